Background: an optimization exercise with open tools, aiming at small area. Do not read the settings as production practice.
At most, simulation tests tie the RTL to the original design; equivalence was not proved.
The runs stand in the order in which they began. Some may have run side by side, so a run need not build on the results above it, and the first need not be the original design.
Some runs may be left out. An edit can pass the tests and still lose a function that they never use.
No functional check of the RTL was part of runs 2 to 5.
In runs 8 to 16 the design's own scripts or RTL, not TritonCTS, make the clock network.
No driver is modelled on the clock port, so clock power and skew are understated where the tree is cut down; a real chip needs a root buffer or a tree.
Power is estimated from default activity; no workload was simulated.

==> design/flow/config.mk <==
export PLATFORM = sky130hd
export DESIGN_NAME = knightrider
export DESIGN_NICKNAME = knightrider
export VERILOG_FILES = /design/flow/design.v
export SDC_FILE = /design/flow/constraint.sdc
export NUM_CORES = 4
export LEC_CHECK = 0
export CAP_MARGIN = 20
export CORE_MARGIN = 2
export CORE_UTILIZATION = 40
export SLEW_MARGIN = 20
==> design/flow/constraint.sdc <==
create_clock -name core_clock -period 10.0 [get_ports {clk}]
set_input_delay 2.0000 -clock core_clock [delete_from_list [all_inputs] [get_ports {clk}]]
set_output_delay 2.0000 -clock core_clock [all_outputs]
set_load 0.01 [all_outputs]
==> design/flow/design.v <==
`timescale 1ns / 1ps
module pwm( input clk,
            input rst,
            input [7:0] duty,
            output reg led
    );
    reg [16:0] count;
    localparam [16:0] period = 17'd99999;
    always @(posedge clk or posedge rst)
        if (rst == 1)
            count <= 0;
        else if (count < period)
            count <= count + 1;
        else
            count <= 0;
    always @(*)
        if (count[16:9] < duty)
            led <= 1;
        else
            led <= 0;
endmodule
`timescale 1ns / 1ps
module knightrider(
    input clk,
	input rst,
    input [1:0]mode,
    output [7:0] led
    );
parameter [20:0] speed=21'd2_097_100;
parameter [14:0] delay1=15'd19_512;
parameter [14:0] delay2=15'd15_512;
parameter [7:0] limit=8'd128;
wire inc,dec;
assign inc=1'b0;
assign dec=1'b0;
reg[7:0]data0;
reg[7:0]data1;
reg[7:0]data2;
reg[7:0]data3;
reg[7:0]data4;
reg[7:0]data5;
reg[7:0]data6;
reg[7:0]data7;
reg[20:0] krt_cnt;
reg [14:0] del_cnt;
reg [7:0] active;
reg direction; 
reg direction_block;
reg [7:0] slow;
wire kr_tick=(speed==krt_cnt);
wire del_tick=mode[1]?(delay1==del_cnt):(delay2==del_cnt);
wire [15:0] disp_data;
pwm pwm_0 (.clk(clk),.rst(rst),.duty(data0),.led(led[0]));
pwm pwm_1 (.clk(clk),.rst(rst),.duty(data1),.led(led[1]));
pwm pwm_2 (.clk(clk),.rst(rst),.duty(data2),.led(led[2]));
pwm pwm_3 (.clk(clk),.rst(rst),.duty(data3),.led(led[3]));
pwm pwm_4 (.clk(clk),.rst(rst),.duty(data4),.led(led[4]));
pwm pwm_5 (.clk(clk),.rst(rst),.duty(data5),.led(led[5]));
pwm pwm_6 (.clk(clk),.rst(rst),.duty(data6),.led(led[6]));
pwm pwm_7 (.clk(clk),.rst(rst),.duty(data7),.led(led[7]));
always@(posedge clk)
	begin
		if(rst|kr_tick)
			krt_cnt<=krt_cnt^krt_cnt;
		else
			krt_cnt<=krt_cnt+1;
	end
always @(posedge clk)
	begin
		if(rst)
			begin
				data0<=data0^data0;
				data1<=data1^data1;
				data2<=data2^data2;
				data3<=data3^data3;
				data4<=data4^data4;
				data5<=data5^data5;
				data6<=data6^data6;
				data7<=data7^data7;
				active<=8'd1;
				direction<=1;
				direction_block<=1;
				del_cnt<=del_cnt^del_cnt;
				slow<=slow^slow;
			end
		else if(mode[0])
			begin
				if(inc)
					begin
						data0<=data0+1;
						data1<=data1+1;
						data2<=data2+1;
						data3<=data3+1;
						data4<=data4+1;
						data5<=data5+1;
						data6<=data6+1;
						data7<=data7+1;
					end
				else if(dec)
					begin
						data0<=data0-1;
						data1<=data1-1;
						data2<=data2-1;
						data3<=data3-1;
						data4<=data4-1;
						data5<=data5-1;
						data6<=data6-1;
						data7<=data7-1;
					end
			end
		else
			begin
				if(kr_tick)
					begin
						if(direction)
							active<=active<<1;
						else
							active<=active>>1;
						if(((active==8'b0000_0010)|(active==8'b0100_0000))&~direction_block)
							begin
								direction_block<=~direction_block;
								direction<=~direction;
							end
						else if(active==8'b0001_0000)
							direction_block<=~direction_block;
						case(active)
							8'd1:	data0<=8'hFF;
							8'd2:	data1<=8'hFF;
							8'd4:	data2<=8'hFF;
							8'd8:	data3<=8'hFF;
							8'd16:	data4<=8'hFF;
							8'd32:	data5<=8'hFF;
							8'd64:	data6<=8'hFF;
							8'd128:	data7<=8'hFF;
						endcase
					end
				else
					begin
						if(del_tick)
							begin
								del_cnt<=del_cnt^del_cnt;
								if(|data0)
									begin
										if(data0>=limit | (slow[0]|mode[1]))
											data0<=data0-1;
										if(data0<limit)
											slow[0]<=~slow[0];
									end
								if(|data1)
									begin
										if(data1>=limit | (slow[1]|mode[1]))
											data1<=data1-1;
										if(data1<limit)
											slow[1]<=~slow[1];
									end
								if(|data2)
									begin
										if(data2>=limit | (slow[2]|mode[1]))
											data2<=data2-1;
										if(data2<limit)
											slow[2]<=~slow[2];
									end
								if(|data3)
									begin
										if(data3>=limit | (slow[3]|mode[1]))
											data3<=data3-1;
										if(data3<limit)
											slow[3]<=~slow[3];
									end
								if(|data4)
									begin
										if(data4>=limit | (slow[4]|mode[1]))
											data4<=data4-1;
										if(data4<limit)
											slow[4]<=~slow[4];
									end
								if(|data5)
									begin
										if(data5>=limit | (slow[5]|mode[1]))
											data5<=data5-1;
										if(data5<limit)
											slow[5]<=~slow[5];
									end
								if(|data6)
									begin
										if(data6>=limit | (slow[6]|mode[1]))
											data6<=data6-1;
										if(data6<limit)
											slow[6]<=~slow[6];
									end
								if(|data7)
									begin
										if(data7>=limit | (slow[7]|mode[1]))
											data7<=data7-1;
										if(data7<limit)
											slow[7]<=~slow[7];
									end
							end
						else
							del_cnt<=del_cnt+1;
					end
			end
	end
endmodule
==> design/flow/run.sh <==
#!/bin/bash
# synth_recipe.tcl (not shown) runs the flow's synth.tcl, then flattens the netlist and writes it again
# the make line also repeats each setting of config.mk as NAME=value (left out here)
make -C /OpenROAD-flow-scripts/flow DESIGN_CONFIG=/design/flow/config.mk WORK_HOME=/design/flow/orfs CLKGATE_MAP_FILE= SYNTH_SCRIPT=/design/flow/synth_recipe.tcl finish
==> metrics.md, run 1 <==
| Metric | Value |
|---|---|
| Hold_buf cts | 0 |
| Syn_nets | 1,615 |
| PwrDens | 149 mW/mm² |
| CP required | 8.00 ns |
| Crit path launch type | register |
| FP Rows | 69 |
| Mapped cell area | 0.0146 mm² |
| CP max-delay cell | clkdlybuf4s50_1 |
| Max Cap Viol | 0 |
| Tot Pwr | 2.40 mW |
| Synth Register Bits | 254 |
| WHS | 0.470 ns |
| Share of flip-flops with an asynchronous set or reset | 53.5% |
| Maximum VDD drop | 122 µV |
| CTS sink count | 254 |
| Total CTS buffers | 30 |
| Worst Path Max Fanout | 3 |
| Worst Tran Pin Value | 1.04 ns |
| H-Tree Depth | 1 |
| Pin count of the biggest net entering global routing | 96 |
| Power Internal | 1.84 mW |
| Commonest cells after routing, fill and taps aside | nor2_1, dfrtp_1, a21oi_1 |
| RD Place Congestion | 0.789 |
| Final ANT Viol Nets | 0 |
| TritonCTS clock tree | done |
| TritonRoute pass-1 iters | 7 |
| Most common cell after layout, fill and taps aside | nor2_1 |
| Sequential Power Share | 47.5% |
| Synth cell types | 67 |
| Vias in the first global route | 10.6k |
| Starting DRC count in detailed routing | 615 |
| Vias per Instance | 5.43 |
| P_sw | 558 µW |
| Fin nets | 1,612 |
| Seq. cell area | 0.00664 mm² |
| Tmin final | 4.59 ns |
| Initial antenna violation count | 0 |
| Synth area leader | dfrtp_1 |
| Post_cts resized | 0 |
| Post-Syn Instances | 1,527 |
| Setup TNS | 0 ns |
| Final slew viol count | 0 |
| Synth top area share | 23.3% |
| CP bufs+invs | 2 |
| Routed WL | 29,200 µm |
| Multi-input logic area | 0.00731 mm² |
| EDFF count, synth | 87 |
| Max-slew headroom | 30.2% |
| Setup Buffers After CTS | 0 |
| Fin cells | 2,009 |
| Ys flop type | dfrtp_1 |
| Die area | 0.0380 mm² |
| Most used cell, CP | a21o_1 |
| Type of the most critical hold path | register to register |
| Clock share of power | 46.2% |
| Core ar. | 0.0357 mm² |
| Net Sw Frac | 23.3% |
| Worst-Skew Late Latency | 0.55 ns |
| Syn avg cell area | 9.56 µm² |
| Status | timing/DRC/antenna clean |
| Crit path arrival time | 2.59 ns |
| Number of port buffers | 11 |
| Final HPWL DP | 19,700 µm |
| Fmax | 218 MHz |
| Effective utilization at floorplan | 40.8% |
| Sequential area share after synthesis | 45.5% |
| GRT Total Usage | 15.4% |
| Global route total overflow | 0 |
| Leakage | 6.58 nW |
| Yosys warnings | 2 |
| Fillers | 3,417 |
| Clock Path Buffers | 3 |
| Final clock skew | 0.0159 ns |
| CP top delay family | compound AO/OA/AOI/OAI gates |
| Clock root buffer | clkbuf_16 |
| Combinational share of power | 6.3% |
| Worst path cell trace | inv_1 > ha_1 > a21o_1 > a21o_1 > a21oi_1 > o31a_1 > clkdlybuf4s50_1 |
| Critical path class | register to primary output |
| IO Pins | 12 |
| Final Setup Violations | 0 |
| Area delta synth->final | 10.6% |
| DIE WIDTH | 195 µm |
| First-pass GRT wire length | 50,800 µm |
| Via count | 10.9k |
| Die height | 195 µm |
| Placed insts | 1,953 |
| CTS clock-pin slew for the worst setup and hold paths | 0.06 ns |
| CP max stage delay | 0.55 ns |
| Top cells by area, synth | dfrtp_1, edfxtp_1, ha_1, xnor2_1, nor2_1 |
| Layout cells sized above 1 | 6.01% |
| # DRC | 0 |
| RSZ-0062 raised after global routing | false |
| Fin crit share | 45.9% |
| Wire length per cell | 14.6 µm |
| Crit. End Element | primary output |
| Diodes inserted | 0 |
| Final Hold Viols | 0 |
-- final cells by class --
class	instances	share of cell area, %
multi-input combinational	1110	45.3
clock buffer	40	5.46
sequential	254	41.1
clock inverter	16	0.829
inverter	103	2.43
tap	461	3.57
timing repair buffer	25	1.32
-- worst register-to-register path: cells and delay by family (launching register included) --
family / cells / cell delay, ns
AOI/OAI and AO/OA: 1 / 0.97
adders and majority gates: 1 / 0.13
buffers and inverters: 1 / 0.09
DFF: 1 / 0.45
and+or+nand+nor: 3 / 0.98
-- power by group through the flow --
stage | clock [mW] | combinational [mW] | sequential, mW
final | 1.11 | 0.151 | 1.14
after global routing | 1.19 | 0.174 | 1.14
after CTS | 1.14 | 0.155 | 1.14
after detailed placement | 0 | 0.153 | 1.16
after global placement | 0 | 0.148 | 1.16
after floorplan | 0 | 0.121 | 1.15
-- cells by family after synthesis --
family	after synthesis	synth area share, %
and+or+nand+nor	579	20.8
AOI/OAI and AO/OA	289	12.4
DFF	254	45.5
buffers and inverters	163	4.54
xor gates and xnor gates	150	9.00
adders and majority gates	84	7.20
muxes	8	0.549
-- worst paths after layout --
| kind | start | endpoint | slack (ns) | depth (start not counted) |
|---|---|---|---|---|
| min in group asynchronous | rst | pwm_0.count[13]$_DFF_PP0_ | 1.67 | 2 |
| worst max-delay path | data3[5]$_SDFFCE_PP0P_ | led[3] | 5.41 | 7 |
| max in group asynchronous | rst | pwm_4.count[14]$_DFF_PP0_ | 7.09 | 3 |
| worst max register to register | del_cnt[0]$_SDFFCE_PP0P_ | data4[4]$_SDFFCE_PP0P_ | 6.99 | 6 |
| worst min-delay path | krt_cnt[0]$_SDFF_PN0_ | krt_cnt[0]$_SDFF_PN0_ | 0.47 | 1 |
| worst min register to register | krt_cnt[0]$_SDFF_PN0_ | krt_cnt[0]$_SDFF_PN0_ | 0.47 | 1 |
-- synthesized netlist by cell type (18+ instances only) --
cell type,n
nor2_1,174
dfrtp_1,136
a21oi_1,115
inv_1,103
xnor2_1,101
edfxtp_1,87
ha_1,84
nand3_1,76
nand2_1,68
nand4_1,50
xor2_1,49
clkbuf_1,41
o21ai_0,40
nor3_1,36
nor4_1,32
or3_1,32
dfxtp_1,31
a21o_1,27
or4_1,18
-- state kept, by name (all words and copies together) (netlist names), 17 cells and up --
register     count
pwm_7.count     17
pwm_0.count     17
pwm_1.count     17
pwm_3.count     17
pwm_4.count     17
krt_cnt         21
pwm_5.count     17
pwm_2.count     17
pwm_6.count     17
-- per-layer routing --
layer / share of wire (%) / vias up / track usage, %
met5: 0 / - / 0
met3: 3.2 / 28 / 2.14
met2: 46 / 119 / 25.8
met4: 1.4 / 0 / 3.19
li1: - / 5500 / -
met1: 49 / 5268 / 21.4
-- metrics by stage --
stage / cell area, µm² / worst slack [ns] / util [%]
3_5_place_dp: 15100 / 4.73 / 42.3
3_3_place_gp: 15100 / 4.87 / 42.3
5_1_grt: 16100 / 5.26 / 45.2
2_1_floorplan: 14600 / 2.46 / -
6_report: 16100 / 5.41 / 45.2
4_1_cts: 16100 / 5.32 / 45.2
==> inputs of run 2 (changes only) <==
==> design/flow/design.v (replaced) <==
`timescale 1ns / 1ps
module pwm( input clk,
            input rst,
            output reg [7:0] hi
    );
    reg [8:0] lo;
    wire wrap = (&{hi[7:6], hi[1:0]}) & (&{lo[7], lo[4:0]});
    always @(posedge clk or posedge rst)
        if (rst)
            {hi, lo} <= 17'd0;
        else if (wrap)
            {hi, lo} <= 17'd0;
        else
            {hi, lo} <= {hi, lo} + 17'd1;
endmodule
`timescale 1ns / 1ps
module knightrider(
    input clk,
    input rst,
    input [1:0] mode,
    output [7:0] led
    );
parameter [20:0] speed=21'd2_097_100;
parameter [14:0] delay1=15'd19_512;
parameter [14:0] delay2=15'd15_512;
localparam [20:0] KRT0 = 21'h1FFFFF - speed;
localparam [14:0] DEL0 = 15'h7FFF - delay1;
localparam [14:0] DEL2 = delay2 + DEL0;
reg [20:0] krt_cnt;
reg [14:0] del_cnt;
reg [2:0] pos;
reg direction;
reg [63:0] data;
reg [7:0] slow;
wire kr_tick = &krt_cnt;
wire del_tick = mode[1] ? (&del_cnt) : (del_cnt == DEL2);
wire kt = kr_tick & ~mode[0];
wire dt = del_tick & ~kr_tick & ~mode[0];
wire del_run = ~kr_tick & ~mode[0];
wire [7:0] phi;
pwm pwm_0 (.clk(clk), .rst(rst), .hi(phi));
always @(posedge clk)
    if (rst | kr_tick)
        krt_cnt <= KRT0;
    else
        krt_cnt <= krt_cnt + 21'd1;
always @(posedge clk)
    if (rst | dt)
        del_cnt <= DEL0;
    else if (del_run)
        del_cnt <= del_cnt + 15'd1;
always @(posedge clk)
    if (rst) begin
        pos <= 3'd0;
        direction <= 1'b1;
    end else if (kt) begin
        pos <= direction ? pos + 3'd1 : pos - 3'd1;
        direction <= direction ? (pos != 3'd6) : (pos == 3'd1);
    end
genvar i;
generate for (i = 0; i < 8; i = i + 1) begin : ch
    wire [7:0] d = data[8*i +: 8];
    wire nz = |d;
    wire dec = dt & (d[7] | (nz & (slow[i] | mode[1])));
    wire tog = dt & nz & ~d[7];
    always @(posedge clk) begin
        if (rst)
            data[8*i +: 8] <= 8'd0;
        else if (kt & (pos == i))
            data[8*i +: 8] <= 8'hFF;
        else if (dec)
            data[8*i +: 8] <= d - 8'd1;
        if (rst)
            slow[i] <= 1'b0;
        else if (tog)
            slow[i] <= ~slow[i];
    end
    assign led[i] = phi < d;
end endgenerate
endmodule
==> metrics.md, run 2 <==
| Metric | Value |
|---|---|
| Fin crit share | 49.1% |
| Final ANT Viol Nets | 0 |
| Die area | 0.0218 mm² |
| Count leader, synth | nor2_1 |
| Synth Register Bits | 129 |
| TritonRoute pass-1 iters | 4 |
| Max Cap Viol | 0 |
| WHS | 0.409 ns |
| Crit path launch type | register |
| Setup Buffers After CTS | 0 |
| Mapped cell area | 0.00825 mm² |
| R2R Path End | del_cnt[9]$_SDFFE_PP1P_ |
| Clock Path Buffers | 2 |
| Leakage | 3.31 nW |
| Sequential Power Share | 44.8% |
| Final instance area | 0.00911 mm² |
| Post-place setup slack | 4.84 ns |
| Min-Delay Endpoint | krt_cnt[0]$_SDFF_PP1_ |
| Setup TNS | 0 ns |
| Via count | 6,911 |
| Area delta synth->final | 10.4% |
| Status | timing/DRC/antenna clean |
| Die height | 148 µm |
| Multi-input logic area | 0.00508 mm² |
| GRT Total Usage | 18.9% |
| P_sw | 294 µW |
| Most common cell after layout, fill and taps aside | nor2_1 |
| RD Place Congestion | 0.854 |
| IO Pins | 12 |
| Final Setup Violations | 0 |
| Vias in the first global route | 6,478 |
| Vias per Instance | 5.51 |
| Hold_buf cts | 0 |
| FP Rows | 52 |
| Fillers | 1,993 |
| Combinational share of power | 3.2% |
| Max-slew headroom | 43.8% |
| Global route total overflow | 0 |
| Pin count of the biggest net entering global routing | 43 |
| Fmax | 204 MHz |
| Sequential area share after synthesis | 32.3% |
| Diodes inserted | 0 |
| Final clock skew | 0.0130 ns |
| Critical path class | register to primary output |
| Hold Crit Depth | 1 |
| Fin cells | 1,254 |
| Max reg flops | 64 |
| Grt met1 use | 25.3% |
| Power Internal | 881 µW |
| EDFF count, synth | 0 |
| Core ar. | 0.0202 mm² |
| Yosys warnings | 2 |
| Commonest cells after routing, fill and taps aside | nor2_1, dfxtp_1, ha_1 |
| Busiest grt layer | met2 |
| Cell Area, Placed | 0.00853 mm² |
| Net Sw Frac | 25.0% |
| Ys flop type | dfxtp_1 |
| Maximum VDD drop | 118 µV |
| Starting DRC count in detailed routing | 451 |
| Final HPWL DP | 14,100 µm |
| Global-route track usage on met3 | 3.55% |
| Total CTS buffers | 17 |
| Number of port buffers | 11 |
| Crit path arrival time | 2.91 ns |
| DIE WIDTH | 148 µm |
| Clock share of power | 52.0% |
| H-Tree Depth | 4 |
| Routed WL | 20,300 µm |
| PwrDens | 129 mW/mm² |
| RSZ-0062 raised after global routing | false |
| Fin nets | 1,057 |
| Top cells by area, synth | dfxtp_1, ha_1, nor2_1, dfrtp_1, xnor2_1 |
| Seq. cell area | 0.00267 mm² |
| Type of the most critical hold path | register to register |
| TritonCTS clock tree | done |
| CTS sink count | 129 |
| Synth area leader | dfxtp_1 |
| Final core occ | 45.0% |
| Syn_nets | 1,051 |
| Wire length per cell | 16.2 µm |
| Worst-Skew Late Latency | 0.43 ns |
| Worst setup margin | 5.09 ns |
| Final Hold Viols | 0 |
| Clock root buffer | clkbuf_16 |
| Reg-to-reg slack, setup | 7.09 ns |
| HP Start | krt_cnt[0]$_SDFF_PP1_ |
| Largest registers | data: 64 flops, krt_cnt: 21 flops, del_cnt: 15 flops |
| CTS clock-pin slew for the worst setup and hold paths | 0.07 ns |
| # DRC | 0 |
| Synth top area share | 27.2% |
| Final slew viol count | 0 |
| Tot Pwr | 1.17 mW |
| CP required | 8.00 ns |
| Synth cell types | 76 |
| R2r startpoint | krt_cnt[0]$_SDFF_PP1_ |
| Worst Path Max Fanout | 14 |
| Synth top cells by count | nor2_1, dfxtp_1, ha_1 |
| Share of flip-flops with an asynchronous set or reset | 13.2% |
| Effective utilization at floorplan | 40.8% |
| Crit. End Element | primary output |
| Layout cells sized above 1 | 8.43% |
| Worst Tran Pin Value | 0.842 ns |
| Placed insts | 1,222 |
| Tmin final | 4.91 ns |
| Met2 usage in global routing | 30.9% |
| Most flops, register | data |
| Worst-case reg-to-reg path depth | 7 |
| First-pass GRT wire length | 32,900 µm |
| Initial antenna violation count | 0 |
| Post-Syn Instances | 965 |
| Post_cts resized | 0 |
| Syn avg cell area | 8.55 µm² |
==> run 2: cell types whose count changed after synthesis, moves of 21 or more <==
cell and delta:
xnor2_1 -57, nor2_1 -55, dfxtp_1 +81, nand4_1 -25, edfxtp_1 -87, clkbuf_1 -27, xor2_1 -21, nand2_1 -29
dfrtp_1 -119, a21oi_1 -76, inv_1 -23, nand3_1 -32, a21o_1 -25, or3_1 -25
==> run 2: area by class of cell <==
cell class / instances / area share (%)
inverters: 81 / 3.34
repair buffers: 16 / 1.57
flip-flops and latches: 129 / 29.3
clock inverters: 15 / 1.64
well taps: 270 / 3.71
clock buffers: 17 / 4.67
multi-input cells: 726 / 55.8
==> run 2: kinds of logic after synthesis <==
family                     after synthesis  synth area share (%)
AOI/OAI and AO/OA                      179                  14.9
xor gates and xnor gates                72                  7.65
buffers and inverters                  110                  6.10
and+or+nand+nor                        382                  25.1
DFF                                    129                  32.3
muxes                                   11                  1.41
adders and majority gates               82                  12.4
==> run 2: critical path: stages, from the launching register on <==
cell             delay [ns]
dfrtp_1                0.79
ha_1                   0.35
o21ai_0                0.07
a21boi_0               0.11
o21ai_0                0.16
a21oi_1                0.08
o41ai_1                0.31
clkdlybuf4s50_1        0.62
==> run 2: routing by layer <==
| metal | routed length [µm] | share of wire (%) | up-vias |
|---|---|---|---|
| met2 | 9380 | 46 | 115 |
| met3 | 664 | 3.3 | 27 |
| met5 | 0 | 0 | - |
| met4 | 343 | 1.7 | 0 |
| met1 | 9890 | 49 | 3258 |
| li1 | - | - | 3511 |
==> run 2: how the worst max path moves through the flow <==
stage,startpoint,to,cells after the start
global route,pwm_0.hi[1]$_DFF_PP0_,led[2],7
global placement,mode[1],data[4]$_SDFFE_PP0P_,7
CTS,pwm_0.hi[1]$_DFF_PP0_,led[1],7
detailed placement,mode[1],data[4]$_SDFFE_PP0P_,7
finish,pwm_0.hi[1]$_DFF_PP0_,led[1],7
floorplan,mode[1],data[4]$_SDFFE_PP0P_,7
==> run 2: power by group through the flow <==
stage | Clock, mW | Combinational, mW | Sequential (mW)
floorplan | 0 | 0.0314 | 0.534
global placement | 0 | 0.0375 | 0.537
detailed placement | 0 | 0.0381 | 0.537
CTS | 0.622 | 0.0382 | 0.526
global route | 0.645 | 0.0417 | 0.527
finish | 0.611 | 0.0379 | 0.526
==> inputs of run 3 (changes only) <==
==> design/flow/design.v (replaced) <==
`timescale 1ns / 1ps
module pwm( input clk,
            input rst,
            output reg [7:0] hi
    );
    reg [8:0] lo;
    wire wrap = (&{hi[7:6], hi[1:0]}) & (&{lo[7], lo[4:0]});
    always @(posedge clk or posedge rst)
        if (rst)
            {hi, lo} <= 17'd0;
        else if (wrap)
            {hi, lo} <= 17'd0;
        else
            {hi, lo} <= {hi, lo} + 17'd1;
endmodule
`timescale 1ns / 1ps
module knightrider(
    input clk,
    input rst,
    input [1:0] mode,
    output [7:0] led
    );
parameter [20:0] speed=21'd2_097_100;
parameter [14:0] delay1=15'd19_512;
parameter [14:0] delay2=15'd15_512;
parameter [20:0] KRT0 = 21'h001100;
localparam [14:0] DEL0 = 15'h7FFF - delay1;
localparam [14:0] DEL2 = delay2 + DEL0;
reg [20:0] krt_cnt;
reg [14:0] del_cnt;
reg [2:0] pos;
reg direction;
reg [63:0] data;
reg [7:0] slow;
wire kr_tick = ~|krt_cnt[19:0];
wire run = ~kr_tick & ~mode[0];
wire kt = kr_tick & ~mode[0];
wire [15:0] dc;
assign dc[0] = run;
genvar k;
generate for (k = 0; k < 15; k = k + 1) begin : dch
    assign dc[k+1] = dc[k] & del_cnt[k];
end endgenerate
wire dt = mode[1] ? dc[15] : (run & (del_cnt == DEL2));
wire [7:0] phi;
pwm pwm_0 (.clk(clk), .rst(rst), .hi(phi));
always @(posedge clk)
    if (rst | kr_tick)
        krt_cnt <= KRT0;
    else
        krt_cnt <= {krt_cnt[19:0], krt_cnt[20] ^ krt_cnt[18]};
always @(posedge clk)
    if (rst | dt)
        del_cnt <= DEL0;
    else
        del_cnt <= del_cnt ^ dc[14:0];
always @(posedge clk)
    if (rst) begin
        pos <= 3'd0;
        direction <= 1'b1;
    end else if (kt) begin
        pos <= direction ? pos + 3'd1 : pos - 3'd1;
        direction <= direction ? (pos != 3'd6) : (pos == 3'd1);
    end
genvar i;
generate for (i = 0; i < 8; i = i + 1) begin : ch
    wire [7:0] d = data[8*i +: 8];
    wire [8:0] z;
    assign z[0] = 1'b1;
    for (k = 0; k < 8; k = k + 1) begin : zc
        assign z[k+1] = z[k] & ~d[k];
    end
    wire nz = ~z[8];
    wire dec = dt & (d[7] | (nz & (slow[i] | mode[1])));
    wire set = kt & (pos == i);
    always @(posedge clk) begin
        data[8*i +: 8] <= {8{~rst}} & ({8{set}} | (d ^ ({8{dec}} & z[7:0])));
        slow[i] <= ~rst & (slow[i] ^ (dt & nz & ~d[7]));
    end
    wire [8:0] c;
    assign c[0] = 1'b0;
    for (k = 0; k < 8; k = k + 1) begin : cmp
        assign c[k+1] = (d[k] & ~phi[k]) | ((d[k] | ~phi[k]) & c[k]);
    end
    assign led[i] = c[8];
end endgenerate
endmodule
--- a/design/flow/config.mk
+++ b/design/flow/config.mk
@@ -7,5 +7,7 @@
 export LEC_CHECK = 0
 export CAP_MARGIN = 20
 export CORE_MARGIN = 2
-export CORE_UTILIZATION = 40
+export CORE_UTILIZATION = 60
+export CTS_BUF_LIST = sky130_fd_sc_hd__clkbuf_4
+export CTS_CLUSTER_SIZE = 30
 export SLEW_MARGIN = 20
==> metrics.md, run 3 <==
| Metric | Value |
|---|---|
| Status | timing/DRC/antenna clean |
| Compound-Gate Fraction of Synth Area | 18.8% |
| Worst-Skew Late Latency | 0.55 ns |
| Syn avg cell area | 8.67 µm² |
| Placed insts | 885 |
| Final clock skew | 0.0159 ns |
| Most flops, register | data |
| Max Cap Viol | 0 |
| Initial antenna violation count | 0 |
| DIE WIDTH | 109 µm |
| Syn_nets | 803 |
| Max-slew headroom | 42.8% |
| Die height | 109 µm |
| FP Rows | 38 |
| CP startpoint | mode[0] |
| Yosys warnings | 2 |
| Setup Buffers After CTS | 0 |
| Type of the most critical hold path | register to register |
| Clock Path Buffers | 2 |
| WHS | 0.469 ns |
| CTS sink count | 129 |
| RD Place Congestion | 0.833 |
| First-pass GRT wire length | 25,700 µm |
| Commonest cells after routing, fill and taps aside | dfxtp_1, nor2_1, o21ai_0 |
| Final Hold Viols | 0 |
| Synth area leader | dfxtp_1 |
| Share of flip-flops with an asynchronous set or reset | 13.2% |
| Mux cell area share after synthesis | 0.301% |
| CTS clock-pin slew for the worst setup and hold paths | 0.11 ns |
| Post-Synth XOR/XNOR Area | 6.97% |
| Post-Synth Simple-Gate Area | 19.2% |
| Synth top area share | 33.7% |
| Core ar. | 0.0108 mm² |
| Synth top cells by count | dfxtp_1, nor2_1, o21ai_0 |
| Synthesized-area fraction occupied by adder cells | 9.81% |
| RSZ-0062 raised after global routing | false |
| Top cells by area, synth | dfxtp_1, dfrtp_1, ha_1, o21ai_0, nor2_1 |
| Pin count of the biggest net entering global routing | 57 |
| Worst Path Max Fanout | 48 |
| CP required | 10.40 ns |
| Post-Syn Instances | 768 |
| H-Tree Depth | 4 |
| Vias in the first global route | 5,308 |
| Largest registers | data: 64 flops, krt_cnt: 21 flops, del_cnt: 15 flops |
| IO Pins | 12 |
| Final HPWL DP | 10,300 µm |
| Final Setup Violations | 0 |
| Starting DRC count in detailed routing | 527 |
| Clock root buffer | clkbuf_4 |
| Synth Register Bits | 129 |
| Number of port buffers | 11 |
| Maximum VDD drop | 139 µV |
| Fmax | 157 MHz |
| Post_cts resized | 0 |
| Hold_buf cts | 0 |
| Count leader, synth | dfxtp_1 |
| Largest family of logic cells by synthesized area | simple AND/OR/NAND/NOR gates |
| Final slew viol count | 0 |
| Diodes inserted | 0 |
| Layout cells sized above 1 | 6.31% |
| EDFF count, synth | 0 |
| HP Start | krt_cnt[0]$_SDFF_PP0_ |
| Die area | 0.0120 mm² |
| TritonRoute pass-1 iters | 5 |
| PwrDens | 134 mW/mm² |
| Synth cell types | 58 |
| Worst Tran Pin Value | 0.858 ns |
| Crit path arrival time | 6.75 ns |
| Area delta synth->final | 6.82% |
| Crit. End Element | register |
| Routed WL | 15,800 µm |
| Tmin final | 6.35 ns |
| Ys flop type | dfxtp_1 |
| R2r startpoint | krt_cnt[14]$_SDFF_PP0_ |
| Wire length per cell | 17.3 µm |
| Via count | 5,654 |
| Vias per Instance | 6.17 |
| Sequential area share after synthesis | 40.1% |
| Fin cells | 916 |
| Final ANT Viol Nets | 0 |
| Crit path launch type | input port |
| Leakage | 2.71 nW |
| Critical path class | input port to register |
| # DRC | 0 |
| Fin crit share | 63.5% |
| TritonCTS clock tree | done |
| Fin nets | 799 |
| Mapped cell area | 0.00666 mm² |
| Max reg flops | 64 |
| Effective utilization at floorplan | 61.4% |
| Most common cell after layout, fill and taps aside | dfxtp_1 |
| Setup TNS | 0 ns |
| Total CTS buffers | 17 |
| GRT Total Usage | 27.9% |
| Global route total overflow | 0 |
-- run 3: changes by cell type after synthesis, sizes merged, moves of 25 or more --
cell / delta
ha: -51
inv: -45
maj3: +26
nand3: -27
nand4: -25
nor2: -55
nor3: -44
-- run 3: per-layer routing --
metal	track usage, %	vias up	wire length, µm
met1	37.1	2673	7190
li1	-	2745	-
met3	6.05	36	1040
met4	11.7	0	373
met2	43.9	200	7210
met5	0	-	0
-- run 3: critical path, stage by stage --
cell and delay, ns:
clkdlybuf4s50_1 0.52, nor2_1 0.07, ha_1 0.19, ha_1 0.18, ha_1 0.18, ha_1 0.18, ha_1 0.18, ha_1 0.18
ha_1 0.18, ha_1 0.18, ha_1 0.18, ha_1 0.18, ha_1 0.18, ha_1 0.18, ha_1 0.18, ha_1 0.18
ha_1 0.16, and2_1 0.13, buf_4 0.28, nor2_1 0.27, buf_4 0.29, nor2_1 0.08, ha_1 0.22, xnor2_1 0.13
a21oi_1 0.07
-- run 3: stage by stage --
step	power [mW]	instance area, µm²	setup WS [ns]	util, %
floorplan	0.572	6660	4.04	-
global placement	0.585	6810	3.15	62.8
detailed placement	0.587	6810	3.07	62.8
CTS	0.963	7110	3.67	65.6
global route	0.989	7110	3.35	65.6
finish	0.955	7110	3.65	65.6
-- run 3: report_power, final --
group	leakage [nW]	switching (mW)	internal, mW
Sequential	1.13	0.00693	0.522
Clock	0.161	0.188	0.192
Combinational	1.42	0.0260	0.0195
Total	2.71	0.221	0.734
-- run 3: cell type report --
cell class,count,area [µm²]
Fill cell,937,3730
Multi-Input combinational cell,560,3670
Clock inverter,14,171
Sequential cell,129,2670
Timing Repair Buffer,18,158
Tap cell,140,175
Clock buffer,17,128
Inverter,38,143
-- run 3: logic make-up (layout without fill, tap and decap cells) --
| kind of cell | count (synthesis) | count (layout) |
|---|---|---|
| AO/OA/AOI/OAI | 198 | 198 |
| XOR/XNOR | 53 | 53 |
| adder cells (fa/ha/maj) | 57 | 57 |
| buffers and inverters | 79 | 87 |
| flip-flops | 129 | 129 |
| multiplexers | 2 | 2 |
| AND/OR/NAND/NOR | 250 | 250 |
-- run 3: path summary, 6_finish.rpt --
kind,endpoint,cells after the start,slack [ns]
max,data[57]$_DFF_P_,25,3.65
min,krt_cnt[1]$_SDFF_PP0_,1,0.47
max reg2reg,data[57]$_DFF_P_,27,4.34
min reg2reg,krt_cnt[1]$_SDFF_PP0_,1,0.47
max in group asynchronous,pwm_0.lo[1]$_DFF_PP0_,3,7.43
min in group asynchronous,pwm_0.hi[1]$_DFF_PP0_,2,1.95
==> inputs of run 4 (changes only) <==
--- a/design/flow/config.mk
+++ b/design/flow/config.mk
@@ -8,6 +8,7 @@
 export CAP_MARGIN = 20
 export CORE_MARGIN = 2
 export CORE_UTILIZATION = 60
-export CTS_BUF_LIST = sky130_fd_sc_hd__clkbuf_4
-export CTS_CLUSTER_SIZE = 30
+export CTS_BUF_LIST = sky130_fd_sc_hd__clkbuf_8
+export CTS_CLUSTER_DIAMETER = 200
+export CTS_CLUSTER_SIZE = 60
 export SLEW_MARGIN = 20
==> metrics.md, run 4 <==
| Metric | Value |
|---|---|
| Post-Syn Instances | 768 |
| Count leader, synth | dfxtp_1 |
| Clock share of power | 46.5% |
| Max reg flops | 64 |
| Via count | 5,638 |
| FP Rows | 38 |
| Routed WL | 16,000 µm |
| TritonRoute pass-1 iters | 4 |
| EDFF count, synth | 0 |
| Area delta synth->final | 9.02% |
| Post_cts resized | 0 |
| Vias per Instance | 6.16 |
| Core ar. | 0.0108 mm² |
| CP required | 10.30 ns |
| Effective utilization at floorplan | 61.4% |
| RSZ-0062 raised after global routing | false |
| Type of the most critical hold path | register to register |
| Net Sw Frac | 22.0% |
| Busiest grt layer | met2 |
| GRT Total Usage | 28.4% |
| Reg-to-reg slack, setup | 4.31 ns |
| TritonCTS clock tree | done |
| RD Place Congestion | 0.833 |
| PwrDens | 148 mW/mm² |
| Worst-Skew Late Latency | 0.46 ns |
| HP Start | krt_cnt[19]$_SDFF_PP0_ |
| Grt met1 use | 36.9% |
| Setup Buffers After CTS | 0 |
| Pin count of the biggest net entering global routing | 57 |
| Hold_buf cts | 0 |
| IO Pins | 12 |
| P_sw | 237 µW |
| Commonest cells after routing, fill and taps aside | dfxtp_1, nor2_1, o21ai_0 |
| Fillers | 917 |
| Clock root buffer | clkbuf_8 |
| Max Cap Viol | 0 |
| Largest registers | data: 64 flops, krt_cnt: 21 flops, del_cnt: 15 flops |
| Fin nets | 799 |
| Total CTS buffers | 17 |
| Fmax | 155 MHz |
| Global-route track usage on met3 | 7.17% |
| Sequential Power Share | 49.3% |
| Crit. End Element | register |
| Seq. cell area | 0.00267 mm² |
| Worst-case reg-to-reg path depth | 27 |
| Maximum VDD drop | 152 µV |
| Final Setup Violations | 0 |
| Status | timing/DRC/antenna clean |
| Clock Path Buffers | 2 |
| Critical path class | input port to register |
| Worst Tran Pin Value | 0.917 ns |
| Die height | 109 µm |
| Synth cell types | 58 |
| Fin crit share | 64.7% |
| First-pass GRT wire length | 26,000 µm |
| Most common cell after layout, fill and taps aside | dfxtp_1 |
| Multi-input logic area | 0.00367 mm² |
| Synth area leader | dfxtp_1 |
| Vias in the first global route | 5,327 |
| Setup TNS | 0 ns |
| Number of port buffers | 11 |
| Hold Crit Depth | 1 |
| CTS sink count | 129 |
| Die area | 0.0120 mm² |
| Cell Area, Placed | 0.00681 mm² |
| WHS | 0.464 ns |
| Ys flop type | dfxtp_1 |
| Worst Path Max Fanout | 48 |
| Most flops, register | data |
| Syn_nets | 803 |
| Leakage | 2.78 nW |
| Power Internal | 837 µW |
| Yosys warnings | 2 |
| Final ANT Viol Nets | 0 |
| Min-Delay Endpoint | krt_cnt[20]$_SDFF_PP0_ |
| Initial antenna violation count | 0 |
| Share of flip-flops with an asynchronous set or reset | 13.2% |
| CTS clock-pin slew for the worst setup and hold paths | 0.07 ns |
| R2R Path End | data[57]$_DFF_P_ |
| R2r startpoint | krt_cnt[14]$_SDFF_PP0_ |
| Combinational share of power | 4.2% |
| Syn avg cell area | 8.67 µm² |
| Final clock skew | 0.0118 ns |
| DIE WIDTH | 109 µm |
| Wire length per cell | 17.4 µm |
| Synth top cells by count | dfxtp_1, nor2_1, o21ai_0 |
| Layout cells sized above 1 | 6.83% |
| Global route total overflow | 0 |
| Sequential area share after synthesis | 40.1% |
| Final instance area | 0.00726 mm² |
| H-Tree Depth | 4 |
| Diodes inserted | 0 |
| Tmin final | 6.47 ns |
| Crit path launch type | input port |
| Crit path arrival time | 6.78 ns |
| Met2 usage in global routing | 44.8% |
| Max-slew headroom | 38.7% |
| Top cells by area, synth | dfxtp_1, dfrtp_1, ha_1, o21ai_0, nor2_1 |
| # DRC | 0 |
| Final Hold Viols | 0 |
| Mapped cell area | 0.00666 mm² |
| Synth top area share | 33.7% |
| Final HPWL DP | 10,300 µm |
| Starting DRC count in detailed routing | 494 |
| Synth Register Bits | 129 |
| Final slew viol count | 0 |
-- run 4: power by group through the flow --
| stage | sequential (mW) | clock, mW | combinational (mW) |
|---|---|---|---|
| 2_1_floorplan | 0.538 | 0 | 0.0333 |
| 3_3_place_gp | 0.540 | 0 | 0.0448 |
| 3_5_place_dp | 0.541 | 0 | 0.0458 |
| 4_1_cts | 0.529 | 0.505 | 0.0461 |
| 5_1_grt | 0.530 | 0.524 | 0.0526 |
| 6_report | 0.529 | 0.499 | 0.0455 |
-- run 4: worst max-delay path by stage --
stage | from | to | slack, ns | depth (start not counted)
floorplan | mode[0] | data[41]$_DFF_P_ | 4.04 | 24
global placement | mode[0] | data[57]$_DFF_P_ | 3.15 | 25
detailed placement | mode[0] | data[57]$_DFF_P_ | 3.07 | 25
CTS | mode[0] | data[57]$_DFF_P_ | 3.53 | 25
global route | mode[0] | data[41]$_DFF_P_ | 3.22 | 25
finish | mode[0] | data[57]$_DFF_P_ | 3.53 | 25
-- run 4: layout make-up --
class | count | share of cell area, %
Clock buffer | 21 | 3.98
Clock inverter | 10 | 2.16
Inverter | 38 | 1.97
Multi-Input combinational cell | 560 | 50.5
Sequential cell | 129 | 36.8
Tap cell | 140 | 2.41
Timing Repair Buffer | 18 | 2.17
-- run 4: kinds of logic (layout without fill, tap and decap cells) --
group                    Yosys count  count (layout)  share of synthesized area [%]
AO/OA/AOI/OAI                    198             198                           18.8
AND/OR/NAND/NOR                  250             250                           19.2
flip-flops                       129             129                           40.1
adder cells (fa/ha/maj)           57              57                           9.81
multiplexers                       2               2                          0.301
buffers and inverters             79              87                           4.81
XOR/XNOR                          53              53                           6.98
-- run 4: worst max-delay path, cell delays in order --
cell and delay [ns]:
clkdlybuf4s50_1 0.52, nor2_1 0.07, ha_1 0.19, ha_1 0.18, ha_1 0.18, ha_1 0.18, ha_1 0.18, ha_1 0.18
ha_1 0.18, ha_1 0.18, ha_1 0.18, ha_1 0.18, ha_1 0.18, ha_1 0.18, ha_1 0.18, ha_1 0.19
ha_1 0.18, and2_1 0.13, buf_4 0.28, nor2_1 0.27, buf_4 0.29, nor2_1 0.08, ha_1 0.22, xnor2_1 0.13
a21oi_1 0.07
-- run 4: metrics by stage --
stage | instances | setup WS, ns | total power [mW] | util, %
after floorplan | 768 | 4.04 | 0.572 | -
after global placement | 885 | 3.15 | 0.585 | 62.8
after detailed placement | 885 | 3.07 | 0.587 | 62.8
after CTS | 916 | 3.53 | 1.08 | 66.9
after global routing | 916 | 3.22 | 1.11 | 66.9
final | 916 | 3.53 | 1.07 | 66.9
-- run 4: per-layer routing --
layer | vias to the layer above | wire (µm)
li1 | 2735 | -
met1 | 2663 | 7210
met2 | 200 | 7340
met3 | 40 | 993
met4 | 0 | 431
met5 | - | 0
==> inputs of run 5 (changes only) <==
==> design/flow/flow/run.sh (new file) <==
#!/bin/bash
# Standard layout, with the clock tree built without dummy loads.
export CTS_ARGS="-sink_clustering_enable -repair_clock_nets -dont_use_dummy_load -buf_list sky130_fd_sc_hd__clkbuf_4 -sink_clustering_size 30"
bash standard.sh > standard.log 2>&1
==> design/flow/standard.sh (new file) <==
#!/bin/bash
# synth_recipe.tcl (not shown) runs the flow's synth.tcl, then flattens the netlist and writes it again
# the make line also repeats each setting of config.mk as NAME=value (left out here)
make -C /OpenROAD-flow-scripts/flow DESIGN_CONFIG=/design/flow/config.mk WORK_HOME=/design/flow/orfs CLKGATE_MAP_FILE= SYNTH_SCRIPT=/design/flow/synth_recipe.tcl "${@:-finish}"
--- a/design/flow/config.mk
+++ b/design/flow/config.mk
@@ -8,7 +8,4 @@
 export CAP_MARGIN = 20
 export CORE_MARGIN = 2
 export CORE_UTILIZATION = 60
-export CTS_BUF_LIST = sky130_fd_sc_hd__clkbuf_8
-export CTS_CLUSTER_DIAMETER = 200
-export CTS_CLUSTER_SIZE = 60
 export SLEW_MARGIN = 20
removed: design/flow/run.sh
==> metrics.md, run 5 <==
| Metric | Value |
|---|---|
| Starting DRC count in detailed routing | 475 |
| Initial antenna violation count | 0 |
| Max Cap Viol | 0 |
| Final slew viol count | 0 |
| GRT Total Usage | 27.7% |
| Clock root buffer | clkbuf_4 |
| PwrDens | 117 mW/mm² |
| Die area | 0.0120 mm² |
| Core ar. | 0.0108 mm² |
| Worst-Skew Late Latency | 0.54 ns |
| Worst setup margin | 3.61 ns |
| Fillers | 960 |
| Synth Register Bits | 129 |
| Yosys warnings | 2 |
| H-Tree Depth | 4 |
| Post-place setup slack | 3.07 ns |
| Largest registers | data: 64 flops, krt_cnt: 21 flops, del_cnt: 15 flops |
| Most used cell, CP | ha_1 |
| Fmax | 157 MHz |
| Status | timing/DRC/antenna clean |
| CP max stage delay | 0.52 ns |
| Fin crit share | 63.9% |
| Die height | 109 µm |
| Final clock skew | 0.0279 ns |
| Commonest cells after routing, fill and taps aside | dfxtp_1, nor2_1, o21ai_0 |
| CP max-delay cell | clkdlybuf4s50_1 |
| RSZ-0062 raised after global routing | false |
| Via count | 5,575 |
| Diodes inserted | 0 |
| Final ANT Viol Nets | 0 |
| CP top delay family | adder cells |
| Crit path launch type | input port |
| Synth area leader | dfxtp_1 |
| Leakage | 2.63 nW |
| Synth top cells by count | dfxtp_1, nor2_1, o21ai_0 |
| TritonRoute pass-1 iters | 5 |
| Fin nets | 799 |
| CP bufs+invs | 3 |
| Sequential area share after synthesis | 40.1% |
| First-pass GRT wire length | 25,500 µm |
| Setup TNS | 0 ns |
| Vias in the first global route | 5,271 |
| Synth top area share | 33.7% |
| Wire length per cell | 17.4 µm |
| Post-Syn Instances | 768 |
| Final Hold Viols | 0 |
| TritonCTS clock tree | done |
| Max-slew headroom | 43.2% |
| RD Place Congestion | 0.833 |
| Number of port buffers | 11 |
| CTS sink count | 129 |
| Total CTS buffers | 17 |
| FP Rows | 38 |
| Most flops, register | data |
| Tmin final | 6.39 ns |
| Effective utilization at floorplan | 61.4% |
| Area delta synth->final | 4.25% |
| Global route total overflow | 0 |
| IO Pins | 12 |
| Count leader, synth | dfxtp_1 |
| DIE WIDTH | 109 µm |
| Pin count of the biggest net entering global routing | 57 |
| Hold_buf cts | 0 |
| Final Setup Violations | 0 |
| EDFF count, synth | 0 |
| Most common cell after layout, fill and taps aside | dfxtp_1 |
| Type of the most critical hold path | register to register |
| Vias per Instance | 6.18 |
| Mapped cell area | 0.00666 mm² |
| Top cells by area, synth | dfxtp_1, dfrtp_1, ha_1, o21ai_0, nor2_1 |
| Worst Path Max Fanout | 48 |
| Routed WL | 15,700 µm |
| Worst Tran Pin Value | 0.852 ns |
| Layout cells sized above 1 | 5.12% |
| Syn avg cell area | 8.67 µm² |
| Clock Path Buffers | 2 |
| Setup Buffers After CTS | 0 |
| Ys flop type | dfxtp_1 |
| CTS clock-pin slew for the worst setup and hold paths | 0.11 ns |
| Share of flip-flops with an asynchronous set or reset | 13.2% |
| Syn_nets | 803 |
| Crit path arrival time | 6.75 ns |
| Critical path class | input port to register |
| # DRC | 0 |
| Final HPWL DP | 10,300 µm |
| Maximum VDD drop | 126 µV |
| Max reg flops | 64 |
| Crit. End Element | register |
| Post_cts resized | 0 |
| Synth cell types | 58 |
| WHS | 0.471 ns |
| CP required | 10.37 ns |
-- run 5: cell counts after synthesis --
Identical to the previous run, type by type.
-- run 5: path summary, 6_finish.rpt --
kind	slack, ns	endpoint	startpoint	cells past startpoint
worst max-delay path	3.61	data[57]$_DFF_P_	mode[0]	25
worst min-delay path	0.47	krt_cnt[1]$_SDFF_PP0_	krt_cnt[0]$_SDFF_PP0_	1
worst max register to register	4.31	data[57]$_DFF_P_	krt_cnt[14]$_SDFF_PP0_	27
worst min register to register	0.47	krt_cnt[1]$_SDFF_PP0_	krt_cnt[0]$_SDFF_PP0_	1
max in group asynchronous	7.43	pwm_0.hi[6]$_DFF_PP0_	rst	3
min in group asynchronous	1.95	pwm_0.hi[1]$_DFF_PP0_	rst	2
-- run 5: cell type report --
type | instances | area [µm²] | share of cell area (%)
clock buffers | 17 | 128 | 1.84
repair buffers | 18 | 158 | 2.27
multi-input cells | 560 | 3670 | 52.9
inverters | 38 | 143 | 2.06
flip-flops and latches | 129 | 2670 | 38.4
well taps | 140 | 175 | 2.52
-- run 5: layer usage --
metal / global-route usage (%) / wire (µm) / share of wire (%) / vias to the layer above
li1: - / - / - / 2719
met1: 36.4 / 7210 / 46 / 2647
met2: 43.5 / 7190 / 46 / 171
met3: 6.34 / 892 / 5.7 / 38
met4: 12.3 / 444 / 2.8 / 0
met5: 0 / 0 / 0 / -
-- run 5: where the power goes --
| group | switching (mW) | internal (mW) |
|---|---|---|
| Clock | 0.160 | 0.0775 |
| Sequential | 0.00693 | 0.522 |
| Combinational | 0.0261 | 0.0195 |
| Total | 0.193 | 0.619 |
-- run 5: cell families (layout without fill, tap and decap cells) --
kind of cell	after synthesis	count (layout)	share of synthesized area [%]
adder cells (fa/ha/maj)	57	57	9.81
AO/OA/AOI/OAI	198	198	18.8
multiplexers	2	2	0.301
XOR/XNOR	53	53	6.98
AND/OR/NAND/NOR	250	250	19.2
buffers and inverters	79	73	4.81
flip-flops	129	129	40.1
-- run 5: per-stage QoR --
step | std cells | total power [mW] | instance area (µm²) | utilization, %
floorplan | 768 | 0.572 | 6660 | -
global placement | 885 | 0.585 | 6810 | 62.8
detailed placement | 885 | 0.587 | 6810 | 62.8
CTS | 902 | 0.818 | 6940 | 64.0
global route | 902 | 0.843 | 6940 | 64.0
finish | 902 | 0.812 | 6940 | 64.0
==> inputs of run 6 (changes only) <==
--- a/design/flow/design.v
+++ b/design/flow/design.v
@@ -4,14 +4,20 @@
             output reg [7:0] hi
     );
     reg [8:0] lo;
-    wire wrap = (&{hi[7:6], hi[1:0]}) & (&{lo[7], lo[4:0]});
+    wire lz = ~|lo[7:0];
+    wire carry = lo[8] & lz;                   
+    wire fb = lo[8] ^ lo[4] ^ lz;
+    wire h194 = hi[7] & hi[6] & hi[1] & ~hi[0];
+    wire h195 = hi[7] & hi[6] & hi[1] & hi[0];
     always @(posedge clk or posedge rst)
-        if (rst)
-            {hi, lo} <= 17'd0;
-        else if (wrap)
-            {hi, lo} <= 17'd0;
-        else
-            {hi, lo} <= {hi, lo} + 17'd1;
+        if (rst) begin
+            lo <= 9'd0;
+            hi <= 8'd0;
+        end else begin
+            lo <= {lo[7:0], fb} | ((carry & h194) ? 9'b110110110 : 9'b0);
+            if (carry)
+                hi <= (hi + 8'd1) & ~(h195 ? 8'b11000100 : 8'b0);
+        end
 endmodule
 `timescale 1ns / 1ps
 module knightrider(
==> design/flow/flow/run.sh (replaced) <==
#!/bin/bash
# The standard layout (standard.sh) with these changes:
#  - synthesis maps with an area-oriented abc script and no adder cells
#  - port buffers are buf_1
#  - the clock tree is built without dummy loads
set -euo pipefail
here=$(pwd)
export AREA_ABC_SCRIPT=$here/flow/area.abc
export ADDER_MAP_FILE=
export BUFFER_PORTS_ARGS="-buffer_cell sky130_fd_sc_hd__buf_1"
export CTS_ARGS="-sink_clustering_enable -repair_clock_nets -dont_use_dummy_load -buf_list {sky130_fd_sc_hd__clkbuf_4 sky130_fd_sc_hd__clkbuf_8} -sink_clustering_size 20"
sed "s#SYNTH_SCRIPT=[^ ]*#SYNTH_SCRIPT=$here/flow/synth.tcl#" standard.sh > flow_standard.sh
bash flow_standard.sh > flow.log 2>&1
==> design/flow/flow/area.abc (new file) <==
strash
&get -n
&st
&dch -f
&nf -a -R 1000
&st
&syn2
&dch -f
&nf -a -R 1000
&st
&dch -f
&nf -a -R 1000
&put
==> design/flow/flow/synth.tcl (new file) <==
# The standard flow's synthesis script (synth_recipe.tcl), with abc's mapping script
# replaced by an area-oriented one (flow/area.abc).
proc synth {args} { yosys synth -nofsm -noshare {*}$args }
proc abc {args} {
  set i [lsearch -exact $args -script]
  if { $i >= 0 } { lset args [expr { $i + 1 }] $::env(AREA_ABC_SCRIPT) }
  yosys abc {*}$args
}
source $::env(SCRIPTS_DIR)/synth.tcl
# left out here: clear keep_hierarchy, flatten, clean up, hide names made inside functions, write 1_2_yosys.v
==> metrics.md, run 6 <==
| Metric | Value |
|---|---|
| Clock root buffer | clkbuf_8 |
| Setup Buffers After CTS | 0 |
| Total CTS buffers | 17 |
| Combinational share of power | 3.8% |
| Final HPWL DP | 7400 µm |
| Max Cap Viol | 0 |
| Net Sw Frac | 21.8% |
| Post_cts resized | 0 |
| Worst Tran Pin Value | 0.778 ns |
| Type of the most critical hold path | register to register |
| Syn_nets | 605 |
| Wire length per cell | 15.8 µm |
| Sequential area share after synthesis | 49.2% |
| Mapped cell area | 0.00543 mm² |
| CP required | 8.00 ns |
| Syn avg cell area | 9.03 µm² |
| Worst-Skew Late Latency | 0.43 ns |
| Status | timing/DRC/antenna clean |
| Vias in the first global route | 4,175 |
| Synth top cells by count | dfxtp_1, o21ai_0, nand2_1 |
| RD Place Congestion | 0.812 |
| First-pass GRT wire length | 19,800 µm |
| PwrDens | 149 mW/mm² |
| Synth cell types | 32 |
| Most flops, register | data |
| CP top delay family | adder cells |
| Commonest cells after routing, fill and taps aside | dfxtp_1, o21ai_0, nand2_1 |
| Vias per Instance | 6.15 |
| Leakage | 2.07 nW |
| GRT Total Usage | 24.9% |
| Share of flip-flops with an asynchronous set or reset | 13.2% |
| TritonRoute pass-1 iters | 5 |
| Hold_buf cts | 0 |
| CTS clock-pin slew for the worst setup and hold paths | 0.09 ns |
| Sequential Power Share | 60.3% |
| Clock Path Buffers | 2 |
| Fin crit share | 55.4% |
| Power Internal | 683 µW |
| Tmin final | 5.54 ns |
| IO Pins | 12 |
| Top cells by area, synth | dfxtp_1, dfrtp_1, maj3_1, o21ai_0, a31oi_1 |
| Area delta synth->final | 8.14% |
| Pin count of the biggest net entering global routing | 75 |
| Worst setup margin | 4.46 ns |
| Final Setup Violations | 0 |
| Maximum VDD drop | 139 µV |
| DIE WIDTH | 99.1 µm |
| P_sw | 191 µW |
| Most common cell after layout, fill and taps aside | dfxtp_1 |
| Synth Register Bits | 129 |
| Ys flop type | dfxtp_1 |
| Effective utilization at floorplan | 61.9% |
| Layout cells sized above 1 | 3.48% |
| Crit. End Element | primary output |
| CP max-delay cell | maj3_1 |
| Synth area leader | dfxtp_1 |
| Worst path cell trace | clkinv_1 > maj3_1 > maj3_1 > maj3_1 > maj3_1 > maj3_1 > a21oi_1 > o2bb2ai_1 > buf_1 |
| CTS sink count | 129 |
| Die area | 0.00982 mm² |
| Initial antenna violation count | 0 |
| Final ANT Viol Nets | 0 |
| Global route total overflow | 0 |
| Final Hold Viols | 0 |
| Max-slew headroom | 48.1% |
| Diodes inserted | 0 |
| CP max stage delay | 0.50 ns |
| Max reg flops | 64 |
| Largest registers | data: 64 flops, krt_cnt: 21 flops, del_cnt: 15 flops |
| Fin nets | 639 |
| # DRC | 0 |
| Crit path launch type | register |
| Worst Path Max Fanout | 9 |
| Setup TNS | 0 ns |
| Fmax | 181 MHz |
| Crit path arrival time | 3.54 ns |
| FP Rows | 34 |
| Count leader, synth | dfxtp_1 |
| Starting DRC count in detailed routing | 231 |
| Die height | 99.1 µm |
| Synth top area share | 41.3% |
| Final slew viol count | 0 |
| RSZ-0062 raised after global routing | false |
| CP bufs+invs | 2 |
| EDFF count, synth | 0 |
| TritonCTS clock tree | done |
| Post-Syn Instances | 601 |
| Clock share of power | 35.9% |
| Yosys warnings | 2 |
| Final clock skew | 0.0360 ns |
| Core ar. | 0.00876 mm² |
| Routed WL | 11,700 µm |
| Post-place setup slack | 4.64 ns |
| Via count | 4,560 |
| H-Tree Depth | 4 |
| Critical path class | register to primary output |
| Most used cell, CP | maj3_1 |
| Final core occ | 66.9% |
| Number of port buffers | 11 |
## run 6: changes by cell type after synthesis, sizes merged, moves of 9 or more
| cell | delta |
|---|---|
| or2 | +19 |
| clkbuf | -27 |
| nor2 | -17 |
| maj3 | +10 |
| buf | -14 |
| xnor2 | -15 |
| a31oi | +24 |
| ha | -31 |
| nor2b | -16 |
| o211ai | -9 |
| xor2 | -23 |
| inv | -35 |
## run 6: stage by stage
step / cells / instance area, µm² / power (mW) / hold WS (ns)
CTS: 741 / 5870 / 0.883 / 0.397
global route: 741 / 5870 / 0.908 / 0.405
floorplan: 601 / 5430 / 0.558 / 0.347
global placement: 724 / 5630 / 0.570 / 0.350
detailed placement: 724 / 5630 / 0.571 / 0.358
finish: 741 / 5870 / 0.874 / 0.392
## run 6: power groups by stage
stage	clock (mW)	combinational, mW	sequential (mW)
final	0.314	0.0330	0.527
after global routing	0.343	0.0370	0.528
after CTS	0.323	0.0332	0.527
after detailed placement	0	0.0331	0.538
after global placement	0	0.0324	0.537
after floorplan	0	0.0211	0.536
## run 6: per-layer routing
metal | GRT usage [%] | part of all wire, %
met4 | 7.27 | 0.99
met5 | 0 | 0
met1 | 33.7 | 46
met2 | 40.5 | 48
met3 | 5.34 | 4.9
## run 6: final timing paths
path	slack, ns	cells after the start	start	to
max	4.46	9	pwm_0.hi[1]$_DFFE_PP0P_	led[5]
min	0.39	0	pwm_0.lo[2]$_DFF_PP0_	pwm_0.lo[3]$_DFF_PP0_
max reg2reg	6.06	19	krt_cnt[14]$_SDFF_PP0_	data[54]$_DFF_P_
min reg2reg	0.39	0	pwm_0.lo[2]$_DFF_PP0_	pwm_0.lo[3]$_DFF_PP0_
max in group asynchronous	7.68	4	rst	pwm_0.hi[6]$_DFFE_PP0P_
min in group asynchronous	2.03	4	rst	pwm_0.lo[2]$_DFF_PP0_
## run 6: cell families (layout without fill, tap and decap cells)
| logic type | Yosys count | count (layout) | synth area share, % |
|---|---|---|---|
| DFF | 129 | 129 | 49.2 |
| AOI/OAI and AO/OA | 177 | 177 | 18.6 |
| adders and majority gates | 36 | 36 | 6.64 |
| xor gates and xnor gates | 15 | 15 | 2.42 |
| and+or+nand+nor | 235 | 235 | 22.6 |
| buffers and inverters | 9 | 41 | 0.623 |
## run 6: final cells by class
class | count | area (µm²)
fillers | 734 | 2900
inverters | 9 | 33.8
well taps | 108 | 135
flip-flops and latches | 129 | 2670
clock buffers | 17 | 234
repair buffers | 15 | 72.6
multi-input cells | 463 | 2720
## run 6: worst register-to-register path, delay by kind of cell, from the launching register on
| kind | cells | cell delay (ns) |
|---|---|---|
| flip-flops | 1 | 0.35 |
| AND/OR/NAND/NOR | 13 | 2.62 |
| AO/OA/AOI/OAI | 3 | 0.33 |
| buffers and inverters | 3 | 0.50 |
==> inputs of run 7 (changes only) <==
==> design/flow/flow/run.sh (replaced) <==
#!/bin/bash
# The standard layout (standard.sh) with these changes:
#  - synthesis maps with an area-oriented abc script and no adder cells
#  - port buffers are buf_1
#  - the clock tree is built without dummy loads
set -euo pipefail
here=$(pwd)
export AREA_ABC_SCRIPT=$here/flow/area.abc
export ADDER_MAP_FILE=
export BUFFER_PORTS_ARGS="-buffer_cell sky130_fd_sc_hd__buf_1"
export CTS_ARGS="-sink_clustering_enable -repair_clock_nets -dont_use_dummy_load -buf_list sky130_fd_sc_hd__clkbuf_8"
sed "s#SYNTH_SCRIPT=[^ ]*#SYNTH_SCRIPT=$here/flow/synth.tcl#" standard.sh > flow_standard.sh
bash flow_standard.sh > flow.log 2>&1
==> metrics.md, run 7 <==
| Metric | Value |
|---|---|
| Final clock skew | 0.0360 ns |
| Initial antenna violation count | 0 |
| Final ANT Viol Nets | 0 |
| R2r startpoint | krt_cnt[14]$_SDFF_PP0_ |
| Worst Tran Pin Value | 0.778 ns |
| Count leader, synth | dfxtp_1 |
| Via count | 4,560 |
| Fmax | 181 MHz |
| Worst path cell trace | clkinv_1 > maj3_1 > maj3_1 > maj3_1 > maj3_1 > maj3_1 > a21oi_1 > o2bb2ai_1 > buf_1 |
| Sequential area share after synthesis | 49.2% |
| CP required | 8.00 ns |
| Reg-to-reg slack, setup | 6.06 ns |
| Final instance area | 0.00587 mm² |
| Hold_buf cts | 0 |
| P_sw | 191 µW |
| Effective utilization at floorplan | 61.9% |
| Mapped cell area | 0.00543 mm² |
| Crit path launch type | register |
| Worst setup margin | 4.46 ns |
| TritonCTS clock tree | done |
| Top cells by area, synth | dfxtp_1, dfrtp_1, maj3_1, o21ai_0, a31oi_1 |
| Fin crit share | 55.4% |
| Status | timing/DRC/antenna clean |
| Synth top cells by count | dfxtp_1, o21ai_0, nand2_1 |
| Global route total overflow | 0 |
| PwrDens | 149 mW/mm² |
| Worst path depth | 9 |
| Clock Path Buffers | 2 |
| Ys flop type | dfxtp_1 |
| Share of flip-flops with an asynchronous set or reset | 13.2% |
| Die area | 0.00982 mm² |
| CTS clock-pin slew for the worst setup and hold paths | 0.09 ns |
| R2R Path End | data[54]$_DFF_P_ |
| Fin nets | 639 |
| Most used cell, CP | maj3_1 |
| Final Hold Viols | 0 |
| Final HPWL DP | 7400 µm |
| EDFF count, synth | 0 |
| Power Internal | 683 µW |
| CP bufs+invs | 2 |
| Synth top area share | 41.3% |
| Clock share of power | 35.9% |
| CP startpoint | pwm_0.hi[1]$_DFFE_PP0P_ |
| Pin count of the biggest net entering global routing | 75 |
| Worst-Skew Late Latency | 0.43 ns |
| Tmin final | 5.54 ns |
| Post-place setup slack | 4.64 ns |
| Max-slew headroom | 48.1% |
| Leakage | 2.07 nW |
| Routed WL | 11,700 µm |
| Wire length per cell | 15.8 µm |
| Worst Path Max Fanout | 9 |
| First-pass GRT wire length | 19,800 µm |
| Core ar. | 0.00876 mm² |
| Vias in the first global route | 4,175 |
| Commonest cells after routing, fill and taps aside | dfxtp_1, o21ai_0, nand2_1 |
| Synth cell types | 32 |
| Largest registers | data: 64 flops, krt_cnt: 21 flops, del_cnt: 15 flops |
| CTS sink count | 129 |
| Final slew viol count | 0 |
| TritonRoute pass-1 iters | 5 |
| Net Sw Frac | 21.8% |
| Crit. End Element | primary output |
| H-Tree Depth | 4 |
| RSZ-0062 raised after global routing | false |
| CP max stage delay | 0.50 ns |
| Crit path arrival time | 3.54 ns |
| Die height | 99.1 µm |
| Sequential Power Share | 60.3% |
| Post-Syn Instances | 601 |
| Diodes inserted | 0 |
| Starting DRC count in detailed routing | 231 |
| Worst-case reg-to-reg path depth | 19 |
| GRT Total Usage | 24.9% |
| RD Place Congestion | 0.812 |
| Yosys warnings | 2 |
| Setup TNS | 0 ns |
| Critical path endpoint | led[5] |
| DIE WIDTH | 99.1 µm |
| Layout cells sized above 1 | 3.48% |
| Area delta synth->final | 8.14% |
| Max reg flops | 64 |
| Cell Area, Placed | 0.00563 mm² |
| Maximum VDD drop | 139 µV |
| Most flops, register | data |
| Vias per Instance | 6.15 |
| Final Setup Violations | 0 |
| # DRC | 0 |
| CP top delay family | adder cells |
| Post_cts resized | 0 |
| Syn avg cell area | 9.03 µm² |
| CP max-delay cell | maj3_1 |
| Number of port buffers | 11 |
| Setup Buffers After CTS | 0 |
| Syn_nets | 605 |
| Critical path class | register to primary output |
| Combinational share of power | 3.8% |
| Synth area leader | dfxtp_1 |
| Most common cell after layout, fill and taps aside | dfxtp_1 |
| FP Rows | 34 |
| IO Pins | 12 |
| Total CTS buffers | 17 |
| Max Cap Viol | 0 |
| Clock root buffer | clkbuf_8 |
| Type of the most critical hold path | register to register |
| Synth Register Bits | 129 |
-- run 7: cell counts after synthesis --
No cell type changed its count.
-- run 7: worst min-delay path by stage --
stage	start	endpoint	slack [ns]	cells past startpoint
final	pwm_0.lo[2]$_DFF_PP0_	pwm_0.lo[3]$_DFF_PP0_	0.39	0
after CTS	pwm_0.lo[5]$_DFF_PP0_	pwm_0.lo[6]$_DFF_PP0_	0.40	0
after floorplan	pwm_0.lo[2]$_DFF_PP0_	pwm_0.lo[3]$_DFF_PP0_	0.35	0
after detailed placement	pwm_0.lo[2]$_DFF_PP0_	pwm_0.lo[3]$_DFF_PP0_	0.36	0
after global placement	pwm_0.lo[2]$_DFF_PP0_	pwm_0.lo[3]$_DFF_PP0_	0.35	0
after global routing	pwm_0.lo[2]$_DFF_PP0_	pwm_0.lo[3]$_DFF_PP0_	0.40	0
-- run 7: power by group through the flow --
stage	clock [mW]	sequential [mW]	combinational, mW
global route	0.343	0.528	0.0370
finish	0.314	0.527	0.0330
detailed placement	0	0.538	0.0331
CTS	0.323	0.527	0.0332
global placement	0	0.537	0.0324
floorplan	0	0.536	0.0211
-- run 7: per-layer routing --
layer	up-vias	wire length, µm	global-route usage (%)
li1	2297	-	-
met1	2128	5440	33.7
met2	122	5580	40.5
met3	13	576	5.34
met4	0	116	7.27
met5	-	0	0
-- run 7: through the flow --
step | cells | util [%] | hold WS, ns | total power [mW]
6_report | 741 | 66.9 | 0.392 | 0.874
3_5_place_dp | 724 | 64.3 | 0.358 | 0.571
3_3_place_gp | 724 | 64.3 | 0.350 | 0.570
5_1_grt | 741 | 66.9 | 0.405 | 0.908
2_1_floorplan | 601 | - | 0.347 | 0.558
4_1_cts | 741 | 66.9 | 0.397 | 0.883
-- run 7: area by class of cell --
type | count | area (µm²)
fillers | 734 | 2900
multi-input cells | 463 | 2720
flip-flops and latches | 129 | 2670
repair buffers | 15 | 72.6
clock buffers | 17 | 234
well taps | 108 | 135
inverters | 9 | 33.8
-- run 7: worst register-to-register path, cell delays in order, from the launching register on --
cell	delay [ns]
dfxtp_1	0.35
nor4_1	0.06
nand4_1	0.08
nor4_1	0.05
buf_4	0.15
nor2_1	0.25
and3_1	0.39
nand4_1	0.13
clkinv_1	0.11
nand2_1	0.09
nor2_1	0.24
nand4_1	0.15
o21ai_1	0.11
buf_4	0.24
o21ai_0	0.16
or4_1	0.49
or3_1	0.37
or2_0	0.24
nand2_1	0.08
a31oi_1	0.06
-- run 7: logic make-up (layout without fill, tap and decap cells) --
logic type / Yosys count / in the layout / share of synthesized area (%)
adder cells (fa/ha/maj): 36 / 36 / 6.64
buffers and inverters: 9 / 41 / 0.623
AND/OR/NAND/NOR: 235 / 235 / 22.6
XOR/XNOR: 15 / 15 / 2.42
AO/OA/AOI/OAI: 177 / 177 / 18.6
flip-flops: 129 / 129 / 49.2
==> inputs of run 8 (changes only) <==
==> design/flow/flow/run.sh (replaced) <==
#!/bin/bash
# The standard layout (standard.sh) with these changes:
#  - synthesis maps with an area-oriented abc script and no adder cells
#  - port buffers are buf_1
#  - the clock tree is rebuilt after CTS as a root buffer and eight leaf
#    buffers, one per cluster of flip-flops (flow/mytree.tcl)
set -euo pipefail
here=$(pwd)
export AREA_ABC_SCRIPT=$here/flow/area.abc
export ADDER_MAP_FILE=
export BUFFER_PORTS_ARGS="-buffer_cell sky130_fd_sc_hd__buf_1"
export CTS_ARGS="-sink_clustering_enable -repair_clock_nets -dont_use_dummy_load -buf_list sky130_fd_sc_hd__clkbuf_8"
export MYTREE_TCL=$here/flow/mytree.tcl
export POST_CTS_TCL=$here/flow/post_cts.tcl
sed "s#SYNTH_SCRIPT=[^ ]*#SYNTH_SCRIPT=$here/flow/synth.tcl#" standard.sh > flow_standard.sh
bash flow_standard.sh > flow.log 2>&1
==> design/flow/flow/mytree.tcl (new file) <==
# Replace the clock tree that CTS built with a two-level tree: one root
# buffer driving one leaf buffer per cluster of flip-flops.
proc mytree_build { nleaf leaf_cell root_cell } {
  set block [ord::get_db_block]
  set db [ord::get_db]
  set leaf_master [$db findMaster $leaf_cell]
  set root_master [$db findMaster $root_cell]
  set clk_port_net [$block findNet clk]
  # flip-flop clock pins
  set sinks {}
  foreach inst [$block getInsts] {
    set m [[$inst getMaster] getName]
    if { [string match "sky130_fd_sc_hd__df*" $m] } {
      set it [$inst findITerm CLK]
      lappend sinks $it
    }
  }
  # remove CTS buffers and their nets
  set old_nets {}
  foreach inst [$block getInsts] {
    set n [$inst getName]
    if { [string match "clkbuf_*" $n] || [string match "clkload*" $n] } {
      foreach it [$inst getITerms] {
        set net [$it getNet]
        if { $net != "NULL" && [$net getName] != "clk" } { lappend old_nets $net }
        $it disconnect
      }
      odb::dbInst_destroy $inst
    }
  }
  foreach it $sinks { $it disconnect }
  foreach net [lsort -unique $old_nets] {
    if { [llength [$net getITerms]] == 0 } { odb::dbNet_destroy $net }
  }
  # k-means on sink locations
  set pts {}
  foreach it $sinks {
    set b [[$it getInst] getBBox]
    lappend pts [list [expr {([$b xMin] + [$b xMax]) / 2}] [expr {([$b yMin] + [$b yMax]) / 2}]]
  }
  set n [llength $pts]
  set sorted [lsort -integer -index 0 $pts]
  set cents {}
  for {set k 0} {$k < $nleaf} {incr k} {
    lappend cents [lindex $sorted [expr {int(($k + 0.5) * $n / $nleaf)}]]
  }
  for {set iter 0} {$iter < 50} {incr iter} {
    set assign {}
    foreach p $pts {
      set best 0; set bd 1e30
      for {set k 0} {$k < $nleaf} {incr k} {
        set c [lindex $cents $k]
        set d [expr {abs([lindex $p 0] - [lindex $c 0]) + abs([lindex $p 1] - [lindex $c 1])}]
        if { $d < $bd } { set bd $d; set best $k }
      }
      lappend assign $best
    }
    set newc {}
    for {set k 0} {$k < $nleaf} {incr k} {
      set sx 0; set sy 0; set cnt 0
      foreach p $pts a $assign { if { $a == $k } { incr cnt; set sx [expr {$sx + [lindex $p 0]}]; set sy [expr {$sy + [lindex $p 1]}] } }
      if { $cnt > 0 } { lappend newc [list [expr {$sx / $cnt}] [expr {$sy / $cnt}]] } else { lappend newc [lindex $cents $k] }
    }
    set cents $newc
  }
  # root buffer at the centroid of the leaves
  set rx 0; set ry 0
  foreach c $cents { set rx [expr {$rx + [lindex $c 0]}]; set ry [expr {$ry + [lindex $c 1]}] }
  set rx [expr {$rx / $nleaf}]; set ry [expr {$ry / $nleaf}]
  set root [odb::dbInst_create $block $root_master clkbuf_root]
  $root setLocation $rx $ry
  $root setPlacementStatus PLACED
  [$root findITerm A] connect $clk_port_net
  set rootnet [odb::dbNet_create $block clknet_root]
  $rootnet setSigType CLOCK
  [$root findITerm X] connect $rootnet
  for {set k 0} {$k < $nleaf} {incr k} {
    set c [lindex $cents $k]
    set leaf [odb::dbInst_create $block $leaf_master clkbuf_leaf_$k]
    $leaf setLocation [lindex $c 0] [lindex $c 1]
    $leaf setPlacementStatus PLACED
    [$leaf findITerm A] connect $rootnet
    set lnet [odb::dbNet_create $block clknet_leaf_$k]
    $lnet setSigType CLOCK
    [$leaf findITerm X] connect $lnet
    set cnt 0
    foreach it $sinks a $assign { if { $a == $k } { $it connect $lnet; incr cnt } }
    puts "mytree: leaf $k at $c drives $cnt flip-flops"
  }
  $clk_port_net setSigType CLOCK
}
==> design/flow/flow/post_cts.tcl (new file) <==
# Runs at the end of ORFS's CTS step (POST_CTS_TCL): rebuild the clock tree
# as a root buffer driving eight leaf buffers, one per cluster of flip-flops.
source $::env(MYTREE_TCL)
mytree_build 8 sky130_fd_sc_hd__clkbuf_8 sky130_fd_sc_hd__clkbuf_4
detailed_placement
check_placement -verbose
estimate_parasitics -placement
report_clock_skew
==> metrics.md, run 8 <==
| Metric | Value |
|---|---|
| WHS | 0.372 ns |
| Syn_nets | 605 |
| Critical path class | register to primary output |
| Share of flip-flops with an asynchronous set or reset | 13.2% |
| FP Rows | 34 |
| Yosys warnings | 2 |
| Final Setup Violations | 0 |
| Number of port buffers | 11 |
| Post-Syn Instances | 601 |
| Max reg flops | 64 |
| Compound-Gate Fraction of Synth Area | 18.6% |
| Wire length per cell | 15.6 µm |
| Synth cell types | 32 |
| Vias per Instance | 6.16 |
| Worst setup margin | 4.41 ns |
| GRT Total Usage | 23.7% |
| Met2 routed WL | 5540 µm |
| Worst-Skew Late Latency | 0.50 ns |
| Crit. End Element | primary output |
| Met1 WL | 5300 µm |
| # DRC | 0 |
| Starting DRC count in detailed routing | 224 |
| Crit path arrival time | 3.59 ns |
| Core ar. | 0.00876 mm² |
| Diodes inserted | 0 |
| Final clock skew | 0.0398 ns |
| Max Cap Viol | 0 |
| Final slew viol count | 0 |
| Final ANT Viol Nets | 0 |
| Mux cell area share after synthesis | 0% |
| Pin count of the biggest net entering global routing | 75 |
| Vias in the first global route | 4,100 |
| Ys flop type | dfxtp_1 |
| Top cells by area, synth | dfxtp_1, dfrtp_1, maj3_1, o21ai_0, a31oi_1 |
| CP startpoint | pwm_0.hi[1]$_DFFE_PP0P_ |
| Routed WL | 11,500 µm |
| CTS sink count | 129 |
| Fin nets | 631 |
| Most flops, register | data |
| Final Hold Viols | 0 |
| Top Layer Used | met4 |
| PwrDens | 136 mW/mm² |
| Commonest cells after routing, fill and taps aside | dfxtp_1, o21ai_0, nand2_1 |
| IO Pins | 12 |
| Setup TNS | 0 ns |
| Largest family of logic cells by synthesized area | simple AND/OR/NAND/NOR gates |
| Die height | 99.1 µm |
| Tot Pwr | 781 µW |
| Most common cell after layout, fill and taps aside | dfxtp_1 |
| Critical path endpoint | led[5] |
| Maximum VDD drop | 123 µV |
| Tmin final | 5.59 ns |
| DIE WIDTH | 99.1 µm |
| Global route total overflow | 0 |
| Initial antenna violation count | 0 |
| Synth top cells by count | dfxtp_1, o21ai_0, nand2_1 |
| Sequential area share after synthesis | 49.2% |
| EDFF count, synth | 0 |
| Synth Register Bits | 129 |
| TritonRoute pass-1 iters | 5 |
| Leakage | 2.01 nW |
| Fmax | 179 MHz |
| Syn avg cell area | 9.03 µm² |
| CTS clock-pin slew for the worst setup and hold paths | 0.08 ns |
| Placed insts | 724 |
| Fin cells | 733 |
| Die area | 0.00982 mm² |
| Metal3 WL | 479 µm |
| Count leader, synth | dfxtp_1 |
| CP required | 8.00 ns |
| Area delta synth->final | 6.00% |
| Reg-to-reg slack, setup | 6.07 ns |
| Max-slew headroom | 48.6% |
| R2r startpoint | krt_cnt[18]$_SDFF_PP0_ |
| Worst Tran Pin Value | 0.768 ns |
| Synth area leader | dfxtp_1 |
| First-pass GRT wire length | 19,500 µm |
| Effective utilization at floorplan | 61.9% |
| Worst Path Max Fanout | 9 |
| Post-Synth XOR/XNOR Area | 2.42% |
| Status | timing/DRC/antenna clean |
| Via count | 4,516 |
| R2R Path End | data[22]$_DFF_P_ |
| Synth top area share | 41.3% |
| Worst-case reg-to-reg path depth | 18 |
| Fin crit share | 55.9% |
| RSZ-0062 raised after global routing | false |
| Type of the most critical hold path | register to register |
| RD Place Congestion | 0.812 |
| Crit path launch type | register |
| Largest registers | data: 64 flops, krt_cnt: 21 flops, del_cnt: 15 flops |
| Layout cells sized above 1 | 2.24% |
| Synthesized-area fraction occupied by adder cells | 6.64% |
| Final HPWL DP | 7400 µm |
| Mapped cell area | 0.00543 mm² |
| Post-place setup slack | 4.64 ns |
| Post-Synth Simple-Gate Area | 22.6% |
-- run 8: cell types whose count changed in the layout (fill, tap and decap cells not counted), sizes merged --
| cell | delta |
|---|---|
| clkbuf | -8 |
-- run 8: how the worst min path moves through the flow --
stage | from | endpoint | slack, ns | cells past startpoint
5_1_grt | pwm_0.lo[2]$_DFF_PP0_ | pwm_0.lo[3]$_DFF_PP0_ | 0.38 | 0
6_report | pwm_0.lo[2]$_DFF_PP0_ | pwm_0.lo[3]$_DFF_PP0_ | 0.37 | 0
3_3_place_gp | pwm_0.lo[2]$_DFF_PP0_ | pwm_0.lo[3]$_DFF_PP0_ | 0.35 | 0
3_5_place_dp | pwm_0.lo[2]$_DFF_PP0_ | pwm_0.lo[3]$_DFF_PP0_ | 0.36 | 0
2_1_floorplan | pwm_0.lo[2]$_DFF_PP0_ | pwm_0.lo[3]$_DFF_PP0_ | 0.35 | 0
-- run 8: final cells by class --
cell class / instances / area (µm²)
sequential: 129 / 2670
inverter: 9 / 33.8
multi-input combinational: 463 / 2720
tap: 108 / 135
buffer: 9 / 118
timing repair buffer: 15 / 72.6
fill: 741 / 3010
-- run 8: cells by family (layout without fill, tap and decap cells) --
logic type               Yosys count  in the layout
flip-flops                       129            129
AND/OR/NAND/NOR                  235            235
AO/OA/AOI/OAI                    177            177
adder cells (fa/ha/maj)           36             36
buffers and inverters              9             33
XOR/XNOR                          15             15
-- run 8: report_power, final --
group | switching [mW] | internal, mW
combinational | 0.0202 | 0.0126
sequential | 0.00520 | 0.521
clock | 0.146 | 0.0759
total | 0.172 | 0.610
-- run 8: metrics by stage --
step	utilization, %	cell area (µm²)
floorplan	-	5430
global placement	64.3	5630
detailed placement	64.3	5630
global route	65.6	5750
finish	65.6	5750
-- run 8: metal layers --
metal  vias to the layer above  track usage (%)
met5                         -                0
met4                         0             5.37
met3                        17             2.95
met2                       103             39.8
met1                      2118             33.0
li1                       2278                -
-- run 8: worst max-delay path, cell delays in order, from the launching register on --
cell,delay [ns]
dfrtp_1,0.40
clkinv_1,0.37
maj3_1,0.49
maj3_1,0.36
maj3_1,0.37
maj3_1,0.37
maj3_1,0.37
a21oi_1,0.15
o2bb2ai_1,0.11
buf_1,0.13
==> inputs of run 9 (changes only) <==
--- a/design/flow/flow/run.sh
+++ b/design/flow/flow/run.sh
@@ -2,8 +2,8 @@
 # The standard layout (standard.sh) with these changes:
 #  - synthesis maps with an area-oriented abc script and no adder cells
 #  - port buffers are buf_1
-#  - the clock tree is rebuilt after CTS as a root buffer and eight leaf
-#    buffers, one per cluster of flip-flops (flow/mytree.tcl)
+#  - the clock tree is rebuilt after CTS as a root inverter and eight leaf
+#    inverters, one per cluster of flip-flops (flow/mytree.tcl)
 set -euo pipefail
 here=$(pwd)
 export AREA_ABC_SCRIPT=$here/flow/area.abc
--- a/design/flow/flow/mytree.tcl
+++ b/design/flow/flow/mytree.tcl
@@ -1,5 +1,12 @@
 # Replace the clock tree that CTS built with a two-level tree: one root
-# buffer driving one leaf buffer per cluster of flip-flops.
+# cell driving one leaf cell per cluster of flip-flops (k-means on their
+# locations). With inverters for both levels the clock keeps its polarity.
+proc mytree_out { inst } {
+  foreach it [$inst getITerms] {
+    if { [$it isOutputSignal] } { return $it }
+  }
+  error "mytree: no output on [$inst getName]"
+}
 proc mytree_build { nleaf leaf_cell root_cell } {
   set block [ord::get_db_block]
   set db [ord::get_db]
@@ -73,7 +80,7 @@
   [$root findITerm A] connect $clk_port_net
   set rootnet [odb::dbNet_create $block clknet_root]
   $rootnet setSigType CLOCK
-  [$root findITerm X] connect $rootnet
+  [mytree_out $root] connect $rootnet
   for {set k 0} {$k < $nleaf} {incr k} {
     set c [lindex $cents $k]
     set leaf [odb::dbInst_create $block $leaf_master clkbuf_leaf_$k]
@@ -82,7 +89,7 @@
     [$leaf findITerm A] connect $rootnet
     set lnet [odb::dbNet_create $block clknet_leaf_$k]
     $lnet setSigType CLOCK
-    [$leaf findITerm X] connect $lnet
+    [mytree_out $leaf] connect $lnet
     set cnt 0
     foreach it $sinks a $assign { if { $a == $k } { $it connect $lnet; incr cnt } }
     puts "mytree: leaf $k at $c drives $cnt flip-flops"
==> design/flow/flow/post_cts.tcl (replaced) <==
# Runs at the end of ORFS's CTS step (POST_CTS_TCL): rebuild the clock tree
# as a root inverter driving eight leaf inverters, one per cluster of
# flip-flops; the two inversions cancel.
source $::env(MYTREE_TCL)
mytree_build 8 sky130_fd_sc_hd__inv_8 sky130_fd_sc_hd__inv_6
detailed_placement
check_placement -verbose
estimate_parasitics -placement
report_clock_skew
==> metrics.md, run 9 <==
| Metric | Value |
|---|---|
| Synth top area share | 41.3% |
| Most flops, register | data |
| CTS clock-pin slew for the worst setup and hold paths | 0.07 ns |
| Ys flop type | dfxtp_1 |
| Setup TNS | 0 ns |
| Global route total overflow | 0 |
| Post-Syn Instances | 601 |
| Wire length per cell | 15.6 µm |
| Most common cell after layout, fill and taps aside | dfxtp_1 |
| Number of port buffers | 11 |
| Yosys warnings | 2 |
| Syn avg cell area | 9.03 µm² |
| Synth top cells by count | dfxtp_1, o21ai_0, nand2_1 |
| Worst path cell trace | clkinv_1 > maj3_1 > maj3_1 > maj3_1 > maj3_1 > maj3_1 > a21oi_1 > o2bb2ai_1 > buf_1 |
| CP max stage delay | 0.49 ns |
| Mapped cell area | 0.00543 mm² |
| Final slew viol count | 0 |
| Layout cells sized above 1 | 2.24% |
| WHS | 0.371 ns |
| Initial antenna violation count | 0 |
| Fin crit share | 53.4% |
| Final core occ | 65.4% |
| Die height | 99.1 µm |
| CTS sink count | 129 |
| Largest registers | data: 64 flops, krt_cnt: 21 flops, del_cnt: 15 flops |
| Sequential area share after synthesis | 49.2% |
| Vias in the first global route | 4,100 |
| GRT Total Usage | 23.6% |
| Most used cell, CP | maj3_1 |
| Max Cap Viol | 0 |
| Routed WL | 11,400 µm |
| Max reg flops | 64 |
| Critical path class | register to primary output |
| Count leader, synth | dfxtp_1 |
| EDFF count, synth | 0 |
| Worst-Skew Late Latency | 0.25 ns |
| Final clock skew | 0.0342 ns |
| Worst Tran Pin Value | 0.782 ns |
| Crit. End Element | primary output |
| CP max-delay cell | maj3_1 |
| RD Place Congestion | 0.812 |
| Area delta synth->final | 5.65% |
| Core ar. | 0.00876 mm² |
| Via count | 4,506 |
| Final HPWL DP | 7400 µm |
| Crit path arrival time | 3.34 ns |
| DIE WIDTH | 99.1 µm |
| Final Hold Viols | 0 |
| Max-slew headroom | 47.9% |
| Fin cells | 733 |
| Effective utilization at floorplan | 61.9% |
| Maximum VDD drop | 105 µV |
| Placed insts | 724 |
| TritonRoute pass-1 iters | 4 |
| Fillers | 738 |
| Share of flip-flops with an asynchronous set or reset | 13.2% |
| Starting DRC count in detailed routing | 238 |
| Die area | 0.00982 mm² |
| IO Pins | 12 |
| Syn_nets | 605 |
| RSZ-0062 raised after global routing | false |
| Top cells by area, synth | dfxtp_1, dfrtp_1, maj3_1, o21ai_0, a31oi_1 |
| CP required | 8.00 ns |
| Tmin final | 5.34 ns |
| PwrDens | 134 mW/mm² |
| # DRC | 0 |
| Commonest cells after routing, fill and taps aside | dfxtp_1, o21ai_0, nand2_1 |
| Synth cell types | 32 |
| Final Setup Violations | 0 |
| First-pass GRT wire length | 19,400 µm |
| Vias per Instance | 6.15 |
| Diodes inserted | 0 |
| Final ANT Viol Nets | 0 |
| Pin count of the biggest net entering global routing | 75 |
| Fmax | 187 MHz |
| Worst Path Max Fanout | 9 |
| Status | timing/DRC/antenna clean |
| Type of the most critical hold path | register to register |
| Crit path launch type | register |
| Synth area leader | dfxtp_1 |
| FP Rows | 34 |
| Leakage | 2.01 nW |
| Synth Register Bits | 129 |
| Fin nets | 631 |
-- run 9: final cells by class --
type	count	area [µm²]	share of cell area, %
inverters	18	133	2.31
multi-input cells	463	2720	47.5
flip-flops and latches	129	2670	46.5
well taps	108	135	2.36
repair buffers	15	72.6	1.27
-- run 9: cell families (layout without fill, tap and decap cells) --
kind of cell | after synthesis | in the layout | share of synthesized area, %
fa+ha+maj | 36 | 36 | 6.64
simple gates | 235 | 235 | 22.6
xor+xnor | 15 | 15 | 2.42
buf+inv | 9 | 33 | 0.623
flops | 129 | 129 | 49.2
compound gates | 177 | 177 | 18.6
-- run 9: per-layer routing --
| layer | vias to the layer above | wire length (µm) | track usage [%] |
|---|---|---|---|
| met5 | - | 0 | 0 |
| met4 | 0 | 148 | 5.06 |
| met3 | 14 | 440 | 2.81 |
| met2 | 97 | 5470 | 39.6 |
| met1 | 2112 | 5380 | 33.1 |
| li1 | 2283 | - | - |
-- run 9: critical path: cells and delay by family, from the launching register on --
family	cells	cell delay (ns)
adders and majority gates	5	1.96
buffers and inverters	2	0.50
DFF	1	0.39
AOI/OAI and AO/OA	2	0.26
-- run 9: where the power goes --
part / internal (mW) / switching [mW] / leakage, nW
sequential: 0.521 / 0.00515 / 1.12
clock: 0.0304 / 0.181 / 0.0529
combinational: 0.0126 / 0.0204 / 0.832
total: 0.564 / 0.206 / 2.01
-- run 9: stage by stage --
step / area [µm²] / power [mW] / setup slack (ns)
global route: 5730 / 0.804 / 4.47
global placement: 5630 / 0.570 / 4.75
finish: 5730 / 0.771 / 4.66
floorplan: 5430 / 0.558 / 4.80
detailed placement: 5630 / 0.571 / 4.64
-- run 9: path summary, 6_finish.rpt --
check	depth (start not counted)	startpoint	slack, ns	end
max reg2reg	19	krt_cnt[15]$_SDFF_PP0_	6.08	data[46]$_DFF_P_
min	0	pwm_0.lo[2]$_DFF_PP0_	0.37	pwm_0.lo[3]$_DFF_PP0_
max in group asynchronous	4	rst	7.52	pwm_0.lo[4]$_DFF_PP0_
min reg2reg	0	pwm_0.lo[2]$_DFF_PP0_	0.37	pwm_0.lo[3]$_DFF_PP0_
min in group asynchronous	4	rst	2.22	pwm_0.hi[4]$_DFFE_PP0P_
max	9	pwm_0.hi[1]$_DFFE_PP0P_	4.66	led[5]
==> inputs of run 10 (changes only) <==
==> design/flow/config.mk (replaced) <==
export PLATFORM = sky130hd
export DESIGN_NAME = knightrider
export DESIGN_NICKNAME = knightrider
export VERILOG_FILES = /design/flow/design.v
export SDC_FILE = /design/flow/constraint.sdc
export NUM_CORES = 4
export LEC_CHECK = 0
export CAP_MARGIN = 10
export CORE_MARGIN = 2
export CORE_UTILIZATION = 75
export SLEW_MARGIN = 10
==> metrics.md, run 10 <==
| Metric | Value |
|---|---|
| Most flops, register | data |
| Fin nets | 630 |
| RSZ-0062 raised after global routing | false |
| Synth top cells by count | dfxtp_1, o21ai_0, nand2_1 |
| Final Setup Violations | 0 |
| Effective utilization at floorplan | 76.0% |
| PwrDens | 135 mW/mm² |
| Synth area leader | dfxtp_1 |
| TritonRoute pass-1 iters | 5 |
| Worst-case reg-to-reg path depth | 18 |
| Most common cell after layout, fill and taps aside | dfxtp_1 |
| Final ANT Viol Nets | 0 |
| Initial antenna violation count | 0 |
| Max-slew headroom | 40.0% |
| Area delta synth->final | 5.30% |
| Crit path launch type | register |
| Worst Path Max Fanout | 9 |
| Worst-Skew Late Latency | 0.25 ns |
| CTS clock-pin slew for the worst setup and hold paths | 0.10 ns |
| Number of port buffers | 11 |
| DIE WIDTH | 89.1 µm |
| Pin count of the biggest net entering global routing | 75 |
| Final clock skew | 0.0247 ns |
| Vias in the first global route | 4,202 |
| Mapped cell area | 0.00543 mm² |
| Die height | 89.1 µm |
| Setup TNS | 0 ns |
| Via count | 4,615 |
| CTS sink count | 129 |
| Ys flop type | dfxtp_1 |
| Wire length per cell | 16.2 µm |
| Core ar. | 0.00714 mm² |
| Largest registers | data: 64 flops, krt_cnt: 21 flops, del_cnt: 15 flops |
| Tmin final | 5.39 ns |
| Sequential area share after synthesis | 49.2% |
| Crit. End Element | primary output |
| Syn avg cell area | 9.03 µm² |
| Count leader, synth | dfxtp_1 |
| Synth cell types | 32 |
| Max Cap Viol | 0 |
| Multi-input logic area | 0.00272 mm² |
| Synth top area share | 41.3% |
| Diodes inserted | 0 |
| Hold Crit Depth | 0 |
| Yosys warnings | 2 |
| Post-Syn Instances | 601 |
| Commonest cells after routing, fill and taps aside | dfxtp_1, o21ai_0, nand2_1 |
| Reg-to-reg slack, setup | 5.95 ns |
| Layout cells sized above 1 | 2.08% |
| EDFF count, synth | 0 |
| Maximum VDD drop | 125 µV |
| Fmax | 186 MHz |
| Max reg flops | 64 |
| IO Pins | 12 |
| Routed WL | 11,700 µm |
| Share of flip-flops with an asynchronous set or reset | 13.2% |
| Fin crit share | 53.9% |
| Syn_nets | 605 |
| WHS | 0.389 ns |
| Leakage | 2.00 nW |
| Top cells by area, synth | dfxtp_1, dfrtp_1, maj3_1, o21ai_0, a31oi_1 |
| Die area | 0.00793 mm² |
| Fillers | 503 |
| # DRC | 0 |
| First-pass GRT wire length | 18,700 µm |
| Type of the most critical hold path | register to register |
| Global route total overflow | 0 |
| Critical path class | register to primary output |
| FP Rows | 31 |
| Worst Tran Pin Value | 0.895 ns |
| Status | timing/DRC/antenna clean |
| Synth Register Bits | 129 |
| Seq. cell area | 0.00267 mm² |
| Starting DRC count in detailed routing | 206 |
| GRT Total Usage | 29.5% |
| Vias per Instance | 6.38 |
| CP required | 8.00 ns |
| Final Hold Viols | 0 |
| RD Place Congestion | 0.814 |
| Crit path arrival time | 3.39 ns |
| Final HPWL DP | 7690 µm |
| Final slew viol count | 0 |
[run 10: cell counts after synthesis]
No cell type changed its count.
[run 10: path summary, 6_finish.rpt]
kind,startpoint,to
hold / removal,pwm_0.lo[2]$_DFF_PP0_,pwm_0.lo[3]$_DFF_PP0_
max in group asynchronous,rst,pwm_0.lo[4]$_DFF_PP0_
min in group asynchronous,rst,pwm_0.lo[6]$_DFF_PP0_
setup / recovery,pwm_0.hi[1]$_DFFE_PP0P_,led[1]
setup reg to reg,krt_cnt[18]$_SDFF_PP0_,data[22]$_DFF_P_
hold reg to reg,pwm_0.lo[2]$_DFF_PP0_,pwm_0.lo[3]$_DFF_PP0_
[run 10: cell type report]
class                      instances  area share (%)
timing repair buffer              14            1.14
sequential                       129            46.7
inverter                          18            2.32
tap                               99            2.17
multi-input combinational        463            47.7
[run 10: power by group]
group	leakage [nW]	internal (mW)	switching (mW)
combinational	0.827	0.0123	0.0202
clock	0.0529	0.0304	0.183
sequential	1.12	0.521	0.00526
[run 10: cells by family (layout without fill, tap and decap cells)]
logic type	Yosys count	count (layout)	share of synthesized area [%]
adder cells (fa/ha/maj)	36	36	6.64
flip-flops	129	129	49.2
AND/OR/NAND/NOR	235	235	22.6
XOR/XNOR	15	15	2.42
AO/OA/AOI/OAI	177	177	18.6
buffers and inverters	9	32	0.623
[run 10: metal layers]
metal	vias to the layer above	GRT usage, %	wire [µm]
li1	2284	-	-
met1	2194	37.2	5170
met2	105	52.0	5720
met3	32	4.06	545
met4	0	10.3	309
met5	-	0	0
[run 10: critical path, cell delays in order (launching register included)]
cell,delay (ns)
dfrtp_1,0.40
clkinv_1,0.38
maj3_1,0.50
maj3_1,0.36
maj3_1,0.36
maj3_1,0.37
maj3_1,0.36
a21oi_1,0.14
o2bb2ai_1,0.13
buf_1,0.14
[run 10: through the flow]
step                std cells  setup slack (ns)  area [µm²]  util, %  power [mW]
global placement          714              4.79        5610     78.7       0.569
global route              723              4.50        5710     80.0       0.798
floorplan                 601              4.80        5430        -       0.558
detailed placement        714              4.59        5610     78.7       0.570
finish                    723              4.61        5710     80.0       0.773
==> inputs of run 11 (changes only) <==
--- a/design/flow/flow/run.sh
+++ b/design/flow/flow/run.sh
@@ -2,7 +2,7 @@
 # The standard layout (standard.sh) with these changes:
 #  - synthesis maps with an area-oriented abc script and no adder cells
 #  - port buffers are buf_1
-#  - the clock tree is rebuilt after CTS as a root inverter and eight leaf
+#  - the clock tree is rebuilt after CTS as a root inverter and seven leaf
 #    inverters, one per cluster of flip-flops (flow/mytree.tcl)
 set -euo pipefail
 here=$(pwd)
==> design/flow/flow/post_cts.tcl (replaced) <==
# Runs at the end of ORFS's CTS step (POST_CTS_TCL): rebuild the clock tree
# as a root inverter driving seven leaf inverters, one per cluster of
# flip-flops; the two inversions cancel.
source $::env(MYTREE_TCL)
mytree_build 7 sky130_fd_sc_hd__inv_8 sky130_fd_sc_hd__inv_6
detailed_placement
check_placement -verbose
estimate_parasitics -placement
report_clock_skew
==> metrics.md, run 11 <==
| Metric | Value |
|---|---|
| Status | timing/DRC/antenna clean |
| CTS clock-pin slew for the worst setup and hold paths | 0.10 ns |
| Syn_nets | 605 |
| Cell Area, Placed | 0.00561 mm² |
| First-pass GRT wire length | 18,700 µm |
| R2r startpoint | krt_cnt[18]$_SDFF_PP0_ |
| Sequential area share after synthesis | 49.2% |
| Fin nets | 629 |
| Min-Delay Endpoint | pwm_0.lo[3]$_DFF_PP0_ |
| CP max stage delay | 0.49 ns |
| Worst path cell trace | clkinv_1 > maj3_1 > maj3_1 > maj3_1 > maj3_1 > maj3_1 > a21oi_1 > o2bb2ai_1 > buf_1 |
| Worst-Skew Late Latency | 0.24 ns |
| Final Setup Violations | 0 |
| Maximum VDD drop | 148 µV |
| Worst Tran Pin Value | 0.906 ns |
| Crit path launch type | register |
| Crit path arrival time | 3.37 ns |
| Yosys warnings | 2 |
| Worst setup margin | 4.63 ns |
| Type of the most critical hold path | register to register |
| Synth top cells by count | dfxtp_1, o21ai_0, nand2_1 |
| Count leader, synth | dfxtp_1 |
| Global-route track usage on met3 | 3.97% |
| Starting DRC count in detailed routing | 284 |
| Post-place setup slack | 4.59 ns |
| Initial antenna violation count | 0 |
| Effective utilization at floorplan | 76.0% |
| Diodes inserted | 0 |
| GRT Total Usage | 29.4% |
| Max Cap Viol | 0 |
| Max-slew headroom | 39.2% |
| Ys flop type | dfxtp_1 |
| Busiest grt layer | met2 |
| Most common cell after layout, fill and taps aside | dfxtp_1 |
| Final clock skew | 0.0170 ns |
| RSZ-0062 raised after global routing | false |
| Setup TNS | 0 ns |
| Vias in the first global route | 4,189 |
| Worst-case reg-to-reg path depth | 18 |
| Fin crit share | 53.7% |
| Vias per Instance | 6.33 |
| # DRC | 0 |
| Top cells by area, synth | dfxtp_1, dfrtp_1, maj3_1, o21ai_0, a31oi_1 |
| Worst Path Max Fanout | 9 |
| Crit. End Element | primary output |
| Die height | 89.1 µm |
| Fillers | 505 |
| FP Rows | 31 |
| HP Start | pwm_0.lo[2]$_DFF_PP0_ |
| Tmin final | 5.37 ns |
| CP bufs+invs | 2 |
| Commonest cells after routing, fill and taps aside | dfxtp_1, o21ai_0, nand2_1 |
| Synth Register Bits | 129 |
| Syn avg cell area | 9.03 µm² |
| Final instance area | 0.00570 mm² |
| DIE WIDTH | 89.1 µm |
| TritonRoute pass-1 iters | 5 |
| R2R Path End | data[22]$_DFF_P_ |
| RD Place Congestion | 0.814 |
| Layout cells sized above 1 | 1.93% |
| Routed WL | 11,700 µm |
| Area delta synth->final | 5.10% |
| Fmax | 186 MHz |
| Largest registers | data: 64 flops, krt_cnt: 21 flops, del_cnt: 15 flops |
| Synth area leader | dfxtp_1 |
| Final ANT Viol Nets | 0 |
| Grt met1 use | 37.1% |
| Most flops, register | data |
| Leakage | 1.99 nW |
| Hold Crit Depth | 0 |
| Final HPWL DP | 7690 µm |
| PwrDens | 134 mW/mm² |
| Seq. cell area | 0.00267 mm² |
| Met2 usage in global routing | 52.2% |
| Max reg flops | 64 |
| Pin count of the biggest net entering global routing | 75 |
| Synth cell types | 32 |
| Number of port buffers | 11 |
| Share of flip-flops with an asynchronous set or reset | 13.2% |
| Core ar. | 0.00714 mm² |
| CP max-delay cell | maj3_1 |
| Final slew viol count | 0 |
| Critical path class | register to primary output |
| Die area | 0.00793 mm² |
| IO Pins | 12 |
| CP top delay family | adder cells |
| Synth top area share | 41.3% |
| Mapped cell area | 0.00543 mm² |
| CTS sink count | 129 |
| Most used cell, CP | maj3_1 |
| Global route total overflow | 0 |
| CP required | 8.00 ns |
| Final Hold Viols | 0 |
| Via count | 4,570 |
| WHS | 0.391 ns |
| Wire length per cell | 16.1 µm |
| EDFF count, synth | 0 |
| Tot Pwr | 764 µW |
| Multi-input logic area | 0.00272 mm² |
| Reg-to-reg slack, setup | 5.93 ns |
| Post-Syn Instances | 601 |
-- run 11: changes by cell type in the layout (fill, tap and decap cells not counted) --
cell / delta
inv_8: -1
-- run 11: final cells by class --
type	instances	share of cell area (%)
Timing Repair Buffer	14	1.14
Multi-Input combinational cell	463	47.8
Inverter	17	2.13
Tap cell	99	2.17
Sequential cell	129	46.8
-- run 11: kinds of logic after synthesis --
| kind of cell | count (synthesis) | synth area share (%) |
|---|---|---|
| DFF | 129 | 49.2 |
| AOI/OAI and AO/OA | 177 | 18.6 |
| and+or+nand+nor | 235 | 22.6 |
| xor gates and xnor gates | 15 | 2.42 |
| buffers and inverters | 9 | 0.623 |
| adders and majority gates | 36 | 6.64 |
-- run 11: metrics by stage --
stage | std cells | util [%]
after floorplan | 601 | -
after global placement | 714 | 78.7
after detailed placement | 714 | 78.7
after global routing | 722 | 79.9
final | 722 | 79.9
-- run 11: how the worst max path moves through the flow --
stage / slack, ns / end / startpoint / cells after the start
after floorplan: 4.80 / data[54]$_DFF_P_ / mode[0] / 14
after global placement: 4.79 / data[22]$_DFF_P_ / mode[0] / 16
after detailed placement: 4.59 / data[22]$_DFF_P_ / mode[0] / 16
after global routing: 4.49 / data[22]$_DFF_P_ / mode[0] / 16
final: 4.63 / led[1] / pwm_0.hi[1]$_DFFE_PP0P_ / 9
-- run 11: per-layer routing --
metal | vias to the layer above | wire length [µm]
met3 | 25 | 490
met4 | 0 | 251
met2 | 119 | 5750
met1 | 2136 | 5150
li1 | 2290 | -
met5 | - | 0
-- run 11: power by group --
part           switching, mW  internal [mW]  total, mW
Combinational         0.0202         0.0123     0.0325
Clock                  0.178         0.0270      0.205
Sequential           0.00530          0.521      0.527
==> inputs of run 12 (changes only) <==
--- a/design/flow/config.mk
+++ b/design/flow/config.mk
@@ -7,5 +7,5 @@
 export LEC_CHECK = 0
 export CAP_MARGIN = 10
 export CORE_MARGIN = 2
-export CORE_UTILIZATION = 75
+export CORE_UTILIZATION = 85
 export SLEW_MARGIN = 10
==> metrics.md, run 12 <==
| Metric | Value |
|---|---|
| Status | timing/DRC/antenna clean |
| GRT Total Usage | 41.4% |
| Crit path arrival time | 5.71 ns |
| Post-Syn Instances | 601 |
| CTS clock-pin slew for the worst setup and hold paths | 0.10 ns |
| Tmin final | 5.55 ns |
| Reg-to-reg slack, setup | 5.50 ns |
| Most flops, register | data |
| Mapped cell area | 0.00543 mm² |
| Final HPWL DP | 8130 µm |
| Starting DRC count in detailed routing | 644 |
| First-pass GRT wire length | 23,500 µm |
| Synth Register Bits | 129 |
| Tot Pwr | 767 µW |
| Min-Delay Endpoint | pwm_0.lo[6]$_DFF_PP0_ |
| Final ANT Viol Nets | 0 |
| CTS sink count | 129 |
| Ys flop type | dfxtp_1 |
| Global route total overflow | 0 |
| Count leader, synth | dfxtp_1 |
| CP required | 10.16 ns |
| DIE WIDTH | 83.9 µm |
| Worst Path Max Fanout | 17 |
| Number of port buffers | 11 |
| Die height | 83.9 µm |
| Worst-Skew Late Latency | 0.24 ns |
| Core ar. | 0.00628 mm² |
| Layout cells sized above 1 | 1.77% |
| Post-place setup slack | 4.63 ns |
| Final clock skew | 0.0111 ns |
| Effective utilization at floorplan | 86.4% |
| Maximum VDD drop | 137 µV |
| Combinational share of power | 4.4% |
| HP Start | pwm_0.lo[5]$_DFF_PP0_ |
| RSZ-0062 raised after global routing | false |
| Area delta synth->final | 4.45% |
| Final Setup Violations | 0 |
| R2r startpoint | krt_cnt[17]$_SDFF_PP0_ |
| Largest registers | data: 64 flops, krt_cnt: 21 flops, del_cnt: 15 flops |
| Commonest cells after routing, fill and taps aside | dfxtp_1, o21ai_0, nand2_1 |
| Worst Tran Pin Value | 0.947 ns |
| Leakage | 1.99 nW |
| Final core occ | 90.3% |
| Die area | 0.00704 mm² |
| Worst setup margin | 4.45 ns |
| FP Rows | 29 |
| Most common cell after layout, fill and taps aside | dfxtp_1 |
| Synth cell types | 32 |
| Vias per Instance | 7.24 |
| Fmax | 180 MHz |
| Max-slew headroom | 36.3% |
| Power Internal | 560 µW |
| Max Cap Viol | 0 |
| Type of the most critical hold path | register to register |
| Final Hold Viols | 0 |
| Critical path class | input port to register |
| Sequential Power Share | 68.7% |
| TritonRoute pass-1 iters | 6 |
| Yosys warnings | 2 |
| Syn_nets | 605 |
| Crit. End Element | register |
| Fin crit share | 55.5% |
| Syn avg cell area | 9.03 µm² |
| Vias in the first global route | 4,901 |
| Initial antenna violation count | 0 |
| Fin nets | 628 |
| Top cells by area, synth | dfxtp_1, dfrtp_1, maj3_1, o21ai_0, a31oi_1 |
| Hold Crit Depth | 0 |
| Max reg flops | 64 |
| Wire length per cell | 20.4 µm |
| P_sw | 207 µW |
| # DRC | 0 |
| IO Pins | 12 |
| R2R Path End | data[13]$_DFF_P_ |
| Pin count of the biggest net entering global routing | 75 |
| Cell Area, Placed | 0.00558 mm² |
| Via count | 5,064 |
| Synth top area share | 41.3% |
| PwrDens | 135 mW/mm² |
| Synth top cells by count | dfxtp_1, o21ai_0, nand2_1 |
| Final instance area | 0.00567 mm² |
| Crit path launch type | input port |
| Diodes inserted | 0 |
| Final slew viol count | 0 |
| Routed WL | 14,300 µm |
| Clock share of power | 26.9% |
| Sequential area share after synthesis | 49.2% |
| Net Sw Frac | 26.9% |
| RD Place Congestion | 0.893 |
| EDFF count, synth | 0 |
| Setup TNS | 0 ns |
| Worst-case reg-to-reg path depth | 17 |
| Synth area leader | dfxtp_1 |
| Share of flip-flops with an asynchronous set or reset | 13.2% |
[run 12: cell counts after synthesis]
No cell type changed its count.
[run 12: cells by family (layout without fill, tap and decap cells)]
logic type	count (synthesis)	in the layout	synth area share [%]
xor+xnor	15	15	2.42
compound gates	177	177	18.6
buf+inv	9	30	0.623
simple gates	235	235	22.6
fa+ha+maj	36	36	6.64
flops	129	129	49.2
[run 12: final cells by class]
type	instances	area, µm²
fill	255	611
inverter	17	121
multi-input combinational	463	2720
sequential	129	2670
tap	77	96.3
timing repair buffer	13	57.6
[run 12: metal layers]
metal  up-vias  wire [µm]  track usage [%]
met3       101       1340             5.93
met4         0        789             21.4
li1       2270          -                -
met2       373       6910             70.8
met5         -          0                0
met1      2320       5240             50.9
[run 12: power by group through the flow]
stage	logic, mW	clock network, mW	registers (mW)
after floorplan	0.0211	0	0.536
after global placement	0.0307	0	0.537
after detailed placement	0.0317	0	0.538
after global routing	0.0364	0.220	0.528
final	0.0336	0.206	0.527
[run 12: worst max path at each step]
stage	from	endpoint	cells past startpoint
after floorplan	mode[0]	data[54]$_DFF_P_	14
after global placement	mode[0]	data[22]$_DFF_P_	16
after detailed placement	mode[0]	data[22]$_DFF_P_	16
after global routing	mode[0]	data[13]$_DFF_P_	16
final	mode[0]	data[13]$_DFF_P_	16
[run 12: worst max-delay path, cell delays in order]
cell      delay [ns]
buf_1           0.10
nor2_1          0.28
and3_1          0.42
nand4_1         0.18
clkinv_1        0.14
nand2_1         0.10
nor2_1          0.28
nand4_1         0.18
o21ai_1         0.14
buf_4           0.26
o21ai_0         0.20
or4_1           0.56
or3_1           0.44
o21ai_0         0.20
a21oi_1         0.09
nor2_1          0.13
[run 12: stage by stage]
stage | instances | hold WS, ns
after floorplan | 601 | 0.347
after global placement | 691 | 0.356
after detailed placement | 691 | 0.371
after global routing | 699 | 0.403
final | 699 | 0.392
==> inputs of run 13 (changes only) <==
--- a/design/flow/design.v
+++ b/design/flow/design.v
@@ -34,8 +34,8 @@
 localparam [14:0] DEL2 = delay2 + DEL0;
 reg [20:0] krt_cnt;
 reg [14:0] del_cnt;
-reg [2:0] pos;
-reg direction;
+reg [2:0] pos;        
+reg direction;        
 reg [63:0] data;
 reg [7:0] slow;
 wire kr_tick = ~|krt_cnt[19:0];
--- a/design/flow/config.mk
+++ b/design/flow/config.mk
@@ -5,7 +5,8 @@
 export SDC_FILE = /design/flow/constraint.sdc
 export NUM_CORES = 4
 export LEC_CHECK = 0
-export CAP_MARGIN = 10
+export CAP_MARGIN = 0
 export CORE_MARGIN = 2
 export CORE_UTILIZATION = 85
-export SLEW_MARGIN = 10
+export GPL_TIMING_DRIVEN = 0
+export SLEW_MARGIN = 0
==> metrics.md, run 13 <==
| Metric | Value |
|---|---|
| Crit path arrival time | 5.88 ns |
| Max-slew headroom | 31.6% |
| Number of port buffers | 11 |
| Most common cell after layout, fill and taps aside | dfxtp_1 |
| TritonRoute pass-1 iters | 6 |
| Vias in the first global route | 5,100 |
| Multi-input logic area | 0.00272 mm² |
| Synth area leader | dfxtp_1 |
| Worst-Skew Late Latency | 0.25 ns |
| R2r startpoint | krt_cnt[17]$_SDFF_PP0_ |
| Synth top area share | 41.3% |
| Worst Path Max Fanout | 10 |
| Status | timing/DRC/antenna clean |
| Post-Syn Instances | 601 |
| Fin crit share | 56.9% |
| Starting DRC count in detailed routing | 584 |
| Syn_nets | 605 |
| Yosys warnings | 2 |
| CTS sink count | 129 |
| Largest registers | data: 64 flops, krt_cnt: 21 flops, del_cnt: 15 flops |
| Synth cell types | 32 |
| IO Pins | 12 |
| Top cells by area, synth | dfxtp_1, dfrtp_1, maj3_1, o21ai_0, a31oi_1 |
| Worst-case reg-to-reg path depth | 16 |
| Final HPWL DP | 8900 µm |
| Seq. cell area | 0.00267 mm² |
| Final clock skew | 0.0202 ns |
| Mapped cell area | 0.00543 mm² |
| Met2 usage in global routing | 74.1% |
| First-pass GRT wire length | 24,300 µm |
| Effective utilization at floorplan | 86.4% |
| Ys flop type | dfxtp_1 |
| Max reg flops | 64 |
| CP required | 10.19 ns |
| Final slew viol count | 0 |
| DIE WIDTH | 83.9 µm |
| Final ANT Viol Nets | 0 |
| Leakage | 1.99 nW |
| Routed WL | 15,100 µm |
| Setup TNS | 0 ns |
| HP Start | pwm_0.lo[5]$_DFF_PP0_ |
| Min-Delay Endpoint | pwm_0.lo[6]$_DFF_PP0_ |
| Final Setup Violations | 0 |
| Diodes inserted | 0 |
| Busiest grt layer | met2 |
| Crit path launch type | input port |
| RSZ-0062 raised after global routing | false |
| Critical path class | input port to register |
| Global-route track usage on met3 | 8.01% |
| Fmax | 176 MHz |
| Die height | 83.9 µm |
| Vias per Instance | 7.40 |
| Global route total overflow | 0 |
| Share of flip-flops with an asynchronous set or reset | 13.2% |
| Die area | 0.00704 mm² |
| Hold Crit Depth | 0 |
| PwrDens | 137 mW/mm² |
| EDFF count, synth | 0 |
| GRT Total Usage | 42.8% |
| Reg-to-reg slack, setup | 5.39 ns |
| Synth Register Bits | 129 |
| Worst Tran Pin Value | 1.02 ns |
| Synth top cells by count | dfxtp_1, o21ai_0, nand2_1 |
| Layout cells sized above 1 | 1.77% |
| Wire length per cell | 21.6 µm |
| Via count | 5,173 |
| Commonest cells after routing, fill and taps aside | dfxtp_1, o21ai_0, nand2_1 |
| FP Rows | 29 |
| Count leader, synth | dfxtp_1 |
| Final core occ | 90.5% |
| Fillers | 241 |
| Crit. End Element | register |
| Maximum VDD drop | 153 µV |
| Type of the most critical hold path | register to register |
| R2R Path End | data[13]$_DFF_P_ |
| Max Cap Viol | 0 |
| RD Place Congestion | 0.843 |
| Tmin final | 5.69 ns |
| Sequential area share after synthesis | 49.2% |
| Pin count of the biggest net entering global routing | 39 |
| Syn avg cell area | 9.03 µm² |
| Initial antenna violation count | 0 |
| Core ar. | 0.00628 mm² |
| # DRC | 0 |
| CTS clock-pin slew for the worst setup and hold paths | 0.11 ns |
| Fin nets | 628 |
| Most flops, register | data |
| Final Hold Viols | 0 |
| Grt met1 use | 49.1% |
| Area delta synth->final | 4.75% |
[run 13: layout make-up]
type / instances / area share [%]
well taps: 77 / 1.70
flip-flops and latches: 129 / 46.9
multi-input cells: 463 / 47.9
repair buffers: 13 / 1.30
inverters: 17 / 2.14
[run 13: metal layers]
layer | vias to the layer above | wire (µm)
met5 | - | 0
met4 | 0 | 1060
met3 | 113 | 1430
met2 | 396 | 7210
met1 | 2396 | 5420
li1 | 2268 | -
[run 13: stage by stage]
stage / std cells / cell area [µm²] / hold WS, ns / worst slack, ns / power (mW)
after floorplan: 601 / 5430 / 0.347 / 4.80 / 0.558
after global placement: 689 / 5560 / 0.354 / 3.17 / 0.568
after detailed placement: 691 / 5600 / 0.399 / 4.36 / 0.571
after global routing: 699 / 5680 / 0.414 / 4.06 / 0.789
final: 699 / 5680 / 0.414 / 4.31 / 0.777
[run 13: power breakdown]
part           leakage (nW)  internal, mW  switching, mW
registers              1.12         0.521        0.00591
clock network        0.0469        0.0271          0.187
logic                 0.827        0.0126         0.0229
total                  1.99         0.561          0.216
[run 13: worst max-delay path by stage]
stage,start,endpoint,slack (ns),cells after the start
global route,mode[0],data[54]$_DFF_P_,4.06,16
detailed placement,mode[0],data[54]$_DFF_P_,4.36,16
finish,mode[0],data[13]$_DFF_P_,4.31,15
global placement,rst,del_cnt[5]$_SDFF_PP0_,3.17,4
floorplan,mode[0],data[54]$_DFF_P_,4.80,14
[run 13: cells by family (layout without fill, tap and decap cells)]
| kind of cell | after synthesis | count (layout) | synth area share, % |
|---|---|---|---|
| simple gates | 235 | 235 | 22.6 |
| compound gates | 177 | 177 | 18.6 |
| flops | 129 | 129 | 49.2 |
| fa+ha+maj | 36 | 36 | 6.64 |
| xor+xnor | 15 | 15 | 2.42 |
| buf+inv | 9 | 30 | 0.623 |
[run 13: worst max-delay path, cell delays in order]
cell	delay, ns
buf_1	0.11
nor2_1	0.34
and3_1	0.42
nand4_1	0.15
clkinv_1	0.12
nand2_1	0.11
nor2_1	0.31
nand4_1	0.16
o21ai_1	0.27
o21ai_0	0.35
or4_1	0.59
or3_1	0.44
o21ai_0	0.32
a21oi_1	0.10
nor2_1	0.09
==> inputs of run 14 (changes only) <==
==> design/flow/config.mk (replaced) <==
export PLATFORM = sky130hd
export DESIGN_NAME = knightrider
export DESIGN_NICKNAME = knightrider
export VERILOG_FILES = /design/flow/design.v
export SDC_FILE = /design/flow/constraint.sdc
export NUM_CORES = 4
export LEC_CHECK = 0
export CAP_MARGIN = 10
export CORE_MARGIN = 2
export CORE_UTILIZATION = 85
export SLEW_MARGIN = 10
==> metrics.md, run 14 <==
| Metric | Value |
|---|---|
| Share of flip-flops with an asynchronous set or reset | 13.2% |
| Post-Syn Instances | 601 |
| Synth cell types | 32 |
| P_sw | 207 µW |
| PwrDens | 135 mW/mm² |
| Fin crit share | 55.5% |
| Area delta synth->final | 4.45% |
| GRT Total Usage | 41.4% |
| EDFF count, synth | 0 |
| Syn avg cell area | 9.03 µm² |
| Die area | 0.00704 mm² |
| Starting DRC count in detailed routing | 644 |
| Final instance area | 0.00567 mm² |
| Synth Register Bits | 129 |
| Top cells by area, synth | dfxtp_1, dfrtp_1, maj3_1, o21ai_0, a31oi_1 |
| Initial antenna violation count | 0 |
| Routed WL | 14,300 µm |
| Layout cells sized above 1 | 1.77% |
| Vias in the first global route | 4,901 |
| Worst Tran Pin Value | 0.947 ns |
| Cell Area, Placed | 0.00558 mm² |
| Count leader, synth | dfxtp_1 |
| Max-slew headroom | 36.3% |
| Sequential area share after synthesis | 49.2% |
| CP top delay family | simple AND/OR/NAND/NOR gates |
| IO Pins | 12 |
| Most common cell after layout, fill and taps aside | dfxtp_1 |
| CTS sink count | 129 |
| Yosys warnings | 2 |
| Leakage | 1.99 nW |
| Wire length per cell | 20.4 µm |
| DIE WIDTH | 83.9 µm |
| Global route total overflow | 0 |
| Final Hold Viols | 0 |
| Pin count of the biggest net entering global routing | 75 |
| Via count | 5,064 |
| Maximum VDD drop | 137 µV |
| Largest registers | data: 64 flops, krt_cnt: 21 flops, del_cnt: 15 flops |
| Max Cap Viol | 0 |
| Sequential Power Share | 68.7% |
| FP Rows | 29 |
| Number of port buffers | 11 |
| Post-place setup slack | 4.63 ns |
| Crit. End Element | register |
| Vias per Instance | 7.24 |
| Mapped cell area | 0.00543 mm² |
| Tmin final | 5.55 ns |
| Worst path cell trace | buf_1 > nor2_1 > and3_1 > nand4_1 > clkinv_1 > nand2_1 > nor2_1 > nand4_1 > o21ai_1 > buf_4 > o21ai_0 > or4_1 > or3_1 > o21ai_0 > a21oi_1 > nor2_1 |
| Critical path class | input port to register |
| Final HPWL DP | 8130 µm |
| Synth top area share | 41.3% |
| Fmax | 180 MHz |
| Synth top cells by count | dfxtp_1, o21ai_0, nand2_1 |
| Ys flop type | dfxtp_1 |
| Worst Path Max Fanout | 17 |
| CP required | 10.16 ns |
| Setup TNS | 0 ns |
| Type of the most critical hold path | register to register |
| Core ar. | 0.00628 mm² |
| Clock share of power | 26.9% |
| Most flops, register | data |
| WHS | 0.392 ns |
| Crit path arrival time | 5.71 ns |
| Final clock skew | 0.0111 ns |
| Combinational share of power | 4.4% |
| CTS clock-pin slew for the worst setup and hold paths | 0.10 ns |
| CP max stage delay | 0.56 ns |
| Commonest cells after routing, fill and taps aside | dfxtp_1, o21ai_0, nand2_1 |
| First-pass GRT wire length | 23,500 µm |
| TritonRoute pass-1 iters | 6 |
| Fin nets | 628 |
| CP bufs+invs | 3 |
| Net Sw Frac | 26.9% |
| RSZ-0062 raised after global routing | false |
| RD Place Congestion | 0.893 |
| Diodes inserted | 0 |
| Synth area leader | dfxtp_1 |
| Effective utilization at floorplan | 86.4% |
| Power Internal | 560 µW |
| Max reg flops | 64 |
| Status | timing/DRC/antenna clean |
| Final Setup Violations | 0 |
| Final ANT Viol Nets | 0 |
| Worst-Skew Late Latency | 0.24 ns |
| Die height | 83.9 µm |
| # DRC | 0 |
| Syn_nets | 605 |
| Crit path launch type | input port |
| Most used cell, CP | nor2_1 |
| Worst setup margin | 4.45 ns |
| Final slew viol count | 0 |
| CP max-delay cell | or4_1 |
[run 14: changes by cell type in the layout (fill, tap and decap cells not counted), sizes merged]
cell	change
clkbuf	+1
buf	-1
[run 14: cell families (layout without fill, tap and decap cells)]
group | after synthesis | after routing | share of synthesized area (%)
AND/OR/NAND/NOR | 235 | 235 | 22.6
AO/OA/AOI/OAI | 177 | 177 | 18.6
flip-flops | 129 | 129 | 49.2
adder cells (fa/ha/maj) | 36 | 36 | 6.64
XOR/XNOR | 15 | 15 | 2.42
buffers and inverters | 9 | 30 | 0.623
[run 14: power by group through the flow]
| stage | registers (mW) | logic, mW | clock network [mW] |
|---|---|---|---|
| 2_1_floorplan | 0.536 | 0.0211 | 0 |
| 3_3_place_gp | 0.537 | 0.0307 | 0 |
| 3_5_place_dp | 0.538 | 0.0317 | 0 |
| 5_1_grt | 0.528 | 0.0364 | 0.220 |
| 6_report | 0.527 | 0.0336 | 0.206 |
[run 14: area by class of cell]
class                      instances  area, µm²
timing repair buffer              13       57.6
inverter                          17        121
sequential                       129       2670
fill                             255        611
tap                               77       96.3
multi-input combinational        463       2720
[run 14: metrics by stage]
stage	total power [mW]	cells	utilization [%]
2_1_floorplan	0.558	601	-
3_3_place_gp	0.568	691	88.9
3_5_place_dp	0.570	691	88.9
5_1_grt	0.785	699	90.3
6_report	0.767	699	90.3
[run 14: worst paths after layout]
check | startpoint | end | slack (ns) | depth (start not counted)
setup / recovery | mode[0] | data[13]$_DFF_P_ | 4.45 | 16
hold / removal | pwm_0.lo[5]$_DFF_PP0_ | pwm_0.lo[6]$_DFF_PP0_ | 0.39 | 0
setup reg to reg | krt_cnt[17]$_SDFF_PP0_ | data[13]$_DFF_P_ | 5.50 | 17
hold reg to reg | pwm_0.lo[5]$_DFF_PP0_ | pwm_0.lo[6]$_DFF_PP0_ | 0.39 | 0
max in group asynchronous | rst | pwm_0.lo[6]$_DFF_PP0_ | 7.27 | 3
min in group asynchronous | rst | pwm_0.hi[1]$_DFFE_PP0P_ | 2.31 | 3
[run 14: routing by layer]
layer  routed length [µm]  vias up  GRT usage (%)
met1                 5240     2320           50.9
li1                     -     2270              -
met2                 6910      373           70.8
met3                 1340      101           5.93
met4                  789        0           21.4
met5                    0        -              0
==> inputs of run 15 (changes only) <==
--- a/design/flow/flow/run.sh
+++ b/design/flow/flow/run.sh
@@ -2,7 +2,7 @@
 # The standard layout (standard.sh) with these changes:
 #  - synthesis maps with an area-oriented abc script and no adder cells
 #  - port buffers are buf_1
-#  - the clock tree is rebuilt after CTS as a root inverter and seven leaf
+#  - the clock tree is rebuilt after CTS as a root inverter and six leaf
 #    inverters, one per cluster of flip-flops (flow/mytree.tcl)
 set -euo pipefail
 here=$(pwd)
==> design/flow/flow/post_cts.tcl (replaced) <==
# Runs at the end of ORFS's CTS step (POST_CTS_TCL): rebuild the clock tree
# as a root inverter driving six leaf inverters, one per cluster of
# flip-flops; the two inversions cancel.
source $::env(MYTREE_TCL)
mytree_build 6 sky130_fd_sc_hd__inv_8 sky130_fd_sc_hd__inv_8
detailed_placement
check_placement -verbose
estimate_parasitics -placement
report_clock_skew
==> metrics.md, run 15 <==
| Metric | Value |
|---|---|
| Syn_nets | 605 |
| Post-Synth XOR/XNOR Area | 2.42% |
| Crit. End Element | register |
| RSZ-0062 raised after global routing | false |
| Max-slew headroom | 32.3% |
| Diodes inserted | 0 |
| Yosys warnings | 2 |
| IO Pins | 12 |
| Core ar. | 0.00628 mm² |
| Syn avg cell area | 9.03 µm² |
| Die height | 83.9 µm |
| Vias per Instance | 7.34 |
| Tmin final | 5.54 ns |
| Most common cell after layout, fill and taps aside | dfxtp_1 |
| Compound-Gate Fraction of Synth Area | 18.6% |
| Layout cells sized above 1 | 1.61% |
| Vias in the first global route | 4,861 |
| Final ANT Viol Nets | 0 |
| Synth top cells by count | dfxtp_1, o21ai_0, nand2_1 |
| Initial antenna violation count | 0 |
| Final HPWL DP | 8130 µm |
| Number of port buffers | 11 |
| Synth area leader | dfxtp_1 |
| Setup TNS | 0 ns |
| CTS sink count | 129 |
| Worst setup margin | 4.46 ns |
| Starting DRC count in detailed routing | 690 |
| Mux cell area share after synthesis | 0% |
| EDFF count, synth | 0 |
| Critical path class | input port to register |
| Post-Syn Instances | 601 |
| CP required | 10.13 ns |
| Status | timing/DRC/antenna clean |
| Fin crit share | 55.4% |
| RD Place Congestion | 0.893 |
| Worst-Skew Late Latency | 0.20 ns |
| Crit path arrival time | 5.67 ns |
| CTS clock-pin slew for the worst setup and hold paths | 0.12 ns |
| Commonest cells after routing, fill and taps aside | dfxtp_1, o21ai_0, nand2_1 |
| Final Setup Violations | 0 |
| Final Hold Viols | 0 |
| Maximum VDD drop | 144 µV |
| Wire length per cell | 20.6 µm |
| # DRC | 0 |
| Fin nets | 627 |
| Largest registers | data: 64 flops, krt_cnt: 21 flops, del_cnt: 15 flops |
| Cell Area, Placed | 0.00558 mm² |
| PwrDens | 134 mW/mm² |
| Pin count of the biggest net entering global routing | 75 |
| Share of flip-flops with an asynchronous set or reset | 13.2% |
| Synth Register Bits | 129 |
| Worst Tran Pin Value | 1.01 ns |
| Most flops, register | data |
| Count leader, synth | dfxtp_1 |
| Sequential area share after synthesis | 49.2% |
| Synth top area share | 41.3% |
| Max Cap Viol | 0 |
| Type of the most critical hold path | register to register |
| Worst Path Max Fanout | 17 |
| GRT Total Usage | 41.3% |
| Final slew viol count | 0 |
| Largest family of logic cells by synthesized area | simple AND/OR/NAND/NOR gates |
| FP Rows | 29 |
| Tot Pwr | 758 µW |
| Post-place setup slack | 4.63 ns |
| Global route total overflow | 0 |
| Synth cell types | 32 |
| Max reg flops | 64 |
| Die area | 0.00704 mm² |
| Leakage | 1.98 nW |
| Via count | 5,121 |
| Fmax | 181 MHz |
| TritonRoute pass-1 iters | 5 |
| Mapped cell area | 0.00543 mm² |
| Area delta synth->final | 4.29% |
| Top cells by area, synth | dfxtp_1, dfrtp_1, maj3_1, o21ai_0, a31oi_1 |
| Ys flop type | dfxtp_1 |
| Effective utilization at floorplan | 86.4% |
| DIE WIDTH | 83.9 µm |
| Post-Synth Simple-Gate Area | 22.6% |
| Synthesized-area fraction occupied by adder cells | 6.64% |
| Final clock skew | 0.0365 ns |
| Final instance area | 0.00566 mm² |
| Routed WL | 14,400 µm |
| Crit path launch type | input port |
| First-pass GRT wire length | 23,500 µm |
-- run 15: per-layer routing --
metal / track usage [%] / vias up / wire length [µm]
met4: 20.7 / 0 / 858
met3: 6.03 / 113 / 1250
li1: - / 2275 / -
met2: 70.8 / 391 / 6890
met1: 50.8 / 2342 / 5370
met5: 0 / - / 0
-- run 15: where the power goes --
part | internal (mW) | switching, mW
combinational | 0.0120 | 0.0215
sequential | 0.521 | 0.00549
clock | 0.0260 | 0.172
-- run 15: worst paths after layout --
path	start	to	slack [ns]	depth (start not counted)
max reg2reg	krt_cnt[17]$_SDFF_PP0_	data[13]$_DFF_P_	5.50	17
min reg2reg	pwm_0.lo[5]$_DFF_PP0_	pwm_0.lo[6]$_DFF_PP0_	0.39	0
max	mode[0]	data[13]$_DFF_P_	4.46	16
min in group asynchronous	rst	pwm_0.hi[7]$_DFFE_PP0P_	2.34	3
max in group asynchronous	rst	pwm_0.lo[2]$_DFF_PP0_	7.23	3
min	pwm_0.lo[5]$_DFF_PP0_	pwm_0.lo[6]$_DFF_PP0_	0.39	0
-- run 15: worst max-delay path, stage by stage --
cell	delay, ns
buf_1	0.10
nor2_1	0.29
and3_1	0.41
nand4_1	0.16
clkinv_1	0.13
nand2_1	0.10
nor2_1	0.28
nand4_1	0.18
o21ai_1	0.14
buf_4	0.26
o21ai_0	0.20
or4_1	0.57
or3_1	0.44
o21ai_0	0.20
a21oi_1	0.09
nor2_1	0.13
-- run 15: final cells by class --
cell class                      instances  area [µm²]
Sequential cell                       129        2670
Fill cell                             258         619
Multi-Input combinational cell        463        2720
Inverter                               16         113
Tap cell                               77        96.3
Timing Repair Buffer                   13        57.6
-- run 15: stage by stage --
step	utilization [%]	instances	hold WS [ns]
6_report	90.1	698	0.392
5_1_grt	90.1	698	0.401
3_5_place_dp	88.9	691	0.371
3_3_place_gp	88.9	691	0.356
2_1_floorplan	-	601	0.347
-- run 15: logic make-up after synthesis --
| group | after synthesis |
|---|---|
| AO/OA/AOI/OAI | 177 |
| XOR/XNOR | 15 |
| adder cells (fa/ha/maj) | 36 |
| buffers and inverters | 9 |
| flip-flops | 129 |
| AND/OR/NAND/NOR | 235 |
==> inputs of run 16 (changes only) <==
--- a/design/flow/flow/run.sh
+++ b/design/flow/flow/run.sh
@@ -2,7 +2,7 @@
 # The standard layout (standard.sh) with these changes:
 #  - synthesis maps with an area-oriented abc script and no adder cells
 #  - port buffers are buf_1
-#  - the clock tree is rebuilt after CTS as a root inverter and six leaf
+#  - the clock tree is rebuilt after CTS as a root inverter and seven leaf
 #    inverters, one per cluster of flip-flops (flow/mytree.tcl)
 set -euo pipefail
 here=$(pwd)
==> design/flow/flow/area.abc (replaced) <==
strash
&get -n
&st
&dch -f
&nf -a -R 1000 -p
&st
&syn2
&dch -f
&nf -a -R 1000 -p
&st
&dch -f
&nf -a -R 1000 -p
&put
==> design/flow/flow/post_cts.tcl (replaced) <==
# Runs at the end of ORFS's CTS step (POST_CTS_TCL): rebuild the clock tree
# as a root inverter driving seven leaf inverters, one per cluster of
# flip-flops; the two inversions cancel.
source $::env(MYTREE_TCL)
mytree_build 7 sky130_fd_sc_hd__inv_8 sky130_fd_sc_hd__inv_6
detailed_placement
check_placement -verbose
estimate_parasitics -placement
report_clock_skew
==> metrics.md, run 16 <==
| Metric | Value |
|---|---|
| CTS clock-pin slew for the worst setup and hold paths | 0.11 ns |
| Fillers | 259 |
| CP top delay family | adder cells |
| Most common cell after layout, fill and taps aside | dfxtp_1 |
| GRT Total Usage | 40.9% |
| Syn_nets | 603 |
| Worst setup margin | 4.51 ns |
| Pin count of the biggest net entering global routing | 73 |
| Synth area leader | dfxtp_1 |
| Vias per Instance | 7.16 |
| Post-Syn Instances | 599 |
| Synth top area share | 41.4% |
| Leakage | 1.99 nW |
| Number of port buffers | 11 |
| Sequential area share after synthesis | 49.2% |
| Worst-Skew Late Latency | 0.25 ns |
| Share of flip-flops with an asynchronous set or reset | 13.2% |
| Max reg flops | 64 |
| WHS | 0.406 ns |
| Effective utilization at floorplan | 86.9% |
| Final HPWL DP | 8270 µm |
| Max Cap Viol | 0 |
| Global route total overflow | 0 |
| Layout cells sized above 1 | 1.77% |
| Crit path arrival time | 3.49 ns |
| Starting DRC count in detailed routing | 619 |
| Worst Tran Pin Value | 0.961 ns |
| Via count | 4,990 |
| Synth cell types | 32 |
| Wire length per cell | 20.3 µm |
| CP required | 8.00 ns |
| Type of the most critical hold path | register to register |
| RD Place Congestion | 0.873 |
| Ys flop type | dfxtp_1 |
| CP bufs+invs | 2 |
| Status | timing/DRC/antenna clean |
| Final Setup Violations | 0 |
| Final ANT Viol Nets | 0 |
| Tmin final | 5.49 ns |
| Maximum VDD drop | 131 µV |
| Crit. End Element | primary output |
| Max-slew headroom | 35.5% |
| CP max-delay cell | maj3_1 |
| FP Rows | 29 |
| IO Pins | 12 |
| Die area | 0.00703 mm² |
| Top cells by area, synth | dfxtp_1, dfrtp_1, maj3_1, o21ai_0, a21oi_1 |
| Setup TNS | 0 ns |
| Count leader, synth | dfxtp_1 |
| Die height | 83.9 µm |
| Syn avg cell area | 9.05 µm² |
| Final core occ | 90.7% |
| Final slew viol count | 0 |
| Final Hold Viols | 0 |
| Most used cell, CP | maj3_1 |
| Fin crit share | 54.9% |
| Diodes inserted | 0 |
| Mapped cell area | 0.00542 mm² |
| Area delta synth->final | 4.45% |
| Fin nets | 626 |
| Crit path launch type | register |
| Final clock skew | 0.0260 ns |
| Critical path class | register to primary output |
| Worst path cell trace | clkinv_1 > maj3_1 > maj3_1 > maj3_1 > maj3_1 > maj3_1 > a21oi_1 > o2bb2ai_1 > buf_1 |
| Fmax | 182 MHz |
| Seq. cell area | 0.00267 mm² |
| Commonest cells after routing, fill and taps aside | dfxtp_1, o21ai_0, a21oi_1 |
| # DRC | 0 |
| Synth Register Bits | 129 |
| Most flops, register | data |
| DIE WIDTH | 83.9 µm |
| Yosys warnings | 2 |
| Initial antenna violation count | 0 |
| Synth top cells by count | dfxtp_1, o21ai_0, a21oi_1 |
| Largest registers | data: 64 flops, krt_cnt: 21 flops, del_cnt: 15 flops |
| CP max stage delay | 0.51 ns |
| CTS sink count | 129 |
| EDFF count, synth | 0 |
| Multi-input logic area | 0.00272 mm² |
| PwrDens | 136 mW/mm² |
| Worst Path Max Fanout | 10 |
| TritonRoute pass-1 iters | 6 |
| First-pass GRT wire length | 23,400 µm |
| Core ar. | 0.00624 mm² |
| Vias in the first global route | 4,885 |
| Post-place setup slack | 4.43 ns |
| RSZ-0062 raised after global routing | false |
| Routed WL | 14,100 µm |
run 16: path summary, 6_finish.rpt:
path	startpoint	end	slack [ns]	cells past startpoint
worst min register to register	pwm_0.lo[2]$_DFF_PP0_	pwm_0.lo[3]$_DFF_PP0_	0.41	0
worst max-delay path	pwm_0.hi[1]$_DFFE_PP0P_	led[1]	4.51	9
max in group asynchronous	rst	pwm_0.hi[6]$_DFFE_PP0P_	7.25	3
worst max register to register	krt_cnt[13]$_SDFF_PP0_	data[14]$_DFF_P_	5.73	17
min in group asynchronous	rst	pwm_0.lo[2]$_DFF_PP0_	2.31	3
worst min-delay path	pwm_0.lo[2]$_DFF_PP0_	pwm_0.lo[3]$_DFF_PP0_	0.41	0
run 16: routing by layer:
metal,track usage (%),wire length (µm),vias to the layer above
met2,70.2,6910,326
met4,16.4,605,0
met3,5.44,1220,75
met5,0,0,-
met1,52.5,5390,2342
li1,-,-,2247
run 16: area by class of cell:
cell class                 instances  share of cell area, %
multi-input combinational        461                   48.0
sequential                       129                   47.1
inverter                          17                   2.14
tap                               77                   1.70
timing repair buffer              13                   1.02
run 16: cells by family after synthesis:
family | count (synthesis) | share of synthesized area [%]
compound gates | 176 | 18.4
xor+xnor | 17 | 2.75
fa+ha+maj | 36 | 6.65
buf+inv | 9 | 0.623
flops | 129 | 49.2
simple gates | 232 | 22.4
run 16: metrics by stage:
stage / std cells / instance area, µm² / power, mW
2_1_floorplan: 599 / 5420 / 0.558
3_3_place_gp: 689 / 5580 / 0.568
3_5_place_dp: 689 / 5580 / 0.570
5_1_grt: 697 / 5660 / 0.788
6_report: 697 / 5660 / 0.769
run 16: where the power goes:
part / internal, mW / total, mW / leakage, nW / switching [mW]
clock network: 0.0270 / 0.207 / 0.0469 / 0.180
registers: 0.521 / 0.527 / 1.12 / 0.00597
logic: 0.0124 / 0.0345 / 0.823 / 0.0220

re-timing with driven ports:
How much do the figures lean on ideal ports? The routed layouts below were timed once more, with nothing changed but the port constraints.
Step 1 (the two cells are an assumption about what drives the block):
set clk [get_ports {clk}]
set_driving_cell -lib_cell sky130_fd_sc_hd__clkbuf_16 $clk
set_driving_cell -lib_cell sky130_fd_sc_hd__buf_2 [delete_from_list [all_inputs] $clk]
Step 2 also shifts input and output timing later by t, the mid clock arrival at the registers, as if the neighbouring blocks saw the same clock.
a / b / c = ideal ports / drivers / drivers and shift; a / b = the first two.
run | t (ns) | setup WS [ns] | worst hold slack (ns) | slew at the worst register clock pin (ns) | pins driven straight from the clock port
run 1 | 0.594 | 5.411 / 5.363 / 5.092 | 0.470 / 0.470 / 0.470 | 0.06 / 0.06 | 1
run 2 | 0.472 | 5.088 / 5.038 / 4.816 | 0.409 / 0.409 / 0.409 | 0.07 / 0.07 | 1
run 3 | 0.573 | 3.650 / 3.658 / 3.085 | 0.469 / 0.469 / 0.469 | 0.12 / 0.12 | 1
run 4 | 0.486 | 3.528 / 3.538 / 3.052 | 0.464 / 0.464 / 0.464 | 0.08 / 0.08 | 1
run 5 | 0.558 | 3.614 / 3.624 / 3.066 | 0.471 / 0.471 / 0.471 | 0.11 / 0.11 | 1
run 6 | 0.443 | 4.464 / 4.433 / 4.638 | 0.392 / 0.392 / 0.392 | 0.09 / 0.09 | 1
run 7 | 0.443 | 4.464 / 4.433 / 4.638 | 0.392 / 0.392 / 0.392 | 0.09 / 0.09 | 1
run 8 | 0.504 | 4.411 / 4.384 / 4.632 | 0.372 / 0.372 / 0.372 | 0.12 / 0.12 | 1
run 9 | 0.277 | 4.657 / 4.613 / 4.636 | 0.371 / 0.371 / 0.371 | 0.10 / 0.10 | 1
run 10 | 0.282 | 4.615 / 4.568 / 4.550 | 0.389 / 0.389 / 0.389 | 0.10 / 0.10 | 1
run 11 | 0.277 | 4.632 / 4.586 / 4.530 | 0.391 / 0.391 / 0.391 | 0.10 / 0.10 | 1
run 12 | 0.277 | 4.454 / 4.419 / 4.205 | 0.392 / 0.392 / 0.392 | 0.10 / 0.10 | 1
run 13 | 0.285 | 4.305 / 4.329 / 4.044 | 0.414 / 0.414 / 0.414 | 0.11 / 0.11 | 1
run 14 | 0.277 | 4.454 / 4.419 / 4.205 | 0.392 / 0.392 / 0.392 | 0.10 / 0.10 | 1
run 15 | 0.240 | 4.462 / 4.443 / 4.256 | 0.392 / 0.392 / 0.392 | 0.12 / 0.12 | 1
run 16 | 0.278 | 4.514 / 4.468 / 4.314 | 0.406 / 0.406 / 0.406 | 0.11 / 0.11 | 1
After both steps every run listed still meets setup and hold. The setup slack of run 3, which loses most, moves by +0.008 ns with the drivers and by -0.565 ns with both steps.
